Source: an optimization exercise on an open RTL-to-GDS flow (aim: small area). Production flows keep margins and buffers that such runs may drop.
Only simulation tests tie the RTL to the original design; equivalence was not proved.
Order is by start time. A run may have started before the one above it ended, and the first run may already hold edits.
Not every run is shown, and edits may drop behaviour that the tests do not exercise.
Power is estimated from default activity; no workload was simulated.

File: flow/config.mk
export PLATFORM = sky130hd
export DESIGN_NAME = linkctrler
export DESIGN_NICKNAME = linkctrler
export VERILOG_FILES = /design/flow/design.v
export SDC_FILE = /design/flow/constraint.sdc
export NUM_CORES = 4
export LEC_CHECK = 0
export CAP_MARGIN = 20
export CORE_MARGIN = 2
export CORE_UTILIZATION = 40
export PLACE_DENSITY = 0.6
export SLEW_MARGIN = 20
File: flow/constraint.sdc
create_clock -name core_clock -period 25.0 [get_ports {clk_6M}]
set_input_delay 5.0000 -clock core_clock [delete_from_list [all_inputs] [get_ports {clk_6M}]]
set_output_delay 5.0000 -clock core_clock [all_outputs]
set_load 0.01 [all_outputs]
File: flow/design.v
module correlator(
clk_6M, rstz, p_1us,
psrxfhs_st_p,
ps_pagerespTO,
pk_encode, conns,
correWindow,
sync_in, ref_sync,
regi_correthreshold,
corre_threshold,
corre_tslotdly_endp, corre_halftslotdly_endp,
corre_trgp,
rx_trailer_st_p,
rxCAC, prerx_trans,
psrxfhs_corwin,
corre_nottrg_p
);
input clk_6M, rstz, p_1us;
input psrxfhs_st_p;
input ps_pagerespTO;
input pk_encode, conns;
input correWindow;
input [63:0] sync_in, ref_sync;
input [5:0] regi_correthreshold;
output corre_threshold;
output corre_tslotdly_endp, corre_halftslotdly_endp;
output corre_trgp;
output rx_trailer_st_p;
output rxCAC, prerx_trans;
output psrxfhs_corwin;
output corre_nottrg_p;
wire [63:0] corrbits = ref_sync!=64'b0 ? ~(sync_in ^ ref_sync) : 64'b0;
integer i;
reg [6:0] pscorres;
always @*
begin
  pscorres = 7'd0;
  for (i=0;i<64;i=i+1)
    begin
      pscorres = pscorres + corrbits[i];
    end
end
reg corre_threshold;
always @(posedge clk_6M or negedge rstz)
begin
  if (!rstz)
     corre_threshold <= 0;
  else if ((pscorres > regi_correthreshold) && correWindow & p_1us)
     corre_threshold <= 1'b1 ;
  else if (corre_tslotdly_endp)
     corre_threshold <= 1'b0 ;
end
reg corre_trgp_t;
always @(posedge clk_6M or negedge rstz)
begin
  if (!rstz)
     corre_trgp_t <= 1'b0;
  else if ((pscorres > regi_correthreshold) &&  correWindow & p_1us)
     corre_trgp_t <= 1'b1 ;
  else if (p_1us)
     corre_trgp_t <= 1'b0 ;
end
assign corre_trgp = corre_trgp_t & p_1us;
assign rx_trailer_st_p = (pscorres > regi_correthreshold) &&  correWindow & p_1us;
wire tslotdly_endp;
reg [9:0] counter_1us;
always @(posedge clk_6M or negedge rstz)
begin
  if (!rstz)
     counter_1us <= 0;
  else if (corre_trgp & p_1us)  
     counter_1us <= 10'h47;      
  else if (tslotdly_endp)  
     counter_1us <= 0;
  else if (p_1us)
     counter_1us <= counter_1us + 1'b1;
end
assign tslotdly_endp = (counter_1us == 10'd624) & p_1us;   
wire halftslotdly_endp = (counter_1us == 10'd312) & p_1us;   
assign corre_tslotdly_endp =  tslotdly_endp ;
assign corre_halftslotdly_endp = halftslotdly_endp ;   
reg rxCAC;
always @(posedge clk_6M or negedge rstz)
begin
  if (!rstz)
     rxCAC <= 1'b0;
  else if (corre_trgp & p_1us & !pk_encode & conns & correWindow)  
     rxCAC <= 1'b1;     
  else if (pk_encode)  
     rxCAC <= 1'b0;
end
reg prerx_trans;
always @(posedge clk_6M or negedge rstz)
begin
  if (!rstz)
     prerx_trans <= 1'b0;
  else if (rxCAC & p_1us & pk_encode & conns)  
     prerx_trans <= 1'b1;     
  else if (!pk_encode)  
     prerx_trans <= 1'b0;
end
reg psrxfhs_corwin;
always @(posedge clk_6M or negedge rstz)
begin
  if (!rstz)
     psrxfhs_corwin <= 1'b0;
  else if (psrxfhs_st_p)  
     psrxfhs_corwin <= 1'b1;     
  else if ((corre_trgp&p_1us) | ps_pagerespTO)
     psrxfhs_corwin <= 1'b0;
end
reg correWindow_d1;
always @(posedge clk_6M or negedge rstz)
begin
  if (!rstz)
     correWindow_d1 <= 1'b0;
  else if (p_1us)
     correWindow_d1 <= correWindow;     
end
wire correWindow_endp = !correWindow & correWindow_d1 & p_1us;
assign corre_nottrg_p = correWindow_endp & !corre_threshold;
endmodule
module ps_ctrl(
clk_6M, rstz, tslot_p, p_1us,
regi_Tpsinterval, regi_Tpswindow,
regi_psinterlace,
PageScanEnable,
ps, gips, spr,
pstxid, ps_corr_halftslotdly_endp,
PageScanWindow,
pagerespTO,
PageScanWindow1more,
PageScanWindow_endp
);
input clk_6M, rstz, tslot_p, p_1us;
input [15:0] regi_Tpsinterval, regi_Tpswindow;
input regi_psinterlace;
input PageScanEnable;
input ps, gips, spr;
input pstxid, ps_corr_halftslotdly_endp;
output PageScanWindow;
output pagerespTO;
output PageScanWindow1more;
output PageScanWindow_endp;
reg [15:0] pswindow_counter_tslot;
always @(posedge clk_6M or negedge rstz)
begin
  if (!rstz)
     pswindow_counter_tslot <= 0;
  else if (!PageScanEnable)
     pswindow_counter_tslot <= 0;
  else if (pswindow_counter_tslot==regi_Tpsinterval)
     pswindow_counter_tslot <= 0;
  else if (tslot_p)
     pswindow_counter_tslot <= pswindow_counter_tslot + 1'b1;
end
wire NorPageScanWindow = (pswindow_counter_tslot < regi_Tpswindow);
wire InterPageScanWindow = (pswindow_counter_tslot < {regi_Tpswindow,1'b0}) ;
assign PageScanWindow_raw =  regi_psinterlace & (regi_Tpsinterval >= {regi_Tpswindow,1'b0}) ? InterPageScanWindow : NorPageScanWindow;
wire PageScanWindow_t = PageScanWindow_raw & PageScanEnable;   
reg PageScanWindow_d1;
always @(posedge clk_6M or negedge rstz)
begin
  if (!rstz)
     PageScanWindow_d1 <= 0;
  else 
     PageScanWindow_d1 <= PageScanWindow_t;
end
assign PageScanWindow_endp = !PageScanWindow_t & PageScanWindow_d1;
assign PageScanWindow = PageScanWindow_d1;
reg [3:0] pagerespTO_count;
always @(posedge clk_6M or negedge rstz)
begin
  if (!rstz)
     pagerespTO_count <= 0;
  else if ((pstxid & ps_corr_halftslotdly_endp) | (!spr))
     pagerespTO_count <= 0;
  else if (tslot_p & spr)
     pagerespTO_count <= pagerespTO_count + 1'b1;
end
assign pagerespTO = (pagerespTO_count==4'h8) & tslot_p;
assign PageScanWindow1more = NorPageScanWindow;
endmodule
module page_ctrl(
clk_6M, rstz,
p_corre_threshold, mpr, CLKE,
page, Master_TX_tslot_endp, Master_RX_tslot_endp, m_tslot_p,
regi_Npage,
regi_slave_SRmode,
regi_Tsco,
regi_scolink_num,
regi_Page_Timeout,
pageAB_2Npage_count,
pageTO_status_p,
Atrain,
pagerespTO
);
input clk_6M, rstz;
input p_corre_threshold, mpr;
input [27:0] CLKE;
input page, Master_TX_tslot_endp, Master_RX_tslot_endp, m_tslot_p;
input [9:0] regi_Npage;
input [1:0] regi_slave_SRmode;
input [2:0] regi_Tsco;
input [1:0] regi_scolink_num;
input [15:0] regi_Page_Timeout;
output [3:0] pageAB_2Npage_count;
output pageTO_status_p;
output Atrain;
output pagerespTO;
reg [9:0] Npage;
always @*
begin
  if (regi_Tsco==3'd6)
    begin
      case(regi_scolink_num)
        2'd0:
          begin        
              Npage = (regi_slave_SRmode==2'd0) ? (regi_Npage>=10'd0 ? regi_Npage : 10'd0) :
                      (regi_slave_SRmode==2'd1) ? (regi_Npage>=10'd127 ? regi_Npage : 10'd127) :
                                             (regi_Npage>=10'd255 ? regi_Npage : 10'd255) ;
          end
        2'd1:
          begin        
              Npage = (regi_slave_SRmode==2'd0) ? (regi_Npage>=10'd1 ? regi_Npage : 10'd1) :
                      (regi_slave_SRmode==2'd1) ? (regi_Npage>=10'd255 ? regi_Npage : 10'd255) :
                                             (regi_Npage>=10'd511 ? regi_Npage : 10'd511) ;
          end
        default:
          begin        
              Npage = (regi_slave_SRmode==2'd0) ? (regi_Npage>=10'd2 ? regi_Npage : 10'd2) :
                      (regi_slave_SRmode==2'd1) ? (regi_Npage>=10'd383 ? regi_Npage : 10'd383) :
                                             (regi_Npage>=10'd767 ? regi_Npage : 10'd767) ;
          end
      endcase
    end
  else
    Npage = regi_Npage;
end
reg [2:0] p_count;
always @(posedge clk_6M or negedge rstz)
begin
  if (!rstz)
     p_count <= 0;
  else if (!page)
     p_count <= 0;
  else if (Master_RX_tslot_endp)
     p_count <= p_count + 1'b1 ;
end
reg [9:0] train_count;
always @(posedge clk_6M or negedge rstz)
begin
  if (!rstz)
     train_count <= 0;
  else if ((train_count==Npage & p_count==3'd7 & Master_RX_tslot_endp) | !page)
     train_count <= 0;
  else if (p_count==3'd7 & Master_RX_tslot_endp)
     train_count <= train_count + 1'b1 ;
end
reg AB_count;
always @(posedge clk_6M or negedge rstz)
begin
  if (!rstz)
     AB_count <= 0;
  else if (!page)
     AB_count <= 0;
  else if (train_count==Npage & p_count==3'd7 & Master_RX_tslot_endp)
     AB_count <= AB_count + 1'b1 ;
end
assign Atrain = !AB_count;
reg [3:0] pageAB_2Npage_count;
always @(posedge clk_6M or negedge rstz)
begin
  if (!rstz)
     pageAB_2Npage_count <= 0;
  else if (!page)
     pageAB_2Npage_count <= 0;
  else if (AB_count==1'b1 & train_count==Npage & p_count==3'd7 & Master_RX_tslot_endp)
     pageAB_2Npage_count <= pageAB_2Npage_count + 1'b1 ;
end
reg pageTO_status_p;
reg [15:0] pagetimeout_count;
always @(posedge clk_6M or negedge rstz)
begin
  if (!rstz)
     pagetimeout_count <= 0;
  else if (pageTO_status_p | !page)
     pagetimeout_count <= 0;
  else if (m_tslot_p)
     pagetimeout_count <= pagetimeout_count + 1'b1 ;
end
always @(posedge clk_6M or negedge rstz)
begin
  if (!rstz)
     pageTO_status_p <= 0;
  else if (pageTO_status_p & m_tslot_p)
     pageTO_status_p <= 0;
  else if (m_tslot_p)
     pageTO_status_p <= (pagetimeout_count > regi_Page_Timeout) ;
end
reg [2:0] pagerespTO_count;
always @(posedge clk_6M or negedge rstz)
begin
  if (!rstz)
     pagerespTO_count <= 0;
  else if ((page & p_corre_threshold & CLKE[1] & m_tslot_p) | (!mpr))
     pagerespTO_count <= 0;
  else if (m_tslot_p & mpr)
     pagerespTO_count <= pagerespTO_count + 1'b1;
end
assign pagerespTO = (pagerespTO_count==3'h7) & m_tslot_p;
endmodule
module is_ctrl(
clk_6M, rstz, tslot_p, p_1us,
is_randwin,
regi_Tsco,
regi_scolink_num,
regi_Tisinterval, regi_Tiswindow,
regi_isinterlace,
regi_InquiryScanEnable,
is, giis,
InquiryScanWindow,
InquiryScanWindow_endp
);
input clk_6M, rstz, tslot_p, p_1us;
input is_randwin;
input [2:0] regi_Tsco;
input [1:0] regi_scolink_num;
input [15:0] regi_Tisinterval, regi_Tiswindow;
input regi_isinterlace;
input regi_InquiryScanEnable;
input is, giis;
output InquiryScanWindow;
output InquiryScanWindow_endp;
wire [15:0] Tisinterval = regi_Tisinterval > 16'h1000 ? 16'h1000 : regi_Tisinterval;   
reg [15:0] Tiswindow;
always @*
begin
  if (regi_Tsco==3'd6)
    begin
      case(regi_scolink_num)
        2'd0:
          begin
            Tiswindow = regi_Tiswindow;
          end
        2'd1:
          begin
            Tiswindow = regi_Tiswindow > 16'd36 ? regi_Tiswindow : 16'd36 ;
          end
        default:  
          begin
            Tiswindow = regi_Tiswindow > 16'd54 ? regi_Tiswindow : 16'd54 ;
          end
      endcase
    end
  else
    Tiswindow = regi_Tiswindow;
end  
reg [15:0] pswindow_counter_tslot;
always @(posedge clk_6M or negedge rstz)
begin
  if (!rstz)
     pswindow_counter_tslot <= 0;
  else if (!regi_InquiryScanEnable)
     pswindow_counter_tslot <= 0;
  else if (is_randwin)
     pswindow_counter_tslot <= regi_isinterlace ? {Tiswindow,1'b0} : Tiswindow;
  else if (pswindow_counter_tslot==Tisinterval)
     pswindow_counter_tslot <= 0;
  else if (tslot_p)
     pswindow_counter_tslot <= pswindow_counter_tslot + 1'b1;
end
wire NorInquiryScanWindow = (pswindow_counter_tslot < Tiswindow);
wire InterInquiryScanWindow = (pswindow_counter_tslot < {Tiswindow,1'b0}) ;
assign InquiryScanWindow_raw =  regi_isinterlace & (Tisinterval >= {Tiswindow,1'b0}) ? InterInquiryScanWindow : NorInquiryScanWindow;
assign InquiryScanWindow_t = InquiryScanWindow_raw & regi_InquiryScanEnable & !is_randwin;   
reg InquiryScanWindow_d1;
always @(posedge clk_6M or negedge rstz)
begin
  if (!rstz)
     InquiryScanWindow_d1 <= 0;
  else 
     InquiryScanWindow_d1 <= InquiryScanWindow_t;
end
assign InquiryScanWindow_endp = !InquiryScanWindow_t & InquiryScanWindow_d1;
assign InquiryScanWindow = InquiryScanWindow_d1;
endmodule
module inquiry_ctrl(
clk_6M, rstz,
inquiry,  Master_RX_tslot_endp, m_tslot_p,
regi_Ninquiry,
regi_Inquiry_Length, regi_Extended_Inquiry_Length,
inquiryAB_2Ninquiry_count,
inquiryTO_status_p,
Atrain
);
input clk_6M, rstz;
input inquiry,  Master_RX_tslot_endp, m_tslot_p;
input [9:0] regi_Ninquiry;
input [15:0] regi_Inquiry_Length, regi_Extended_Inquiry_Length;
output [3:0] inquiryAB_2Ninquiry_count;
output inquiryTO_status_p;
output Atrain;
wire [9:0] Ninquiry = regi_Ninquiry >= 10'd256 ? regi_Ninquiry : 10'd256;
reg [2:0] p_count;
always @(posedge clk_6M or negedge rstz)
begin
  if (!rstz)
     p_count <= 0;
  else if (!inquiry)
     p_count <= 0;
  else if (Master_RX_tslot_endp)
     p_count <= p_count + 1'b1 ;
end
reg [9:0] train_count;
always @(posedge clk_6M or negedge rstz)
begin
  if (!rstz)
     train_count <= 0;
  else if ((train_count==Ninquiry & p_count==3'd7 & Master_RX_tslot_endp) | !inquiry)
     train_count <= 0;
  else if (p_count==3'd7 & Master_RX_tslot_endp)
     train_count <= train_count + 1'b1 ;
end
reg AB_count;
always @(posedge clk_6M or negedge rstz)
begin
  if (!rstz)
     AB_count <= 0;
  else if (!inquiry)
     AB_count <= 0;
  else if (train_count==Ninquiry & p_count==3'd7 & Master_RX_tslot_endp)
     AB_count <= AB_count + 1'b1 ;
end
assign Atrain = !AB_count;
reg [3:0] inquiryAB_2Ninquiry_count;
always @(posedge clk_6M or negedge rstz)
begin
  if (!rstz)
     inquiryAB_2Ninquiry_count <= 0;
  else if (!inquiry)
     inquiryAB_2Ninquiry_count <= 0;
  else if (AB_count==1'b1 & train_count==Ninquiry & p_count==3'd7 & Master_RX_tslot_endp)
     inquiryAB_2Ninquiry_count <= inquiryAB_2Ninquiry_count + 1'b1 ;
end
reg inquiryTO_status_p;
reg [15:0] inquirytimeout_count;
always @(posedge clk_6M or negedge rstz)
begin
  if (!rstz)
     inquirytimeout_count <= 0;
  else if (inquiryTO_status_p | !inquiry)
     inquirytimeout_count <= 0;
  else if (m_tslot_p)
     inquirytimeout_count <= inquirytimeout_count + 1'b1 ;
end
wire [15:0] inquiry_len = regi_Inquiry_Length + regi_Extended_Inquiry_Length;
always @(posedge clk_6M or negedge rstz)
begin
  if (!rstz)
     inquiryTO_status_p <= 0;
  else if (inquiryTO_status_p & m_tslot_p)
     inquiryTO_status_p <= 0;
  else if (m_tslot_p)
     inquiryTO_status_p <= (inquirytimeout_count > inquiry_len) ;
end
endmodule
module linkctrler(
clk_6M, rstz, p_1us, s_tslot_p,
conns_rx1stslot,
m_inquiry_uncerWindow,
mask_corre_win,
occpuy_slots,
sendoldpy,
rxextendslot,
py_endp,
ms_RXslot_endp,
ms_acltxcmd_p,
rxisfhs, dec_hecgood, dec_crcgood,
s_half_tslot_p,
regi_LMPcmdfg,
regi_pagetruncated,
regi_InquiryEnable_oneshot,  regi_PageEnable_oneshot, 
regi_ConnHold_oneshot, regi_ConnSniff_oneshot, regi_ConnPark_oneshot,
Master_TX_tslot_endp, Master_RX_tslot_endp, m_tslot_p, m_half_tslot_p, ms_tslot_p,
CLKE, CLK, CLKN,
Slave_TX_tslot_endp, Slave_RX_tslot_endp,
m_page_uncerWindow, m_conns_uncerWindow, s_conns_uncerWindow, spr_correWin,
regi_extendedInquiryResponse,
Inquiry_Complete_status,
regi_Tpsinterval, regi_Tpswindow,
regi_Tisinterval, regi_Tiswindow,
regi_correthreshold,
regi_psinterlace, regi_isinterlace,
regi_syncword_DAC,
regi_syncword_GIAC, regi_syncword_CAC,
regi_inquiryDIAC, regi_syncword_DIAC,
sync_in,
regi_Npage,
regi_slave_SRmode,
regi_Tsco,
regi_scolink_num,
regi_Page_Timeout,
regi_isMaxRand,
regi_PageScanEnable_oneshot, regi_PageScanCancel_oneshot, 
regi_InquiryScanEnable_oneshot, regi_InquiryScanCancel_oneshot,
rxispoll, lt_addressed,
regi_Ninquiry,
regi_Inquiry_Length, regi_Extended_Inquiry_Length,
dec_iscanEIR,
regi_isMaster,
txextendslot,
regi_txcmd_p,
ps, gips, is, giis, page, inquiry, mpr, spr, ir, conns,
ps_corre_sync_p, conns_corre_sync_p,
pageAB_2Npage_count,
counter_isFHS,
Atrain,
ps_N_incr_p,
prs_clock_frozen, prm_clock_frozen,
tx_packet_st_p,
psrxfhs, inquiryrxfhs,
rx_trailer_st_p,
pagetxfhs, istxfhs, connsnewmaster, connsnewslave,
pk_encode,
pssyncCLK_p,
conns_tx1stslot,
pk_encode_1stslot,
ms_txcmd_p,
rxCAC, prerx_trans,
LMP_c_slot,
pstxid,
psrxfhs_succ_p,
PageScanWindow_endp,
InquiryScanWindow_endp,
correWindow,
corre_nottrg_p,
counter_clkN1, counter_clkE1,
psackfhs, pagetmp, pagerxackfhs,
corre_threshold,
scancase,
fk_page,
ps_pagerespTO,
regi_txdatready,
m_2active_p, s_2active_p,
m_fail2active_p, s_fail2active_p,
connsactive,
regi_lc_cs,
corre_trgp,
istxextFHS,
extFHS_correwin
);
input clk_6M, rstz, p_1us, s_tslot_p;
input conns_rx1stslot;
input m_inquiry_uncerWindow;
input mask_corre_win;
input [2:0] occpuy_slots;
input sendoldpy;
input rxextendslot;
input py_endp;
input ms_RXslot_endp;
input ms_acltxcmd_p;
input rxisfhs, dec_hecgood, dec_crcgood;
input s_half_tslot_p;
input regi_LMPcmdfg;
input regi_pagetruncated;
input regi_InquiryEnable_oneshot,  regi_PageEnable_oneshot;
input regi_ConnHold_oneshot, regi_ConnSniff_oneshot, regi_ConnPark_oneshot;
input Master_TX_tslot_endp, Master_RX_tslot_endp, m_tslot_p, m_half_tslot_p, ms_tslot_p;
input [27:0] CLKE, CLK, CLKN;
input Slave_TX_tslot_endp, Slave_RX_tslot_endp;
input m_page_uncerWindow, m_conns_uncerWindow, s_conns_uncerWindow, spr_correWin;
input regi_extendedInquiryResponse;
input Inquiry_Complete_status;
input [15:0] regi_Tpsinterval, regi_Tpswindow;
input [15:0] regi_Tisinterval, regi_Tiswindow;
input [5:0] regi_correthreshold;
input regi_psinterlace, regi_isinterlace;
input [63:0] regi_syncword_DAC, regi_syncword_GIAC, regi_syncword_CAC, regi_syncword_DIAC;
input regi_inquiryDIAC;
input [63:0] sync_in;
input [9:0] regi_Npage;
input [1:0] regi_slave_SRmode;
input [2:0] regi_Tsco;
input [1:0] regi_scolink_num;
input [15:0] regi_Page_Timeout;
input [9:0] regi_isMaxRand;
input regi_PageScanEnable_oneshot, regi_PageScanCancel_oneshot;
input regi_InquiryScanEnable_oneshot, regi_InquiryScanCancel_oneshot;
input rxispoll, lt_addressed;
input [9:0] regi_Ninquiry;
input [15:0] regi_Inquiry_Length, regi_Extended_Inquiry_Length;
input dec_iscanEIR;
input regi_isMaster;
input txextendslot;
input regi_txcmd_p;
output ps, gips, is, giis, page, inquiry, mpr, spr, ir, conns;
output ps_corre_sync_p, conns_corre_sync_p;
output [3:0] pageAB_2Npage_count;
output [4:0] counter_isFHS;
output Atrain;
output ps_N_incr_p;
output prs_clock_frozen, prm_clock_frozen;
output tx_packet_st_p;
output psrxfhs, inquiryrxfhs;
output rx_trailer_st_p;
output pagetxfhs, istxfhs, connsnewmaster, connsnewslave;
output pk_encode;
output pssyncCLK_p;
output conns_tx1stslot;
output pk_encode_1stslot;
output ms_txcmd_p;
assign ms_txcmd_p = 1'b0;
output rxCAC, prerx_trans;
output LMP_c_slot;
output pstxid;
output psrxfhs_succ_p;
output PageScanWindow_endp;
output InquiryScanWindow_endp;
output correWindow;
output corre_nottrg_p;
output [5:0] counter_clkN1;
output [4:0] counter_clkE1;
output psackfhs, pagetmp, pagerxackfhs ;
output corre_threshold;
output scancase;
output fk_page;
output ps_pagerespTO;
output regi_txdatready;
output m_2active_p, s_2active_p;
output m_fail2active_p, s_fail2active_p;
output connsactive;
output [4:0] regi_lc_cs;
output corre_trgp;
output istxextFHS;
output extFHS_correwin;
wire is_randwin_endp;
wire PageScanWindow, InquiryScanWindow;
wire corre_threshold;
wire ps_corre_threshold    =  corre_threshold ; 
wire p_corre_threshold     =  corre_threshold ; 
wire is_corre_threshold    =  corre_threshold ; 
wire conns_corre_threshold =  corre_threshold ; 
wire corr_tslotdly_endp, corr_halftslotdly_endp;
wire ps_corr_halftslotdly_endp = corr_halftslotdly_endp;
wire pageTO_status, inquiryTO;
wire is_corr_4tslotdly_endp, is_corr_3tslotdly_endp, is_corr_2tslotdly_endp, is_corr_tslotdly_endp;
wire ps_pagerespTO, page_pagerespTO;
wire psrxfhs_corwin;
wire PageScanWindow1more;
wire psrxfhs;
wire istxfhs_tslotdly_endp, istxfhs_tslot2dly_endp, isextfhs_tslotdly_endp;
reg m_corre, s_corre;
wire newconnectionTO;
wire inqExt_tslotdly_endp, inqExt_tslot2dly_endp;
reg m_txcmd, s_txcmd;
reg m_conns_1stslot, s_conns_1stslot;
wire conns_tx_pac_st_p;
wire connsactive;
wire singleslot;
reg ms_enable;
parameter STANDBY_STATE=5'd0, Inquiry_STATE=5'd1, InquiryScan_STATE=5'd2, Page_STATE=5'd3, PageScan_STATE=5'd4,
          CONNECTIONActive_STATE=5'd5, CONNECTIONHold_STATE=5'd6, CONNECTIONSniff_STATE=5'd7, CONNECTIONPark_STATE=5'd8,
          PageMasterResp_STATE=5'd9, PageMasterResp_rxid_STATE=5'd10, PageMasterResp_txfhs_STATE=5'd11,
          PageMasterResp_rxackfhs_STATE=5'd12, PageScan1more_STATE=5'd13, PageSlaveResp_txid_STATE=5'd14,
          PageSlaveResp_rxfhs_STATE=5'd15, PageSlaveResp_ackfhs_STATE=5'd16, InquiryScanRand_STATE=5'd17,
          InquiryScantxFHS_STATE=5'd18, InquiryScantxExtIRP_STATE=5'd19, CONNECTIONnewslave_STATE=5'd20, CONNECTIONnewmaster_STATE=5'd21,
          InquiryEIR_STATE=5'd22, Inquiryintern_STATE=5'd23, Pagetmp_STATE=5'd24, PageSlaveResp_rxfhsdone_STATE=5'd25,
          CONNECTIONnewslave_ackpoll_STATE=5'd26, Inquiryrsp_STATE=5'd27, InquiryScanMatch_STATE=5'd28;
reg [4:0] cs, ns, pre_state_ff, pre_state;
assign regi_lc_cs = cs;
always @(posedge clk_6M or negedge rstz)
begin
  if (!rstz)
    begin
      cs <= 0;
      pre_state_ff <= 0;
    end 
  else if (p_1us)
    begin
      cs <= ns;
      pre_state_ff <= pre_state;
    end
end
always @*
begin
  ns = cs;
  pre_state = pre_state_ff;
  case(cs)
    STANDBY_STATE:
      begin
        pre_state = STANDBY_STATE;
        if (regi_InquiryEnable_oneshot)
          ns = Inquiry_STATE;
        else if (InquiryScanWindow)   
          ns = InquiryScan_STATE;
        else if (regi_PageEnable_oneshot)
          ns = Page_STATE;
        else if (PageScanWindow)   
          ns = PageScan_STATE;
      end  
    CONNECTIONnewslave_STATE:
      begin
        if (s_corre & rxispoll & s_tslot_p & lt_addressed)    
          ns = CONNECTIONnewslave_ackpoll_STATE;
        else if (newconnectionTO)
          ns = PageScan_STATE;
      end
    CONNECTIONnewslave_ackpoll_STATE:
      begin
        if (s_tslot_p)                  
          ns = CONNECTIONActive_STATE;
      end
    CONNECTIONnewmaster_STATE:
      begin
        if (m_corre & m_tslot_p)
          ns = CONNECTIONActive_STATE;         
        else if (newconnectionTO)
          ns = Page_STATE;
      end
    CONNECTIONActive_STATE:
      begin
        pre_state = CONNECTIONActive_STATE;
        if (regi_ConnHold_oneshot)
          ns = CONNECTIONHold_STATE;
        else if (regi_ConnSniff_oneshot)
          ns = CONNECTIONSniff_STATE;
        else if (regi_ConnPark_oneshot)
          ns = CONNECTIONPark_STATE;
        else if (regi_InquiryEnable_oneshot)
          ns = Inquiry_STATE;
        else if (InquiryScanWindow)   
          ns = InquiryScan_STATE;
        else if (regi_PageEnable_oneshot)
          ns = Page_STATE;
        else if (PageScanWindow)   
          ns = PageScan_STATE;
      end  
    CONNECTIONHold_STATE:
      begin
        pre_state = CONNECTIONHold_STATE;
        if (regi_InquiryEnable_oneshot)
          ns = Inquiry_STATE;
        else if (InquiryScanWindow)   
          ns = InquiryScan_STATE;
        else if (regi_PageEnable_oneshot)
          ns = Page_STATE;
        else if (PageScanWindow)   
          ns = PageScan_STATE;        
      end
    Page_STATE:    
      begin
        if (pageTO_status)
          ns = pre_state_ff;
        else if (p_corre_threshold & CLKE[1])
          ns = Pagetmp_STATE;  
      end  
    Pagetmp_STATE:    
      begin
        if (m_tslot_p)
          ns = PageMasterResp_txfhs_STATE;  
      end  
    PageMasterResp_txfhs_STATE:   
      begin        
        if (pageTO_status)
          ns = pre_state_ff;
        else if (!CLKE[1] & m_tslot_p)
          ns = PageMasterResp_rxackfhs_STATE;
      end  
    PageMasterResp_rxackfhs_STATE:   
      begin        
        if (pageTO_status)
          ns = pre_state_ff;
        else if (m_corre & CLKE[1] & m_tslot_p)
          ns = CONNECTIONnewmaster_STATE;
        else if (page_pagerespTO)
          ns = Page_STATE;
        else if (m_tslot_p)
          ns = PageMasterResp_txfhs_STATE;
      end  
    PageScan_STATE:
      begin
        if (!PageScanWindow)
          ns = pre_state_ff;
        else if (ps_corre_threshold & corr_tslotdly_endp)
          ns = PageSlaveResp_txid_STATE; 
      end  
    PageScan1more_STATE:
      begin        
        if (!PageScanWindow1more)
          ns = pre_state_ff;
        else if (ps_corre_threshold & corr_tslotdly_endp)   
          ns = PageSlaveResp_txid_STATE;
      end  
    PageSlaveResp_txid_STATE:    
      begin        
        if (ps_corr_halftslotdly_endp)   
          ns = PageSlaveResp_rxfhs_STATE;
      end  
    PageSlaveResp_rxfhs_STATE:    
      begin        
        if (ps_pagerespTO)
          ns = PageScan1more_STATE;
        else if (ps_corre_threshold & rxisfhs & dec_hecgood & dec_crcgood)  
          ns = PageSlaveResp_rxfhsdone_STATE;
      end  
    PageSlaveResp_rxfhsdone_STATE:    
      begin        
        if (s_tslot_p) 
          ns = PageSlaveResp_ackfhs_STATE;
      end  
    PageSlaveResp_ackfhs_STATE:   
      begin        
        if (s_tslot_p)       
          ns = CONNECTIONnewslave_STATE;
      end  
    InquiryScan_STATE:    
      begin
        if (!InquiryScanWindow)
          ns = pre_state_ff;
        else if (corre_trgp)  
          ns = InquiryScanMatch_STATE;  
      end  
    InquiryScanMatch_STATE:    
      begin
        if (is_corre_threshold & corr_tslotdly_endp)   
          ns = InquiryScantxFHS_STATE;
      end  
    InquiryScanRand_STATE:    
      begin
        if (is_randwin_endp)
          ns = pre_state_ff;
      end  
    InquiryScantxFHS_STATE:     
      begin
        if (regi_extendedInquiryResponse & istxfhs_tslot2dly_endp)
          ns = InquiryScantxExtIRP_STATE;
        else if (!regi_extendedInquiryResponse & istxfhs_tslotdly_endp)
          ns = pre_state_ff;  
      end  
    InquiryScantxExtIRP_STATE:    
      begin
        if (isextfhs_tslotdly_endp)
          ns = pre_state_ff;  
      end  
    Inquiry_STATE:
      begin
        if (inquiryTO)
          ns = pre_state_ff;
        else if (corre_threshold)
          ns = Inquiryrsp_STATE;
      end  
    Inquiryrsp_STATE:
      begin
        if ((!dec_iscanEIR) & corr_tslotdly_endp)
          ns = Inquiryintern_STATE;
        else if (dec_iscanEIR & corr_tslotdly_endp)
          ns = InquiryEIR_STATE;
      end  
    InquiryEIR_STATE:   
      begin
        if (inqExt_tslot2dly_endp)
          ns = Inquiryintern_STATE;
      end  
    Inquiryintern_STATE:
      begin
        if (m_tslot_p)
          ns = Inquiry_STATE;
      end  
  endcase
end
reg [11:0] is_counter_1us;
always @(posedge clk_6M or negedge rstz)
begin
  if (!rstz)
     is_counter_1us <= 0;
  else if (cs==InquiryScan_STATE)
     is_counter_1us <= 0;
  else if (cs==Inquiryrsp_STATE & dec_iscanEIR & corr_tslotdly_endp)
     is_counter_1us <= 0;
  else if (p_1us & (cs==InquiryEIR_STATE))
     is_counter_1us <= is_counter_1us + 1'b1;
  else if (regi_extendedInquiryResponse & istxfhs_tslot2dly_endp & (cs==InquiryScantxFHS_STATE))
     is_counter_1us <= 0;     
  else if (is_corre_threshold & corr_tslotdly_endp & (cs==InquiryScan_STATE))
     is_counter_1us <= 0;     
  else if (p_1us & (cs==InquiryScantxFHS_STATE || cs==InquiryScantxExtIRP_STATE))
     is_counter_1us <= is_counter_1us + 1'b1;
end
assign istxfhs_tslotdly_endp  = (is_counter_1us==12'd624)  & p_1us & (cs==InquiryScantxFHS_STATE);
assign istxfhs_tslot2dly_endp = (is_counter_1us==12'd1249) & p_1us & (cs==InquiryScantxFHS_STATE);
wire [11:0] extfhs_endcnt = occpuy_slots==3'd5 ? 12'd3124 :
                     occpuy_slots==3'd3 ? 12'd1874 :
                                          12'd624 ;
assign isextfhs_tslotdly_endp =  (is_counter_1us==extfhs_endcnt)  & p_1us & (cs==InquiryScantxExtIRP_STATE);
assign inqExt_tslotdly_endp   = (is_counter_1us==12'd624)  & p_1us & (cs==InquiryEIR_STATE) ;
assign extFHS_correwin = (is_counter_1us>=12'd614) & (is_counter_1us<=12'd702) & (cs==InquiryEIR_STATE) ;
assign inqExt_tslot2dly_endp  = (is_counter_1us==(extfhs_endcnt+12'd625)) & p_1us & (cs==InquiryEIR_STATE) ;
reg PageScanEnable;
always @(posedge clk_6M or negedge rstz)
begin
  if (!rstz)
     PageScanEnable <= 1'b0;
  else if (regi_PageScanEnable_oneshot)
     PageScanEnable <= 1'b1;
  else if ((cs==PageSlaveResp_ackfhs_STATE & s_tslot_p) || regi_PageScanCancel_oneshot)
     PageScanEnable <= 1'b0;
end
reg InquiryScanEnable;
always @(posedge clk_6M or negedge rstz)
begin
  if (!rstz)
     InquiryScanEnable <= 1'b0;
  else if (regi_InquiryScanEnable_oneshot)
     InquiryScanEnable <= 1'b1;
  else if (regi_InquiryScanCancel_oneshot)
     InquiryScanEnable <= 1'b0;
end
wire enter_rand_p = ((cs==InquiryScantxFHS_STATE) & (!regi_extendedInquiryResponse & istxfhs_tslotdly_endp)) |
                       ((cs==InquiryScantxExtIRP_STATE) & isextfhs_tslotdly_endp );
reg is_randwin;
always @(posedge clk_6M or negedge rstz)
begin
  if (!rstz)
     is_randwin <= 1'b0;
  else if (is_randwin_endp)
     is_randwin <= 1'b0;
  else if (enter_rand_p)   
     is_randwin <=  1'b1;
end
reg [9:0] randcnt;
always @(posedge clk_6M or negedge rstz)
begin
  if (!rstz)
     randcnt <= 10'b0;
  else if (!is_randwin)
     randcnt <=  10'b0;
  else if (is_randwin & ms_tslot_p)
     randcnt <= randcnt+1'b1;
end
assign is_randwin_endp = (randcnt == regi_isMaxRand) & is_randwin & ms_tslot_p;
reg [4:0] counter_isFHS;
wire isFHS_en = regi_isMaster ? ( dec_iscanEIR ? (cs==InquiryEIR_STATE) & inqExt_tslot2dly_endp : 
                                                                 (cs==Inquiryrsp_STATE) & corr_tslotdly_endp ) : 
                regi_extendedInquiryResponse ? (cs==InquiryScantxExtIRP_STATE) & isextfhs_tslotdly_endp :
                                               (cs==InquiryScantxFHS_STATE) & istxfhs_tslotdly_endp;
always @(posedge clk_6M or negedge rstz)
begin
  if (!rstz)
    begin
     counter_isFHS <= 0;
    end 
  else if (isFHS_en)
    begin
     counter_isFHS <= counter_isFHS+1'b1;
    end 
end
reg [5:0] counter_clkN1;
always @(posedge clk_6M or negedge rstz)
begin
  if (!rstz)
    begin
     counter_clkN1 <= 0;
    end 
  else if (!spr)   
    begin
     counter_clkN1 <= 6'h1;
    end 
  else if (psrxfhs_succ_p)
     counter_clkN1 <= {counter_clkN1[5:1],1'b0};
  else if (ps_N_incr_p)
    begin
     counter_clkN1 <= counter_clkN1+1'b1;
    end 
end
reg [4:0] counter_clkE1;
always @(posedge clk_6M or negedge rstz)
begin
  if (!rstz)
    begin
     counter_clkE1 <= 0;
    end 
  else if (!mpr)   
    begin
     counter_clkE1 <= 5'd1;
    end 
  else if (CLKE[1] & m_tslot_p)
    begin
     counter_clkE1 <= counter_clkE1+1'b1;
    end 
end
wire corre_trgp;
assign ps_corre_sync_p = corre_trgp & (ps|spr);
assign conns_corre_sync_p = corre_trgp & conns;
reg prs_clock_frozen;
always @(posedge clk_6M or negedge rstz)
begin
  if (!rstz)
    begin
     prs_clock_frozen <= 0;
    end 
  else if (!PageScanWindow)
    begin
     prs_clock_frozen <= 0;
    end     
  else if (cs==PageSlaveResp_ackfhs_STATE && s_tslot_p)
    begin
     prs_clock_frozen <= 1'b0;
    end 
  else if (ps & ps_corre_sync_p) 
    begin
     prs_clock_frozen <= 1'b1;
    end 
end
reg prm_clock_frozen;
always @(posedge clk_6M or negedge rstz)
begin
  if (!rstz)
    begin
     prm_clock_frozen <= 0;
    end 
  else if (pageTO_status)
    begin
     prm_clock_frozen <= 0;
    end        
  else if (cs==PageMasterResp_rxackfhs_STATE && m_corre & CLKE[1] & m_tslot_p)
    begin
     prm_clock_frozen <= 1'b0;
    end 
  else if (page && p_corre_threshold )  
    begin
     prm_clock_frozen <= 1'b1;
    end 
end
reg [10:0] ps_FHS_count_1us;
always @(posedge clk_6M or negedge rstz)
begin
  if (!rstz)
    begin
     ps_FHS_count_1us <= 0;
    end 
  else if ( cs==PageSlaveResp_txid_STATE && ps_corr_halftslotdly_endp)
     ps_FHS_count_1us <= 0;
  else if ( cs==PageSlaveResp_rxfhs_STATE && (ps_FHS_count_1us==11'd1249) && p_1us)
     ps_FHS_count_1us <= 0;  
  else if ( cs==PageSlaveResp_ackfhs_STATE && (ps_FHS_count_1us==11'd1249) && p_1us)
     ps_FHS_count_1us <= 0;  
  else if ((cs==PageSlaveResp_rxfhs_STATE | cs==PageSlaveResp_ackfhs_STATE) & p_1us)
    begin
     ps_FHS_count_1us <= ps_FHS_count_1us + 1'b1;
    end 
  else if (p_1us)
     ps_FHS_count_1us <= 0;
end
assign ps_N_incr_p = pstxid ? ps_corr_halftslotdly_endp : (s_tslot_p & spr);  
wire s_wpoll = cs == CONNECTIONnewslave_STATE;
wire newc_p = regi_isMaster ? connsnewmaster & (!m_corre) & m_tslot_p & CLK[1] : s_wpoll & CLK[1] & s_tslot_p;
reg [4:0] newconnectionTO_count;
always @(posedge clk_6M or negedge rstz)
begin
  if (!rstz)
     newconnectionTO_count <= 0;
  else if (regi_isMaster & (!connsnewmaster))
     newconnectionTO_count <= 0;
  else if ((!regi_isMaster) & (!s_wpoll))
     newconnectionTO_count <= 0;
  else if (newc_p)
     newconnectionTO_count <= newconnectionTO_count + 1'b1;
end
assign newconnectionTO = newconnectionTO_count > 5'd15;
ps_ctrl ps_ctrl_u(
.clk_6M                   (clk_6M                   ), 
.rstz                     (rstz                     ), 
.tslot_p                  (s_tslot_p                ), 
.p_1us                    (p_1us                    ),
.regi_Tpsinterval         (regi_Tpsinterval         ), 
.regi_Tpswindow           (regi_Tpswindow           ),
.regi_psinterlace         (regi_psinterlace         ),
.PageScanEnable           (PageScanEnable           ),
.ps                       (ps                       ),
.gips                     (gips                     ),
.spr                      (spr                      ),
.pstxid                   (pstxid                   ), 
.ps_corr_halftslotdly_endp(ps_corr_halftslotdly_endp),
.PageScanWindow           (PageScanWindow           ),
.pagerespTO               (ps_pagerespTO            ),
.PageScanWindow1more      (PageScanWindow1more      ),
.PageScanWindow_endp      (PageScanWindow_endp      )
);
page_ctrl page_ctrl_u(
.clk_6M              (clk_6M              ), 
.rstz                (rstz                ),
.p_corre_threshold   (m_corre             ), 
.mpr                 (mpr                 ),
.CLKE                (CLKE                ),
.page                (page                ), 
.Master_TX_tslot_endp(Master_TX_tslot_endp),
.Master_RX_tslot_endp(Master_RX_tslot_endp),
.m_tslot_p           (m_tslot_p           ),
.regi_Npage          (regi_Npage          ),
.regi_slave_SRmode   (regi_slave_SRmode   ),
.regi_Tsco           (regi_Tsco           ),
.regi_scolink_num    (regi_scolink_num    ),
.regi_Page_Timeout   (regi_Page_Timeout   ),
.pageAB_2Npage_count (pageAB_2Npage_count ),
.pageTO_status_p     (pageTO_status       ),
.Atrain              (Atrain              ),
.pagerespTO          (page_pagerespTO     )
);
wire p_correWin = m_page_uncerWindow ;
wire mpr_correWin = m_page_uncerWindow ;
wire page_rx_endp = CLKE[1] & m_tslot_p;
is_ctrl is_ctrl_u(
.clk_6M                (clk_6M                ), 
.rstz                  (rstz                  ), 
.tslot_p               (s_tslot_p             ), 
.p_1us                 (p_1us                 ),
.is_randwin            (is_randwin            ),
.regi_Tsco             (regi_Tsco             ),
.regi_scolink_num      (regi_scolink_num      ),
.regi_Tisinterval      (regi_Tisinterval      ), 
.regi_Tiswindow        (regi_Tiswindow        ),
.regi_isinterlace      (regi_isinterlace      ),
.regi_InquiryScanEnable(InquiryScanEnable     ),
.is                    (is                    ), 
.giis                  (giis                  ),
.InquiryScanWindow     (InquiryScanWindow     ),
.InquiryScanWindow_endp(InquiryScanWindow_endp)
);
inquiry_ctrl inquiry_ctrl_u(
.clk_6M                      (clk_6M                      ), 
.rstz                        (rstz                        ),
.inquiry                     (inquiry                     ),  
.Master_RX_tslot_endp        (Master_RX_tslot_endp        ), 
.m_tslot_p                   (m_tslot_p                   ),
.regi_Ninquiry               (regi_Ninquiry               ),
.regi_Inquiry_Length         (regi_Inquiry_Length         ), 
.regi_Extended_Inquiry_Length(regi_Extended_Inquiry_Length),
.inquiryTO_status_p          (inquiryTO                   ),
.Atrain                      (inquiryAtrain               )
);
wire ConnsWindow_t = regi_isMaster ? m_conns_uncerWindow : s_conns_uncerWindow;  
wire ConnsWindow = ConnsWindow_t & (!ms_enable) & (!mask_corre_win) & (!rxextendslot);
wire [63:0] ref_sync = PageScanWindow | page | mpr | spr | ps ? regi_syncword_DAC :
                       InquiryScanWindow | inquiry | ir ? (regi_inquiryDIAC ? regi_syncword_DIAC : regi_syncword_GIAC) :
                       conns ? regi_syncword_CAC : 64'b0 ;
wire correWindow = inquiry ? m_inquiry_uncerWindow :
                   ir ? extFHS_correwin :
                   page    ? p_correWin :
                   ps ? PageScanWindow :
                   spr ? spr_correWin | psrxfhs_corwin :
                   mpr ? mpr_correWin :
                   is ? InquiryScanWindow :
                   conns ? ConnsWindow : 1'b0;
correlator correlator_u(
.clk_6M                 (clk_6M                   ), 
.rstz                   (rstz                     ), 
.psrxfhs_st_p           (psrxfhs_st_p             ),
.ps_pagerespTO          (ps_pagerespTO            ),
.p_1us                  (p_1us                    ),
.pk_encode              (pk_encode                ), 
.conns                  (conns                    ),
.correWindow            (correWindow              ),
.sync_in                (sync_in                  ), 
.ref_sync               (ref_sync                 ),
.regi_correthreshold    (regi_correthreshold      ),
.corre_threshold        (corre_threshold          ),
.corre_tslotdly_endp    (corr_tslotdly_endp       ), 
.corre_halftslotdly_endp(corr_halftslotdly_endp   ),
.corre_trgp             (corre_trgp               ),
.rx_trailer_st_p        (raw_rx_trailer_st_p      ),
.rxCAC                  (rxCAC                    ), 
.prerx_trans            (prerx_trans              ),
.psrxfhs_corwin         (psrxfhs_corwin           ),
.corre_nottrg_p         (corre_nottrg_p           )
);
always @(posedge clk_6M or negedge rstz)
begin
  if (!rstz)
    begin
     m_corre <= 0;
    end 
  else if (corre_trgp)
    begin
     m_corre <= 1'b1;
    end 
  else if (m_tslot_p)
    begin
     m_corre <= 1'b0;
    end 
end
always @(posedge clk_6M or negedge rstz)
begin
  if (!rstz)
    begin
     s_corre <= 0;
    end 
  else if (corre_trgp)
    begin
     s_corre <= 1'b1;
    end 
  else if (s_tslot_p)
    begin
     s_corre <= 1'b0;
    end 
end
assign rx_trailer_st_p = raw_rx_trailer_st_p & (spr | conns | inquiry | ir);
assign fk_page = (cs == Page_STATE);
assign page = (cs == Page_STATE) | (cs == Pagetmp_STATE) ;
assign ps =  (cs==PageScan_STATE) | (cs==PageScan1more_STATE);
assign inquiry =  (cs==Inquiry_STATE);
assign is = (cs==InquiryScan_STATE);
assign gips = ps & regi_psinterlace & (regi_Tpsinterval >= {regi_Tpswindow,1'b0});
assign giis = is & regi_isinterlace & (regi_Tisinterval >= {regi_Tiswindow,1'b0});
assign mpr = (cs==PageMasterResp_txfhs_STATE) | (cs==PageMasterResp_rxackfhs_STATE) ;
assign spr = (cs==PageSlaveResp_txid_STATE) | (cs==PageSlaveResp_rxfhs_STATE) | (cs==PageSlaveResp_rxfhsdone_STATE) | (cs==PageSlaveResp_ackfhs_STATE);
assign ir = (cs==InquiryScanMatch_STATE) | (cs==InquiryScantxFHS_STATE) | (cs==InquiryScantxExtIRP_STATE) | (cs==Inquiryrsp_STATE) | (cs==InquiryEIR_STATE);
assign istxextFHS = (cs==InquiryScantxExtIRP_STATE);
assign pagetmp = (cs==Pagetmp_STATE);
assign pagetxfhs = (cs==PageMasterResp_txfhs_STATE);
assign pagerxackfhs = (cs==PageMasterResp_rxackfhs_STATE);
assign istxfhs = (cs==InquiryScantxFHS_STATE);
assign connsnewmaster = (cs==CONNECTIONnewmaster_STATE);
assign connsnewslave = (cs==CONNECTIONnewslave_STATE) | (cs==CONNECTIONnewslave_ackpoll_STATE);
assign s_2active_p = (cs==CONNECTIONnewslave_ackpoll_STATE) & s_tslot_p;
assign m_2active_p = (cs==CONNECTIONnewmaster_STATE) & m_corre & m_tslot_p;
assign s_fail2active_p = (cs==CONNECTIONnewslave_STATE) & newconnectionTO;
assign m_fail2active_p = (cs==CONNECTIONnewmaster_STATE) & newconnectionTO;
assign conns = (cs==CONNECTIONActive_STATE) | connsnewslave | connsnewmaster;
assign connsactive = (cs==CONNECTIONActive_STATE);
assign pstxid = (cs==PageSlaveResp_txid_STATE);
assign psackfhs = (cs==PageSlaveResp_ackfhs_STATE);
assign psrxfhs = (cs==PageSlaveResp_rxfhs_STATE) | (cs==PageSlaveResp_rxfhsdone_STATE);
assign inquiryrxfhs = (cs==Inquiryrsp_STATE);
assign pssyncCLK_p = (cs==PageSlaveResp_ackfhs_STATE) & s_half_tslot_p; 
assign psrxfhs_succ_p = (cs==PageSlaveResp_rxfhs_STATE) & corre_trgp;
assign psrxfhs_st_p = pstxid & ps_corr_halftslotdly_endp;
assign tx_packet_st_p = 
                       page & m_corre    ?  CLKE[1] & m_tslot_p & (!regi_pagetruncated)  :    
                       page & (!m_corre) ? (!CLKE[1] & m_half_tslot_p) | (CLKE[1] & m_tslot_p ) :    
                     inquiry ? (!CLK[1]  & m_half_tslot_p) | (CLK[1]  & m_tslot_p ) :    
                     ps  ? ps_corre_threshold & corr_tslotdly_endp :   
                     cs==PageSlaveResp_rxfhsdone_STATE ? s_tslot_p :    
                     cs==InquiryScanMatch_STATE ? is_corre_threshold & corr_tslotdly_endp :   
                     cs==InquiryScantxFHS_STATE ? regi_extendedInquiryResponse & istxfhs_tslot2dly_endp :  
                     cs==PageMasterResp_rxackfhs_STATE & m_corre    ?  CLKE[1] & m_tslot_p :   
                     cs==PageMasterResp_rxackfhs_STATE & (!m_corre) ?  CLKE[1] & m_tslot_p & (!regi_pagetruncated) :   
                     cs==CONNECTIONnewmaster_STATE ? (!m_corre) & CLKE[1] & m_tslot_p :    
                     cs==CONNECTIONnewslave_STATE  ? s_corre & rxispoll & s_tslot_p & lt_addressed :    
                     conns ? conns_tx_pac_st_p :   
                     1'b0;
wire pk_encode_1stslot = page | mpr ? !CLKE[1] :
                   spr ? (cs==PageSlaveResp_txid_STATE) | (cs==PageSlaveResp_ackfhs_STATE) :
                   connsnewmaster | connsnewslave ? (regi_isMaster ? !CLK[1] : CLK[1]) :
                   conns ? conns_tx1stslot :  
                   inquiry ? !CLKN[1] :
                   cs==InquiryScantxFHS_STATE ? 1'b1 :
                   cs==InquiryScantxExtIRP_STATE ? 1'b1 : 
                   1'b0;
wire m_scotxcmd_p = 1'b0;  
wire s_scotxcmd_p = 1'b0;  
wire s_1st_resp_p_t = connsnewslave & s_corre & rxispoll & s_tslot_p & lt_addressed;
wire s1_resp_p_t    = connsactive & s_corre & s_tslot_p & lt_addressed;
wire s_1st_resp_p = s_1st_resp_p_t & (!regi_isMaster);
wire s1_resp_p    = s1_resp_p_t    & (!regi_isMaster);
reg [2:0] s_slotcnt;
always @(posedge clk_6M or negedge rstz)
begin
  if (!rstz)
     ms_enable <= 0;
  else if (s1_resp_p & !singleslot)
     ms_enable <= 1'b1;
  else if (s_slotcnt==occpuy_slots & s_tslot_p)
     ms_enable <= 1'b0;
end
always @(posedge clk_6M or negedge rstz)
begin
  if (!rstz)
     s_slotcnt <= 0;
  else if (s1_resp_p & !singleslot)
     s_slotcnt <= 3'd2;
  else if (s_tslot_p & ms_enable)
     s_slotcnt <= s_slotcnt+1'b1;
end
wire sm_resp_p = s_slotcnt==occpuy_slots & s_tslot_p & ms_enable;
wire s_resp_p = singleslot ? s1_resp_p : sm_resp_p;
wire m_txcmd_p;
wire m_1st_resp_p_t =  connsnewmaster & m_corre & m_tslot_p;
reg m_1stcmdperiod;
always @(posedge clk_6M or negedge rstz)
begin
  if (!rstz)
     m_1stcmdperiod <= 0;
  else if (m_1st_resp_p_t)
     m_1stcmdperiod <= 1'b1;
  else if (m_txcmd_p)   
     m_1stcmdperiod <= 1'b0;
end
assign singleslot = occpuy_slots==3'd1;
always @(posedge clk_6M or negedge rstz)
begin
  if (!rstz)
     m_txcmd <= 0;
  else if (regi_txcmd_p)
     m_txcmd <= 1'b1;
  else if (m_1stcmdperiod & m_tslot_p & CLK[1])
     m_txcmd <= 1'b0;
  else if (m_tslot_p & CLK[1] & singleslot)    
     m_txcmd <= 1'b0;
  else if (ms_RXslot_endp)  
     m_txcmd <= 1'b0;
  else if (!conns_rx1stslot & m_tslot_p & CLK[1] & !singleslot)
     m_txcmd <= 1'b0;
end
assign m_txcmd_p = singleslot | m_1stcmdperiod ? m_txcmd & m_tslot_p & CLK[1] : 
                                                 m_txcmd & (ms_RXslot_endp | (!conns_rx1stslot & m_tslot_p & CLK[1] & !singleslot));
reg ms_conns_tx1stslot;
always @(posedge clk_6M or negedge rstz)
begin
  if (!rstz)
     ms_conns_tx1stslot <= 0;
  else if (conns_tx_pac_st_p)
     ms_conns_tx1stslot <= 1'b1;
  else if (ms_tslot_p)
     ms_conns_tx1stslot <= 1'b0;
end
wire regw_txdatready_p;
assign regw_txdatready_p = 1'b0;
reg regi_txdatready;
always @(posedge clk_6M or negedge rstz)
begin
  if (!rstz)
     regi_txdatready <= 0;
  else if (regw_txdatready_p)
     regi_txdatready <= 1'b1;
  else if (pk_encode & py_endp)  
     regi_txdatready <= 1'b0;
end
wire ms_isoacl_p = 1'b0;  
wire m_re_tx_p = ms_RXslot_endp & sendoldpy & regi_isMaster;
assign conns_tx_pac_st_p = ms_isoacl_p | m_txcmd_p | m_re_tx_p | s_1st_resp_p | s_resp_p;  
assign conns_tx1stslot = conns & ms_conns_tx1stslot; 
assign pk_encode = pk_encode_1stslot | txextendslot;
reg LMPcmd;
always @(posedge clk_6M or negedge rstz)
begin
  if (!rstz)
     LMPcmd <= 0;
  else if (ms_txcmd_p & regi_LMPcmdfg)
     LMPcmd <= 1'b1;
  else if (ms_tslot_p & !pk_encode)
     LMPcmd <= 1'b0;
end
reg LMP_c_slot;
always @(posedge clk_6M or negedge rstz)
begin
  if (!rstz)
     LMP_c_slot <= 1'b0;
  else if (LMPcmd & ms_tslot_p)
     LMP_c_slot <= 1'b1;
  else if (ms_tslot_p)
     LMP_c_slot <= 1'b0 ;
end
assign scancase = ps | is | gips | giis;
reg [1:0] scancase_ff;
always @(posedge clk_6M or negedge rstz)
begin
  if (!rstz)
     scancase_ff <= 0;
  else 
     scancase_ff <= {scancase_ff[0],scancase};
end
wire scancase_fk_chg_p = scancase_ff[0] & (!scancase_ff[1]);
endmodule
File: flow/run.sh
#!/bin/bash
# synth_recipe.tcl (not shown) runs the flow's synth.tcl, then flattens the netlist and writes it again
# the make line also repeats each setting of config.mk as NAME=value (left out here)
make -C /OpenROAD-flow-scripts/flow DESIGN_CONFIG=/design/flow/config.mk WORK_HOME=/design/flow/orfs CLKGATE_MAP_FILE= SYNTH_SCRIPT=/design/flow/synth_recipe.tcl finish
==> flow_summary.json, run 1 <==
{
  "outcome": "complete, no violations",
  "grt_usage_pct": 32.6,
  "yosysWarnings": 12,
  "coreArea_um2": 50400,
  "clock-root-buffer": "clkbuf_16",
  "cts.path.max_buffers": 2,
  "hold_path_class": "register to register",
  "num_vias": 21600,
  "chipHeight_um": 230,
  "drt_iter0_markers": 1822,
  "synth_cell_types": 77,
  "final_cell_count_no_fill": 3820,
  "drt_pass1_iterations": 5,
  "placed_cells": 3768,
  "routed_via_density": 5.67,
  "wl_per_cell_um": 23.3,
  "initial_utilization_pct": 40.7,
  "wirelength_mm": 89.1,
  "cts_hold_buf": 0,
  "leakagePower_nw": 12.2,
  "setup-tns-final_ns": 0,
  "ys_dominant_reg_cell": "dfrtp_1",
  "vdd_drop_max_mv": 0.864,
  "min_to": "counter_isFHS[4]",
  "async_reset_ff_share_pct": 100,
  "fmax_ghz": 0.0453,
  "grt_max_degree": 104,
  "drive_gt1_share_pct": 2.62,
  "placed_area_um2": 27000,
  "post_cts_resized": 0,
  "dpl.hpwl_mm": 73.3,
  "setup_violations": 0,
  "ys_seq_area_share_pct": 21.2,
  "crit_path_start_kind": "input pin",
  "min_period_ns": 22.07,
  "rsz0062_at_grt": "false",
  "area_growth_pct": 34.6,
  "worst-r2r-cell-count": 38,
  "post-route-util_pct": 54.8,
  "grt_pass1_wl_mm": 132,
  "reg2reg_from": "cs[0]",
  "syn_area_per_cell_um2": 7.90,
  "clk_pin_slew_ns": 0.07,
  "crit_path_max_incr_delay_ns": 0.93,
  "crit_fanout": 42,
  "cts_sinks": 174,
  "ys_ff_latch": 174,
  "end_kind": "primary output",
  "maxCapViolations": 0,
  "path_common_cell": "fa_1",
  "r2r_slack_ns": 12.25,
  "cts_setup_buffers": 0,
  "relSlewSlack_pct": 29.8,
  "numCtsBuffers": 17,
  "ant_nets": 0,
  "cts_tree": "built",
  "portBuffers": 588,
  "die_area_um2": 53100,
  "path_class": "input pin to primary output",
  "finalMaxSlewViolations": 0,
  "nets": 3978,
  "grt_overflow": 0,
  "die_w_um": 230,
  "h-tree-depth": 4,
  "worstMarginPinSlew_ns": 1.05,
  "worstPathArrival_ns": 17.07,
  "synth-edff-count": 0,
  "num_io_pins": 690,
  "clock_latency_ns": 0.46,
  "worst_hold_path.num_cells": 1,
  "power_density_nw_per_um2": 150,
  "fin_skew_ns": 0.0139,
  "first_global_vias": 21400,
  "synth_area_um2": 20500,
  "cp.required_ns": 20.00,
  "hold_violations": 0,
  "r2r_end": "correlator_u.corre_trgp_t",
  "rows": 82,
  "min_from": "counter_isFHS[4]",
  "drc": 0,
  "power_mw": 4.13,
  "cp_slowest_cell": "nor4_4",
  "finalCritPeriodShare_pct": 88.3,
  "globalplace.congestion": 1.04,
  "final_cell_area_um2": 27600,
  "antenna_found_initial": 25,
  "postSynthCellCount": 2596
}
==> power breakdown <==
group / internal, mW / total [mW] / switching [mW]
logic: 1.66 / 3.53 / 1.87
clock network: 0.136 / 0.270 / 0.135
registers: 0.302 / 0.333 / 0.0310
==> layout make-up <==
| class | instances | area (µm²) |
|---|---|---|
| fillers | 4785 | 22800 |
| multi-input cells | 2122 | 15000 |
| repair buffers | 610 | 6050 |
| flip-flops and latches | 174 | 4350 |
| well taps | 672 | 841 |
| inverters | 190 | 713 |
| clock buffers | 18 | 439 |
| clock inverters | 14 | 146 |
| diodes | 20 | 50.0 |
==> layer usage <==
layer / global-route usage, % / part of all wire, % / wire length, µm
met5: 0 / 0.061 / 54
met4: 16.2 / 4.9 / 4400
met3: 6.79 / 7.2 / 6410
met2: 55.7 / 49 / 43300
met1: 38.8 / 39 / 35000
==> cell usage in the layout (no fill, tap or decap), types with 24 or more instances in the layout <==
cell / count
a21o_1: 35
a21oi_1: 165
a31oi_1: 83
and2_1: 33
and3_1: 32
clkdlybuf4s50_1: 586
dfrtp_1: 174
fa_1: 55
ha_1: 197
inv_1: 186
mux2i_1: 96
nand2_1: 223
nand2b_1: 72
nand3_1: 71
nand4_1: 64
nor2_1: 219
nor2b_1: 62
nor3_1: 36
nor4_1: 45
o21ai_0: 156
o22ai_1: 24
xnor2_1: 120
xor2_1: 112
==> critical path, delay by kind of cell <==
kind / cells / cell delay [ns]
AO/OA/AOI/OAI: 8 / 1.71
XOR/XNOR: 1 / 0.12
adder cells (fa/ha/maj): 11 / 5.01
buffers and inverters: 9 / 2.45
multiplexers: 1 / 0.28
AND/OR/NAND/NOR: 7 / 2.39
==> state kept, by name (all words and copies together), names as in the netlist, 6 cells and up <==
name / count
correlator_u.counter_1us: 10
counter_clkN1: 6
inquiry_ctrl_u.inquirytimeout_count: 16
is_counter_1us: 12
is_ctrl_u.pswindow_counter_tslot: 16
page_ctrl_u.pagetimeout_count: 16
page_ctrl_u.train_count: 10
ps_ctrl_u.pswindow_counter_tslot: 16
randcnt: 10
==> worst max path at each step <==
stage | start | endpoint | slack (ns) | cells after the start
finish | regi_inquiryDIAC | rx_trailer_st_p | 2.93 | 37
detailed placement | regi_inquiryDIAC | rx_trailer_st_p | 3.18 | 37
CTS | regi_inquiryDIAC | rx_trailer_st_p | 3.16 | 37
floorplan | regi_inquiryDIAC | rx_trailer_st_p | 5.80 | 36
global route | regi_inquiryDIAC | rx_trailer_st_p | 2.26 | 39
global placement | regi_inquiryDIAC | rx_trailer_st_p | 3.29 | 37
==> cell families after synthesis <==
family | synth area share (%)
AOI/OAI and AO/OA | 18.3
buffers and inverters | 5.86
muxes | 4.90
and+or+nand+nor | 22.4
xor gates and xnor gates | 9.91
other | 0.0183
adders and majority gates | 17.4
DFF | 21.2
==> metrics by stage <==
stage | setup slack, ns | hold slack (ns)
global route | 2.26 | 0.518
global placement | 3.29 | 0.460
detailed placement | 3.18 | 0.465
CTS | 3.16 | 0.483
finish | 2.93 | 0.477
floorplan | 5.80 | 0.449
==> synth_stat cells, types with 14 or more instances <==
library cell	n	area (µm²)
buf_2	31	155
and3_1	32	200
clkbuf_1	64	240
o21ai_1	14	70.1
xor2_1	112	981
o22ai_1	24	150
nor4_1	46	288
a21oi_1	165	826
and2_1	34	213
nor2_1	219	822
fa_1	55	1100
nand2_1	223	837
xnor2_1	120	1050
mux2i_1	96	961
nand3_1	71	355
nand4_1	64	400
a21o_1	35	263
a31oi_1	83	519
a211oi_1	18	135
inv_1	186	698
nand2b_1	72	450
dfrtp_1	174	4350
nor3_1	36	180
o21ai_0	156	781
o21a_1	23	173
or3_1	14	87.6
nor2b_1	62	388
ha_1	197	2460
==> run 2, diff against run 1 <==
==> flow/flow/run.sh (new file) <==
#!/bin/bash
# Standard ORFS layout, but the port buffers use the smallest buffer cell.
set -euo pipefail
export BUFFER_PORTS_ARGS="-buffer_cell sky130_fd_sc_hd__buf_1"
bash standard.sh > standard_make.log 2>&1
==> flow/standard.sh (new file) <==
#!/bin/bash
# synth_recipe.tcl (not shown) runs the flow's synth.tcl, then flattens the netlist and writes it again
# the make line also repeats each setting of config.mk as NAME=value (left out here)
make -C /OpenROAD-flow-scripts/flow DESIGN_CONFIG=/design/flow/config.mk WORK_HOME=/design/flow/orfs CLKGATE_MAP_FILE= SYNTH_SCRIPT=/design/flow/synth_recipe.tcl "${@:-finish}"
removed: flow/run.sh
==> run 2 against run 1 <==
Register-to-register slack improved by 0.07 ns. Critical path depth unchanged. Worst setup slack improved by 0.65 ns. Sequential cell count unchanged. Utilization decreased by 7.2 points. Global-route usage increased by 0.24 points. Design area decreased by 13%. Hold slack about the same. Sequential share of layout area increased by 2.4 points. Final cell count decreased by 0.18%. Sequential power about the same. Via count about the same. Largest power group unchanged. Highest routed layer unchanged.
==> flow_summary.json, run 2 <==
{
  "cts_setup_buffers": 0,
  "h-tree-depth": 4,
  "ant_nets": 0,
  "switching_power_mw": 1.97,
  "path_class": "input pin to primary output",
  "relSlewSlack_pct": 35.1,
  "first_global_vias": 21300,
  "ys_dominant_reg_cell": "dfrtp_1",
  "hold_path_class": "register to register",
  "drc": 0,
  "vdd_drop_max_mv": 0.915,
  "worstPathArrival_ns": 16.42,
  "cts_tree": "built",
  "synthAdderAreaFrac_pct": 17.4,
  "worst-r2r-cell-count": 38,
  "rsz0062_at_grt": "false",
  "crit_path_max_incr_delay_ns": 0.70,
  "power_density_nw_per_um2": 168,
  "crit_end": "rx_trailer_st_p",
  "num_vias": 21600,
  "synth_area_um2": 20500,
  "synth_top_area_cell": "dfrtp_1",
  "setup_violations": 0,
  "globalplace.congestion": 1.05,
  "cts_hold_buf": 0,
  "setup-tns-final_ns": 0,
  "power_frac_clock_pct": 7.4,
  "wirelength_mm": 89.5,
  "r2r_slack_ns": 12.32,
  "comb_power_share_pct": 84.3,
  "r2r_end": "correlator_u.corre_trgp_t",
  "grt_usage_pct": 32.8,
  "drt_pass1_iterations": 5,
  "final_cell_mix": "584 x buf_1, 223 x nand2_1, 219 x nor2_1",
  "cp-startpoint": "regi_inquiryDIAC",
  "routed_via_density": 5.68,
  "chipHeight_um": 230,
  "synth_top_cells_by_count": "223 x nand2_1, 219 x nor2_1, 197 x ha_1, 186 x inv_1, 174 x dfrtp_1",
  "synthSimpleGateAreaFrac_pct": 22.4,
  "leakagePower_nw": 10.7,
  "clk_pin_slew_ns": 0.07,
  "drt_iter0_markers": 1478,
  "finalMaxSlewViolations": 0,
  "netSwitchingFraction_pct": 48.8,
  "synth_top_area_share_pct": 21.2,
  "reg2reg_from": "cs[0]",
  "portBuffers": 588,
  "n_fill_cell": 5226,
  "initial_utilization_pct": 40.7,
  "sequentialPowerShare_pct": 8.3,
  "min_period_ns": 21.42,
  "grt_max_degree": 85,
  "layout_commonest_cell": "buf_1",
  "yosys-top-cells-area": "dfrtp_1 21%, ha_1 12%, fa_1 5.4%, xnor2_1 5.1%, xor2_1 4.8%",
  "synth_cell_types": 77,
  "nets": 3979,
  "cp.required_ns": 20.00,
  "die_w_um": 230,
  "yosysWarnings": 12,
  "coreArea_um2": 50400,
  "crit_fanout": 64,
  "numCtsBuffers": 17,
  "intPower_mw": 2.06,
  "clock_latency_ns": 0.46,
  "path_common_cell": "fa_1",
  "clock-root-buffer": "clkbuf_16",
  "synth_top_family_by_area": "simple AND/OR/NAND/NOR gates",
  "wl_per_cell_um": 23.5,
  "dpl.hpwl_mm": 74.1,
  "postSynthCellCount": 2596,
  "finalCritPeriodShare_pct": 85.7,
  "grt_pass1_wl_mm": 132,
  "async_reset_ff_share_pct": 100,
  "cts.path.max_buffers": 2,
  "outcome": "complete, no violations",
  "synthMuxAreaShare_pct": 4.90,
  "fmax_ghz": 0.0467,
  "num_io_pins": 690,
  "cp_slowest_cell": "buf_4",
  "post_cts_resized": 0,
  "antenna_found_initial": 24,
  "synth-compound-area-share_pct": 18.3,
  "hold_violations": 0,
  "fin_skew_ns": 0.0174,
  "area_growth_pct": 16.9,
  "holdWs_ns": 0.477,
  "end_kind": "primary output",
  "maxCapViolations": 0,
  "synth-edff-count": 0,
  "ys_seq_area_share_pct": 21.2,
  "ys_ff_latch": 174,
  "cts_sinks": 174,
  "crit_path_start_kind": "input pin",
  "yosys.area_share.xor_xnor_pct": 9.91,
  "grt_overflow": 0,
  "die_area_um2": 53100,
  "rows": 82,
  "drive_gt1_share_pct": 2.69,
  "syn_area_per_cell_um2": 7.90,
  "synthMostInstantiatedCell": "nand2_1",
  "worstMarginPinSlew_ns": 0.973
}
-- run 2: cell count changes in the layout (fill, tap and decap cells not counted), moves of 3 or more --
cell and change:
clkdlybuf4s50_1 -586, buf_1 +584, diode_2 -7, bufinv_16 +4, inv_6 +4, inv_8 -4, clkinv_4 -3
-- run 2: worst min path at each step --
| stage | start | cells after the start | slack, ns | to |
|---|---|---|---|---|
| finish | counter_isFHS[4] | 1 | 0.48 | counter_isFHS[4] |
| detailed placement | counter_isFHS[4] | 1 | 0.46 | counter_isFHS[4] |
| floorplan | newconnectionTO_count[4] | 2 | 0.45 | newconnectionTO_count[4] |
| CTS | counter_isFHS[4] | 1 | 0.48 | counter_isFHS[4] |
| global route | counter_isFHS[4] | 1 | 0.51 | counter_isFHS[4] |
| global placement | newconnectionTO_count[4] | 2 | 0.46 | newconnectionTO_count[4] |
-- run 2: critical path, delay by kind of cell --
family	cells	cell delay, ns
xor gates and xnor gates	1	0.09
and+or+nand+nor	7	1.87
AOI/OAI and AO/OA	8	1.70
muxes	1	0.26
buffers and inverters	8	1.97
adders and majority gates	12	5.44
-- run 2: power by group through the flow --
stage          combinational (mW)  sequential (mW)  clock (mW)
2_1_floorplan                2.67            0.329           0
3_3_place_gp                 3.29            0.338           0
3_5_place_dp                 3.39            0.339           0
4_1_cts                      3.41            0.334       0.304
5_1_grt                      4.04            0.338       0.315
6_report                     3.40            0.335       0.298
-- run 2: final cells by class --
cell class                 count  area, µm²  area share (%)
inverter                     190        713            2.97
clock inverter                14        203           0.845
antenna                       13       32.5           0.136
tap                          672        841            3.51
clock buffer                  17        425            1.77
multi-input combinational   2122      15000            62.6
timing repair buffer         611       2390            9.97
sequential                   174       4350            18.2
-- run 2: per-stage QoR --
| stage | utilization, % | total power, mW | instance area (µm²) | cells | setup WS, ns |
|---|---|---|---|---|---|
| 6_report | 47.6 | 4.03 | 24000 | 3813 | 3.58 |
| 3_3_place_gp | 46.3 | 3.63 | 23300 | 3769 | 3.88 |
| 5_1_grt | 47.6 | 4.70 | 24000 | 3809 | 3.02 |
| 4_1_cts | 47.5 | 4.05 | 23900 | 3800 | 3.73 |
| 2_1_floorplan | - | 3.00 | 20500 | 2601 | 5.80 |
| 3_5_place_dp | 46.3 | 3.73 | 23300 | 3769 | 3.77 |
-- run 2: kinds of logic (layout without fill, tap and decap cells) --
logic type / Yosys count / count (layout)
adder cells (fa/ha/maj): 252 / 252
AO/OA/AOI/OAI: 617 / 617
other: 1 / 19
multiplexers: 100 / 100
XOR/XNOR: 232 / 232
buffers and inverters: 305 / 832
AND/OR/NAND/NOR: 915 / 915
flip-flops: 174 / 174
-- run 2: routing by layer --
layer | share of wire (%) | track usage [%]
met1 | 40 | 39.8
met2 | 49 | 56.6
met3 | 7.2 | 6.92
met4 | 4.2 | 13.5
met5 | 0.11 | 0
==> run 3, diff against run 2 <==
--- a/flow/config.mk
+++ b/flow/config.mk
@@ -9,4 +9,4 @@
 export CORE_MARGIN = 2
-export CORE_UTILIZATION = 40
-export PLACE_DENSITY = 0.6
+export CORE_UTILIZATION = 70
+export PLACE_DENSITY = 0.8
 export SLEW_MARGIN = 20
==> run 3 against run 2 <==
The run now fails in 3_2_place_iop. Synthesized cell count stayed put. Synthesized area stayed put.
==> flow_summary.json, run 3 <==
{
  "ys_dominant_reg_cell": "dfrtp_1",
  "synthAdderAreaFrac_pct": 17.4,
  "yosys.area_share.xor_xnor_pct": 9.91,
  "error": "[ERROR PPL-0024] Number of IO pins (690) exceeds maximum number of available positions (628). Increase the die perimeter from 700.70um to 938.40um.",
  "lastStage": "3_2_place_iop",
  "outcome": "aborted with a tool error",
  "rows": 62,
  "synth-compound-area-share_pct": 18.3,
  "chipHeight_um": 175,
  "die_w_um": 175,
  "syn_area_per_cell_um2": 7.90,
  "ys_ff_latch": 174,
  "synth_top_family_by_area": "simple AND/OR/NAND/NOR gates",
  "async_reset_ff_share_pct": 100,
  "synth_top_cells_by_count": "223 x nand2_1, 219 x nor2_1, 197 x ha_1, 186 x inv_1, 174 x dfrtp_1",
  "initial_utilization_pct": 71.3,
  "synth-edff-count": 0,
  "synthSimpleGateAreaFrac_pct": 22.4,
  "yosys-top-cells-area": "dfrtp_1 21%, ha_1 12%, fa_1 5.4%, xnor2_1 5.1%, xor2_1 4.8%",
  "synthMostInstantiatedCell": "nand2_1",
  "synth_top_area_cell": "dfrtp_1",
  "synth_cell_types": 77,
  "ys_seq_area_share_pct": 21.2,
  "synthMuxAreaShare_pct": 4.90,
  "synth_top_area_share_pct": 21.2,
  "yosysWarnings": 12,
  "postSynthCellCount": 2596,
  "synth_area_um2": 20500
}
## run 3: logic make-up after synthesis
| group | Yosys count |
|---|---|
| flip-flops | 174 |
| multiplexers | 100 |
| AO/OA/AOI/OAI | 617 |
| other | 1 |
| AND/OR/NAND/NOR | 915 |
| XOR/XNOR | 232 |
| adder cells (fa/ha/maj) | 252 |
| buffers and inverters | 305 |
==> run 4, diff against run 3 <==
--- a/flow/config.mk
+++ b/flow/config.mk
@@ -8,5 +8,6 @@
 export CAP_MARGIN = 20
+export CORE_ASPECT_RATIO = 0.3
 export CORE_MARGIN = 2
-export CORE_UTILIZATION = 70
-export PLACE_DENSITY = 0.8
+export CORE_UTILIZATION = 60
+export PLACE_DENSITY = 0.75
 export SLEW_MARGIN = 20
==> run 4 against run 3 <==
The run now finishes clean. Synthesized cell count did not move. Synthesized area did not move.
==> flow_summary.json, run 4 <==
{
  "setup-tns-final_ns": 0,
  "ys_seq_area_share_pct": 21.2,
  "min_period_ns": 21.66,
  "synth_top_area_share_pct": 21.2,
  "rsz0062_at_grt": "false",
  "hold_path_class": "register to register",
  "synthMuxAreaShare_pct": 4.90,
  "path_common_cell": "fa_1",
  "dpl.hpwl_mm": 58.6,
  "clock-root-buffer": "clkbuf_16",
  "crit_path_start_kind": "input pin",
  "synth_cell_types": 77,
  "yosys.area_share.xor_xnor_pct": 9.91,
  "drc": 0,
  "drive_gt1_share_pct": 2.68,
  "comb_power_share_pct": 84.5,
  "post-route-util_pct": 71.9,
  "hold_violations": 0,
  "fin_skew_ns": 0.0326,
  "sequentialPowerShare_pct": 8.0,
  "clock_latency_ns": 0.52,
  "cts.path.max_buffers": 3,
  "rows": 36,
  "synth_top_area_cell": "dfrtp_1",
  "synth_top_family_by_area": "simple AND/OR/NAND/NOR gates",
  "dpl_worst_slack_ns": 3.56,
  "antenna_found_initial": 1,
  "portBuffers": 588,
  "clk_pin_slew_ns": 0.06,
  "crit_path_max_incr_delay_ns": 0.69,
  "ys_ff_latch": 174,
  "grt_max_degree": 83,
  "ys_dominant_reg_cell": "dfrtp_1",
  "vdd_drop_max_mv": 0.925,
  "synthMostInstantiatedCell": "nand2_1",
  "finalCritPeriodShare_pct": 86.6,
  "final_cell_mix": "585 x buf_1, 223 x nand2_1, 219 x nor2_1",
  "synthAdderAreaFrac_pct": 17.4,
  "cp_slowest_cell": "o21ai_0",
  "wl_per_cell_um": 20.3,
  "num_io_pins": 690,
  "die_w_um": 342,
  "switching_power_mw": 2.07,
  "grt_overflow": 0,
  "synth-compound-area-share_pct": 18.3,
  "worstPathArrival_ns": 16.66,
  "drt_iter0_markers": 2727,
  "wirelength_mm": 72.9,
  "yosys-top-cells-area": "dfrtp_1 21%, ha_1 12%, fa_1 5.4%, xnor2_1 5.1%, xor2_1 4.8%",
  "cp.required_ns": 20.00,
  "crit_fanout": 54,
  "synthSimpleGateAreaFrac_pct": 22.4,
  "layout_commonest_cell": "buf_1",
  "setup_violations": 0,
  "maxCapViolations": 0,
  "drt_pass1_iterations": 8,
  "power_frac_clock_pct": 7.5,
  "critPathBufInv": 8,
  "fin_ws_ns": 3.34,
  "ant_nets": 0,
  "first_global_vias": 20300,
  "numCtsBuffers": 25,
  "grt_usage_pct": 39.5,
  "synth_area_um2": 20500,
  "syn_area_per_cell_um2": 7.90,
  "chipHeight_um": 105,
  "worstMarginPinSlew_ns": 1.04,
  "cts_sinks": 174,
  "coreArea_um2": 33000,
  "path_class": "input pin to primary output",
  "num_vias": 22000,
  "post_cts_resized": 0,
  "nets": 3989,
  "postSynthCellCount": 2596,
  "die_area_um2": 36000,
  "area_growth_pct": 15.8,
  "routed_via_density": 6.12,
  "intPower_mw": 2.10,
  "h-tree-depth": 4,
  "async_reset_ff_share_pct": 100,
  "synth-edff-count": 0,
  "leakagePower_nw": 10.7,
  "cts_hold_buf": 0,
  "finalMaxSlewViolations": 0,
  "crit_family": "adder cells",
  "cts_tree": "built",
  "n_fill_cell": 2790,
  "power_density_nw_per_um2": 175,
  "synth_top_cells_by_count": "223 x nand2_1, 219 x nor2_1, 197 x ha_1, 186 x inv_1, 174 x dfrtp_1",
  "grt_pass1_wl_mm": 111,
  "fmax_ghz": 0.0462,
  "netSwitchingFraction_pct": 49.6,
  "globalplace.congestion": 1.05,
  "outcome": "complete, no violations",
  "end_kind": "primary output",
  "initial_utilization_pct": 62.1,
  "yosysWarnings": 12,
  "relSlewSlack_pct": 29.7,
  "cts_setup_buffers": 0
}
[run 4: cell counts after synthesis]
No cell type changed its count.
[run 4: power by group through the flow]
stage	combinational (mW)	sequential, mW	clock, mW
floorplan	2.67	0.329	0
global placement	3.28	0.337	0
detailed placement	3.46	0.338	0
CTS	3.49	0.333	0.312
global route	4.03	0.337	0.325
finish	3.52	0.334	0.310
[run 4: per-layer routing]
metal	part of all wire, %	global-route usage (%)
met2	42	58.6
met1	43	55.9
met5	0	0.694
met4	3.1	11.6
met3	12	11.1
[run 4: area by class of cell]
class                           count  area, µm²  area share [%]
Multi-Input combinational cell   2122      15000            63.2
Antenna cell                        2       5.00          0.0211
Tap cell                          456        571            2.40
Sequential cell                   174       4350            18.3
Clock buffer                       28        657            2.77
Inverter                          190        713            3.00
Timing Repair Buffer              613       2410            10.1
Clock inverter                      5       27.5           0.116
[run 4: final timing paths]
kind                            depth (start not counted)  slack (ns)              from                                  end
worst max-delay path                                   37        3.34  regi_inquiryDIAC                      rx_trailer_st_p
worst min-delay path                                    1        0.48  counter_isFHS[4]                     counter_isFHS[4]
worst max register to register                         37       12.36             cs[1]            correlator_u.corre_trgp_t
worst min register to register                          1        0.48  counter_isFHS[4]                     counter_isFHS[4]
max in group asynchronous                               2       19.32              rstz  is_ctrl_u.pswindow_counter_tslot[5]
min in group asynchronous                               1        4.43              rstz   page_ctrl_u.pageAB_2Npage_count[1]
[run 4: kinds of logic after synthesis]
kind of cell / count (synthesis)
and+or+nand+nor: 915
AOI/OAI and AO/OA: 617
buffers and inverters: 305
adders and majority gates: 252
xor gates and xnor gates: 232
DFF: 174
muxes: 100
other: 1
[run 4: stage by stage]
step                hold WS [ns]  total power, mW  instances  instance area, µm²
floorplan                  0.449             3.00       2601               20500
global placement           0.458             3.61       3555               23000
detailed placement         0.472             3.80       3555               23000
CTS                        0.481             4.13       3588               23700
global route               0.487             4.69       3588               23700
finish                     0.475             4.16       3590               23700
[run 4: worst reg2reg max path: cells and delay by family, from the launching register on]
family / cells / cell delay (ns)
fa+ha+maj: 12 / 5.48
simple gates: 7 / 2.16
buf+inv: 8 / 2.19
xor+xnor: 1 / 0.11
flops: 1 / 0.55
compound gates: 9 / 2.08

-- port drivers added, routing unchanged --
How much do the figures lean on ideal ports? The routed layouts below were timed once more, with nothing changed but the port constraints. Step 1, drivers: a clkbuf_16 drives clk_6M and a buf_2 each remaining input, both assumed. Step 2 adds t to the input delays and takes it off the output delays; t is the mean of the earliest and latest rising clock arrival at the registers after step 1. Input paths then give back, and output paths get back, about the clock's delay inside the block. Three values: ideal ports, drivers, drivers and shift; two values: the first two.
| run | t, ns | setup slack, ns | worst setup path at the end | latest minus earliest clock arrival (ns) | slew at the worst register clock pin (ns) |
|---|---|---|---|---|---|
| run 1 | 0.506 | 2.932 / 2.905 / 2.905 | input to output | 0.015 / 0.015 | 0.08 / 0.08 |
| run 2 | 0.498 | 3.582 / 3.554 / 3.554 | input to output | 0.019 / 0.018 | 0.08 / 0.08 |
| run 4 | 0.566 | 3.341 / 3.313 / 3.313 | input to output | 0.033 / 0.033 | 0.08 / 0.08 |
After both steps every run listed still meets setup and hold.
